This is an optimization exercise on Yosys and OpenROAD, whose aim is small area, not a production implementation.
Function was checked by simulation only, so behaviour that the tests miss may differ from the original.
The runs stand in the order in which they began. Some may have run side by side, so a run need not build on the results above it, and the first need not be the original design.
Not every run is shown, and edits may drop behaviour that the tests do not exercise.
The clock cells of runs 13 and 14 come from the design's own scripts or RTL, not from TritonCTS.
The clock port is modelled as an ideal driver, which makes a skipped or thinned clock tree look cheaper than it is; a real chip needs a root buffer or a tree.

[design/flow/run.sh]
#!/bin/bash
# synth_recipe.tcl (not shown) runs the flow's synth.tcl, then flattens the netlist and writes it again
# the make line also repeats each setting of config.mk as NAME=value (left out here)
make -C /OpenROAD-flow-scripts/flow DESIGN_CONFIG=/design/flow/config.mk WORK_HOME=/design/flow/orfs CLKGATE_MAP_FILE= SYNTH_SCRIPT=/design/flow/synth_recipe.tcl finish
[design/flow/config.mk]
export PLATFORM = sky130hd
export DESIGN_NAME = spireg_top
export DESIGN_NICKNAME = spireg_top
export VERILOG_FILES = /design/flow/design.v
export SDC_FILE = /design/flow/constraint.sdc
export NUM_CORES = 4
export LEC_CHECK = 0
export CAP_MARGIN = 20
export CORE_MARGIN = 2
export CORE_UTILIZATION = 40
export SLEW_MARGIN = 20
[design/flow/constraint.sdc]
create_clock -name core_clock -period 5.0 [get_ports {clk}]
set_input_delay 1.0000 -clock core_clock [delete_from_list [all_inputs] [get_ports {clk}]]
set_output_delay 1.0000 -clock core_clock [all_outputs]
set_load 0.01 [all_outputs]
[design/flow/design.v]
`timescale 1ns / 1ps
module spireg_top(
    input clk,
    input nrst,
    input mosi,
    output miso,
    input sclk,
    input nss
);
reg mosi1, mosi2;
reg sclk1, sclk2;
reg nss1, nss2;
always @(posedge clk)
if(!nrst) begin
    mosi1 <= 0;
    mosi2 <= 0;
    sclk1 <= 0;
    sclk2 <= 0;
    nss1 <= 0;
    nss2 <= 0;
end else begin
    mosi1 <= mosi;
    mosi2 <= mosi1;
    sclk1 <= sclk;
    sclk2 <= sclk1;
    nss1 <= nss;
    nss2 <= nss1;
end
spireg_example core(
    .clk(clk),
    .nrst(nrst),
    .mosi(mosi2),
    .miso(miso),
    .sclk(sclk2),
    .nss(nss2)
);
endmodule

`timescale 1ns / 1ps
module spireg #(
    parameter ADDR_W = 6,    
    parameter REG_W = 16     
) (
    input clk,
    input nrst,
    input mosi,      
    output miso,
    input sclk,      
    input nss,       
    output [ADDR_W-1:0] reg_addr,
    input [REG_W-1:0] reg_data_i,
    output [REG_W-1:0] reg_data_o,
    output reg reg_data_o_vld,
    input [7:0] status,
    output [5:0] fastcmd,
    output reg fastcmd_vld
);
wire mosi2, sclk2, nss2;
reg sclk3;
reg [REG_W-2:0] mosi_sr;
wire [REG_W-1:0] isr; 
reg [REG_W-1:0] osr;
reg [7:0] cmd;   
reg cmd_vld;
wire [5:0] new_reg_addr;
wire [REG_W-1:0] reg_data_i_be;
reg [REG_W-1:0] reg_data_o_be; 
reg [$clog2(REG_W)-1:0] cnt; 
reg [1:0] state;
wire sclk_samp, sclk_upd, sel, desel, nss_val;
assign isr = {mosi_sr, mosi2};
assign miso = osr[REG_W-1];
assign reg_addr = cmd[ADDR_W-1:0];
assign new_reg_addr = reg_addr + 1;
assign fastcmd = cmd[5:0];
generate 
genvar i;
for(i = 0; i < REG_W / 8; i = i + 1) begin
    localparam integer j = REG_W / 8 - 1 - i;
    assign reg_data_i_be[(i*8)+:8] = reg_data_i[(j*8)+:8];
    assign reg_data_o[(i*8)+:8] = reg_data_o_be[(j*8)+:8];
end
endgenerate
localparam cmd_reg_rd = 2'b00;
localparam cmd_reg_wr = 2'b10;
localparam cmd_fastcmd = 2'b11;
always @(posedge clk)
if(!nrst) begin
    mosi_sr <= 0;
    osr <= 0;
    cmd <= 0;
    cmd_vld <= 0; 
    reg_data_o_be <= 0;
    reg_data_o_vld <= 0;
    fastcmd_vld <= 0;
    cnt <= 0;
    state <= 2'd0;
end else begin
    if(reg_data_o_vld) begin
        reg_data_o_vld <= 0;
        cmd <= {cmd[7:6], new_reg_addr};
    end
    if(fastcmd_vld) fastcmd_vld <= 0;
    case(state)
    2'd0: if(nss_val) begin      
            state <= 2'd1;
        end          
    2'd1: if(!nss_val) begin     
            cmd_vld <= 0;
            cnt <= 0;    
            osr <= {status, {(REG_W-8){1'b0}}};
            state <= 2'd2;
        end
    2'd2: if(nss_val) begin   
            state <= 2'd1;
        end else if(sclk_samp) begin
            if(!cmd_vld && (cnt == 4'd7)) begin
                cmd <= isr;
                if(isr[7:6] == cmd_fastcmd) begin
                    if(!fastcmd_vld) fastcmd_vld <= 1;
                    state <= 2'd0;
                end else begin
                    state <= 2'd3;
                end
            end else if(cmd_vld && (cnt == (REG_W-1))) begin
                if(cmd[7:6] == cmd_reg_wr) begin
                    reg_data_o_be <= isr;
                    if(!reg_data_o_vld) reg_data_o_vld <= 1;
                end
                state <= 2'd3;
            end else begin
                mosi_sr <= isr[REG_W-2:0];
                state <= 2'd3;
            end
        end
    2'd3: if(nss_val) begin   
            state <= 2'd1;
        end else if(sclk_upd) begin
            if((!cmd_vld && (cnt == 4'd7)) ||
               (cmd_vld && (cnt == (REG_W-1)))) begin
                if(!cmd_vld) cmd_vld <= 1;
                if(cmd[7:6] == cmd_reg_rd) begin
                    osr <= reg_data_i_be;
                    cmd <= {cmd[7:6], new_reg_addr};
                end else begin
                    osr <= {REG_W{1'b0}};
                end
                cnt <= 0;
                state <= 2'd2;
            end else begin
                osr <= {osr[REG_W-2:0], 1'b0};
                cnt <= cnt + 1;
                state <= 2'd2; 
            end
        end
    endcase 
end
assign sclk_samp = sclk2 && (!sclk3);    
assign sclk_upd = (!sclk2) && sclk3;     
assign nss_val = nss2;
assign mosi2 = mosi;
assign sclk2 = sclk;
assign nss2 = nss;
always @(posedge clk)
if(!nrst) begin
    sclk3 <= 0;
end else begin
    sclk3 <= sclk2;
end
endmodule
`timescale 1ns / 1ps
module spireg_example(
    input clk,
    input nrst,
    input mosi,
    output miso,
    input sclk,
    input nss
);
localparam integer ADDR_WIDTH = 3;   
localparam integer REG_WIDTH = 16;   
wire [ADDR_WIDTH-1:0] reg_addr;
wire [REG_WIDTH-1:0] reg_data_i, reg_data_o;
wire reg_data_o_vld;
wire [7:0] status;
wire [5:0] fastcmd;
wire fastcmd_vld;
reg [REG_WIDTH-1:0] mem [0:(2**ADDR_WIDTH-1)];
spireg #(
    .ADDR_W(ADDR_WIDTH),
    .REG_W(REG_WIDTH)
) spireg_inst(
    .clk(clk),
    .nrst(nrst),
    .mosi(mosi),
    .miso(miso),
    .sclk(sclk),
    .nss(nss),
    .reg_addr(reg_addr),
    .reg_data_i(reg_data_i),
    .reg_data_o(reg_data_o),
    .reg_data_o_vld(reg_data_o_vld),
    .status(status),
    .fastcmd(fastcmd),
    .fastcmd_vld(fastcmd_vld)
);
assign reg_data_i = mem[reg_addr];
assign status = mem[0][7:0];
integer i;
always @(posedge clk or negedge nrst)
if(!nrst) begin
    for(i = 0; i < 2**ADDR_WIDTH; i = i+1)
        mem[i] <= 0;
end else begin
    if(fastcmd_vld) begin
        case(fastcmd)
            6'd0:  mem[0] <= mem[0] &~ {{(REG_WIDTH - 16){1'b0}}, 16'b00000000_00000001};
            6'd1:  mem[0] <= mem[0] |  {{(REG_WIDTH - 16){1'b0}}, 16'b00000000_00000001};
            6'd2:  mem[0] <= mem[0] &~ {{(REG_WIDTH - 16){1'b0}}, 16'b00000000_00000010};
            6'd3:  mem[0] <= mem[0] |  {{(REG_WIDTH - 16){1'b0}}, 16'b00000000_00000010};
            6'd4:  mem[0] <= mem[0] &~ {{(REG_WIDTH - 16){1'b0}}, 16'b00000000_00000100};
            6'd5:  mem[0] <= mem[0] |  {{(REG_WIDTH - 16){1'b0}}, 16'b00000000_00000100};
            6'd6:  mem[0] <= mem[0] &~ {{(REG_WIDTH - 16){1'b0}}, 16'b00000000_00001000};
            6'd7:  mem[0] <= mem[0] |  {{(REG_WIDTH - 16){1'b0}}, 16'b00000000_00001000};
            6'd8:  mem[0] <= mem[0] &~ {{(REG_WIDTH - 16){1'b0}}, 16'b00000000_00010000};
            6'd9:  mem[0] <= mem[0] |  {{(REG_WIDTH - 16){1'b0}}, 16'b00000000_00010000};
            6'd10: mem[0] <= mem[0] &~ {{(REG_WIDTH - 16){1'b0}}, 16'b00000000_00100000};
            6'd11: mem[0] <= mem[0] |  {{(REG_WIDTH - 16){1'b0}}, 16'b00000000_00100000};
            6'd12: mem[0] <= mem[0] &~ {{(REG_WIDTH - 16){1'b0}}, 16'b00000000_01000000};
            6'd13: mem[0] <= mem[0] |  {{(REG_WIDTH - 16){1'b0}}, 16'b00000000_01000000};
            6'd14: mem[0] <= mem[0] &~ {{(REG_WIDTH - 16){1'b0}}, 16'b00000000_10000000};
            6'd15: mem[0] <= mem[0] |  {{(REG_WIDTH - 16){1'b0}}, 16'b00000000_10000000};
            6'd16: mem[0] <= mem[0] &~ {{(REG_WIDTH - 16){1'b0}}, 16'b00000001_00000000};
            6'd17: mem[0] <= mem[0] |  {{(REG_WIDTH - 16){1'b0}}, 16'b00000001_00000000};
            6'd18: mem[0] <= mem[0] &~ {{(REG_WIDTH - 16){1'b0}}, 16'b00000010_00000000};
            6'd19: mem[0] <= mem[0] |  {{(REG_WIDTH - 16){1'b0}}, 16'b00000010_00000000};
            6'd20: mem[0] <= mem[0] &~ {{(REG_WIDTH - 16){1'b0}}, 16'b00000100_00000000};
            6'd21: mem[0] <= mem[0] |  {{(REG_WIDTH - 16){1'b0}}, 16'b00000100_00000000};
            6'd22: mem[0] <= mem[0] &~ {{(REG_WIDTH - 16){1'b0}}, 16'b00001000_00000000};
            6'd23: mem[0] <= mem[0] |  {{(REG_WIDTH - 16){1'b0}}, 16'b00001000_00000000};
            6'd24: mem[0] <= mem[0] &~ {{(REG_WIDTH - 16){1'b0}}, 16'b00010000_00000000};
            6'd25: mem[0] <= mem[0] |  {{(REG_WIDTH - 16){1'b0}}, 16'b00010000_00000000};
            6'd26: mem[0] <= mem[0] &~ {{(REG_WIDTH - 16){1'b0}}, 16'b00100000_00000000};
            6'd27: mem[0] <= mem[0] |  {{(REG_WIDTH - 16){1'b0}}, 16'b00100000_00000000};
            6'd28: mem[0] <= mem[0] &~ {{(REG_WIDTH - 16){1'b0}}, 16'b01000000_00000000};
            6'd29: mem[0] <= mem[0] |  {{(REG_WIDTH - 16){1'b0}}, 16'b01000000_00000000};
            6'd30: mem[0] <= mem[0] &~ {{(REG_WIDTH - 16){1'b0}}, 16'b10000000_00000000};
            6'd31: mem[0] <= mem[0] |  {{(REG_WIDTH - 16){1'b0}}, 16'b10000000_00000000};
        endcase
    end else if(reg_data_o_vld) begin
        mem[reg_addr] <= reg_data_o;
    end
end
endmodule
==> impl_metrics.env, run 1 <==
export IMPL_synth_largest_area_cell="dfrtp_1"
export IMPL_cp_top_family="adder cells"
export IMPL_topRoutingLayerUsed="met4"
export IMPL_setup_slack_ns=1.81
export IMPL_coreArea_um2=23300
export IMPL_cts_path_max_buffers=2
export IMPL_cts_root_buf="clkbuf_16"
export IMPL_crit_chain="ha_1 > ha_1 > nand2_1 > mux2_2"
export IMPL_yosysUniqueCellTypes=74
export IMPL_die_y_um=157
export IMPL_relSlewSlack_pct=28.2
export IMPL_rows=56
export IMPL_required_ns=5.32
export IMPL_pre_cts_slack_ns=1.84
export IMPL_crit_path_max_fanout=17
export IMPL_port_buffers=5
export IMPL_netlist_instances=874
export IMPL_start_util_pct=40.5
export IMPL_wl_met1_um=11700
export IMPL_antenna_found_initial=0
export IMPL_rsz0062_at_grt="no"
export IMPL_die_x_um=157
export IMPL_num_vias=6837
export IMPL_cts_sinks=199
export IMPL_dp_cells=1140
export IMPL_synthTopCellsByArea="dfrtp_1, mux2_2, dfxtp_1, mux2i_1, nand2_1"
export IMPL_synth_edff_count=0
export IMPL_fin_util_pct=44.1
export IMPL_post_cts_buffers=0
export IMPL_yosys_area_top_type_share_pct=34.0
export IMPL_ys_seq_area_share_pct=49.1
export IMPL_clk_pin_slew_ns=0.07
export IMPL_worstPathArrival_ns=3.51
export IMPL_drv_slew=0
export IMPL_worstMarginPinSlew_ns=1.08
export IMPL_cts_tree="done"
export IMPL_drtIter0Drc=688
export IMPL_skew_ns=0.00790
export IMPL_multi_input_area_um2=4440
export IMPL_grt_pass1_wl_um=39900
export IMPL_clock_latency_ns=0.44
export IMPL_dp_hpwl_um=16600
export IMPL_wl_um=25000
export IMPL_synth_nets=886
export IMPL_drc=0
export IMPL_cts_max_level=4
export IMPL_area_delta_synth_final_pct=8.80
export IMPL_hold_path_class="flip-flop to flip-flop"
export IMPL_crit_path_end_kind="flip-flop"
export IMPL_routed_wl_met2_um=11100
export IMPL_wl_met3_um=1330
export IMPL_synthFlopType="dfrtp_1"
export IMPL_fill_cells=2216
export IMPL_syn_avg_cell_area_um2=10.8
export IMPL_finalSetupTns_ns=0
export IMPL_hold_viol_final=0
export IMPL_grtUsageTotal_pct=21.3
export IMPL_period_needed_ns=3.19
export IMPL_cpPeakStageDelay_ns=0.77
export IMPL_ys_seq_elements=199
export IMPL_synthArstFlopShare_pct=64.3
export IMPL_fmax_mhz=314
export IMPL_path_buf_inv=0
export IMPL_cts_hold_buffers=0
export IMPL_fin_crit_sh_pct=63.8
export IMPL_syn_area_um2=9420
export IMPL_grt_pass1_vias=6759
export IMPL_cts_made_buffers=17
export IMPL_yosys_warnings=4
export IMPL_cpMostUsedCell="ha_1"
export IMPL_grt_ovfl_total=0
export IMPL_ios=6
export IMPL_grt_start_max_net_pins=53
export IMPL_first_pass_iters=6
export IMPL_layout_nets=853
export IMPL_setup_violations=0
export IMPL_register_area_um2=4630
export IMPL_cts_repair_resized=0
export IMPL_place_congestion=0.951
export IMPL_dieArea_um2=24800
export IMPL_outcome="complete, no violations"
export IMPL_antenna_cells=0
export IMPL_wire_per_inst_um=21.4
export IMPL_final_cells=1173
export IMPL_cap_violations=0
export IMPL_routed_via_density=5.83
export IMPL_setup_worst_path_class="flip-flop to flip-flop"
export IMPL_drive_gt1_share_pct=23.1
export IMPL_worstSetupStartpointType="flip-flop"
export IMPL_ant_nets=0
export IMPL_cpMaxStageDelayCell="ha_1"
==> cell type report <==
| type | count | area share, % |
|---|---|---|
| Tap cell | 319 | 3.89 |
| Timing Repair Buffer | 20 | 1.67 |
| Clock buffer | 19 | 4.53 |
| Multi-Input combinational cell | 592 | 43.3 |
| Clock inverter | 13 | 1.04 |
| Inverter | 11 | 0.403 |
| Sequential cell | 199 | 45.1 |
==> worst reg2reg max path: cells and delay by family, from the launching register on <==
family	cells	cell delay, ns
fa+ha+maj	2	1.36
simple gates	1	0.73
mux	1	0.50
flops	1	0.49
==> path summary, 6_finish.rpt <==
kind	from	end	slack [ns]	cells after the start
worst max-delay path	core.spireg_inst.cmd[1]	core.mem[3][14]	1.81	4
min in group asynchronous	nrst	core.mem[1][3]	0.48	1
worst min register to register	sclk1	sclk2	0.43	1
worst min-delay path	sclk1	sclk2	0.43	1
max in group asynchronous	nrst	core.mem[0][8]	3.48	2
worst max register to register	core.spireg_inst.cmd[1]	core.mem[3][14]	1.81	4
==> layer usage <==
metal,GRT usage [%],vias up
li1,-,3155
met1,29.5,3427
met2,32.5,201
met3,4.35,54
met4,9.13,0
met5,0,-
==> cells in the mapped netlist, types with 5 or more instances <==
cell       instances
a211oi_1           9
a21oi_1           38
a221oi_1           5
a222oi_1          15
a22oi_1           10
a31oi_1           16
a32o_1             8
a41oi_1            5
and2_1            14
buf_2             23
clkbuf_1          40
dfrtp_1          128
dfxtp_1           71
ha_1               7
inv_1             10
mux2_2           130
mux2i_1           34
nand2_1           66
nand2b_1           8
nand3_1           16
nand4_1           18
nor2_1            64
nor2b_1            5
nor3_1             8
nor4_1             6
o211a_1            6
o21a_1             7
o21ai_0           19
o2bb2ai_1          6
or2_2              5
==> through the flow <==
step,cell area (µm²),hold WS (ns)
2_1_floorplan,9420,0.412
3_3_place_gp,9670,0.415
3_5_place_dp,9670,0.419
4_1_cts,10200,0.433
5_1_grt,10300,0.443
6_report,10300,0.432
==> logic make-up after synthesis <==
kind of cell / after synthesis / share of synthesized area (%)
and+or+nand+nor: 241 / 12.9
DFF: 199 / 49.1
AOI/OAI and AO/OA: 177 / 13.6
muxes: 165 / 19.3
buffers and inverters: 83 / 3.98
adders and majority gates: 7 / 0.930
xor gates and xnor gates: 2 / 0.186
==> flip-flops by register name, indices dropped and copies added (netlist names) <==
signal and cells:
core.mem 128, core.spireg_inst.cmd 8, core.spireg_inst.cmd_vld 1, core.spireg_inst.cnt 4, core.spireg_inst.fastcmd_vld 1, core.spireg_inst.mosi_sr 15
core.spireg_inst.osr 16, core.spireg_inst.reg_data_o_be 16, core.spireg_inst.reg_data_o_vld 1, core.spireg_inst.sclk3 1, core.spireg_inst.state 2, mosi1 1
mosi2 1, nss1 1, nss2 1, sclk1 1, sclk2 1
==> placed cells by master (no fill, tap or decap), types with 3 or more instances in the layout <==
master	count
mux2_2	130
dfrtp_1	128
dfxtp_1	70
nand2_1	66
nor2_1	64
a21oi_1	38
mux2i_1	34
o21ai_0	19
nand4_1	18
clkbuf_16	18
nand3_1	16
a31oi_1	16
a222oi_1	15
and2_1	14
buf_4	14
a22oi_1	10
inv_1	9
a211oi_1	9
nand2b_1	8
a32o_1	8
nor3_1	8
o21a_1	7
ha_1	7
o211a_1	6
o2bb2ai_1	6
nor2b_1	5
or2_2	5
a221oi_1	5
a41oi_1	5
or3_1	4
nor3b_1	4
nor4_1	4
clkinv_4	4
inv_6	4
clkdlybuf4s50_1	4
or3b_2	3
a22o_1	3
nand4b_1	3
and3_1	3
Power of run 1 is not shown: the default activity estimate is doubtful for this run.
==> run 2, diff against run 1 <==
==> design/flow/design.v (replaced) <==
`timescale 1ns / 1ps
module spireg_top(
    input clk,
    input nrst,
    input mosi,
    output miso,
    input sclk,
    input nss
);
reg mosi1, mosi2;
reg sclk1, sclk2;
reg nss1, nss2;
always @(posedge clk)
if(!nrst) begin
    mosi1 <= 0;
    mosi2 <= 0;
    sclk1 <= 0;
    sclk2 <= 0;
    nss1 <= 0;
    nss2 <= 0;
end else begin
    mosi1 <= mosi;
    mosi2 <= mosi1;
    sclk1 <= sclk;
    sclk2 <= sclk1;
    nss1 <= nss;
    nss2 <= nss1;
end
spireg_example core(
    .clk(clk),
    .nrst(nrst),
    .mosi(mosi2),
    .miso(miso),
    .sclk(sclk2),
    .nss(nss2)
);
endmodule

`timescale 1ns / 1ps
module spireg (
    input clk,
    input mosi,              
    input sclk,              
    input nss,               
    output busy_cmd,         
    output rd_data,          
    output [2:0] reg_addr,   
    output [3:0] bit_idx,    
    output [15:0] wdata,     
    output wr_stb,           
    output fc_stb,           
    output [4:0] fc          
);
localparam ST_CMD = 2'd0, ST_RD = 2'd1, ST_WR = 2'd2, ST_IDLE = 2'd3;
reg sclk_d;
reg [1:0] st;
reg [3:0] cnt;
reg [2:0] addr;
reg [14:0] isr;
wire rise = sclk & ~sclk_d;
wire last = (cnt == 4'd15);
wire [7:0] cmd = {isr[6:0], mosi};
always @(posedge clk) begin
    sclk_d <= sclk;
    if (rise)
        isr <= {isr[13:0], mosi};
    if (nss) begin
        st <= ST_CMD;
        cnt <= 4'd8;
    end else if (rise) begin
        cnt <= cnt + 4'd1;
        if (last) begin
            if (st == ST_CMD) begin
                addr <= cmd[2:0];
                case (cmd[7:6])
                    2'b00: st <= ST_RD;
                    2'b10: st <= ST_WR;
                    default: st <= ST_IDLE;
                endcase
            end else begin
                addr <= addr + 3'd1;
            end
        end
    end
end
assign busy_cmd = (st == ST_CMD);
assign rd_data = (st == ST_RD);
assign reg_addr = addr;
assign bit_idx = {cnt[3] & ~busy_cmd, ~cnt[2:0]};
assign wdata = {isr[6:0], mosi, isr[14:7]};
assign wr_stb = rise & ~nss & last & (st == ST_WR);
assign fc_stb = rise & ~nss & last & busy_cmd & (cmd[7:5] == 3'b110);
assign fc = cmd[4:0];
endmodule
`timescale 1ns / 1ps
module spireg_example(
    input clk,
    input nrst,
    input mosi,
    output miso,
    input sclk,
    input nss
);
wire busy_cmd, rd_data, wr_stb, fc_stb;
wire [2:0] reg_addr;
wire [3:0] bit_idx;
wire [15:0] wdata;
wire [4:0] fc;
reg [15:0] mem [0:7];
spireg spireg_inst(
    .clk(clk),
    .mosi(mosi),
    .sclk(sclk),
    .nss(nss),
    .busy_cmd(busy_cmd),
    .rd_data(rd_data),
    .reg_addr(reg_addr),
    .bit_idx(bit_idx),
    .wdata(wdata),
    .wr_stb(wr_stb),
    .fc_stb(fc_stb),
    .fc(fc)
);
wire [2:0] rd_addr = busy_cmd ? 3'd0 : reg_addr;
wire [15:0] rd_word = mem[rd_addr];
assign miso = (busy_cmd | rd_data) & rd_word[bit_idx];
integer i;
always @(posedge clk) begin
    if (!nrst) begin
        for (i = 0; i < 8; i = i + 1)
            mem[i] <= 16'h0000;
    end else begin
        if (wr_stb)
            mem[reg_addr] <= wdata;
        if (fc_stb)
            mem[0][fc[4:1]] <= fc[0];
    end
end
endmodule
==> run 2 against run 1 <==
Still clean on timing, DRC and antenna; global-route usage shrank 1.3 points; cell count shrank 27%; critical path depth grew 5; register-to-register slack lost 0.31 ns; hold slack lost 0.052 ns; count of clock-buffer cells in the layout shrank 1; die area shrank 18%; flip-flop and latch count shrank 40; final area shrank 18%; maximum frequency shrank 30%; critical path type is now flip-flop to primary output; critical endpoint is now miso; highest routed layer unchanged.
==> impl_metrics.env, run 2 <==
export IMPL_drv_slew=0
export IMPL_layout_common_cells="edfxtp_1, and2_1, o21ai_0"
export IMPL_cpPeakStageDelay_ns=0.69
export IMPL_cap_violations=0
export IMPL_fin_crit_sh_pct=91.1
export IMPL_r2r_cells=8
export IMPL_yosys_warnings=3
export IMPL_finalSetupTns_ns=0
export IMPL_place_area_um2=7840
export IMPL_netlist_instances=623
export IMPL_cts_path_max_buffers=2
export IMPL_top_usage_layer="met2"
export IMPL_drtIter0Drc=635
export IMPL_synth_largest_area_cell="edfxtp_1"
export IMPL_worstSetupStartpointType="flip-flop"
export IMPL_period_needed_ns=4.55
export IMPL_area_delta_synth_final_pct=10.4
export IMPL_critical_path_endpoint="miso"
export IMPL_worstMarginPinSlew_ns=0.981
export IMPL_reg_top3="core.mem: 128 flops, core.spireg_inst.isr: 15 flops, core.spireg_inst.cnt: 4 flops"
export IMPL_die_x_um=142
export IMPL_coreArea_um2=18700
export IMPL_crit_chain="buf_12 > inv_2 > or3_1 > o21ai_0 > a21oi_1 > o31ai_1 > o21bai_1 > o31a_1 > clkdlybuf4s50_1"
export IMPL_antenna_found_initial=0
export IMPL_yosysUniqueCellTypes=72
export IMPL_setup_worst_path_class="flip-flop to primary output"
export IMPL_grt_pass1_wl_um=29700
export IMPL_crit_path_end_kind="primary output"
export IMPL_place_congestion=0.956
export IMPL_clock_latency_ns=0.43
export IMPL_timing_rr_start="core.spireg_inst.cnt[0]"
export IMPL_worstSetupStartpoint="core.spireg_inst.addr[0]"
export IMPL_port_buffers=5
export IMPL_antenna_cells=0
export IMPL_grtUsageTotal_pct=20.0
export IMPL_synthArstFlopShare_pct=0
export IMPL_ys_seq_elements=159
export IMPL_yosys_area_top_type_share_pct=57.3
export IMPL_crit_path_max_fanout=50
export IMPL_r2r_setup_slack_ns=1.50
export IMPL_rows=50
export IMPL_drc=0
export IMPL_grt_pass1_vias=5059
export IMPL_layout_commonest_cell="edfxtp_1"
export IMPL_synthFlopType="edfxtp_1"
export IMPL_cts_sinks=159
export IMPL_layout_nets=622
export IMPL_grt_start_max_net_pins=51
export IMPL_cp_top_family="compound AO/OA/AOI/OAI gates"
export IMPL_cts_root_buf="clkbuf_16"
export IMPL_routed_via_density=5.88
export IMPL_drive_gt1_share_pct=13.2
export IMPL_largest_reg_flops=128
export IMPL_worstPathArrival_ns=3.55
export IMPL_first_pass_iters=5
export IMPL_ios=6
export IMPL_path_buf_inv=3
export IMPL_gr_usage_met1_pct=26.5
export IMPL_cts_tree="done"
export IMPL_wire_per_inst_um=22.2
export IMPL_start_util_pct=40.9
export IMPL_post_cts_buffers=0
export IMPL_relSlewSlack_pct=34.4
export IMPL_synth_most_common_cell="edfxtp_1"
export IMPL_rr_endpoint="core.mem[1][0]"
export IMPL_synthTopCellsByArea="edfxtp_1, and2_1, dfxtp_1, o21ai_0, mux2i_1"
export IMPL_ys_seq_area_share_pct=60.7
export IMPL_die_y_um=142
export IMPL_fin_area_um2=8440
export IMPL_fmax_mhz=220
export IMPL_wl_um=19100
export IMPL_syn_avg_cell_area_um2=12.3
export IMPL_cts_repair_resized=0
export IMPL_synth_edff_count=146
export IMPL_dieArea_um2=20200
export IMPL_rsz0062_at_grt="no"
export IMPL_skew_ns=0.00604
export IMPL_ant_nets=0
export IMPL_setup_violations=0
export IMPL_synth_nets=630
export IMPL_required_ns=4.00
export IMPL_synthTopCellsByCount="edfxtp_1, and2_1, o21ai_0"
export IMPL_cts_max_level=4
export IMPL_num_vias=5069
export IMPL_cpMaxStageDelayCell="edfxtp_1"
export IMPL_grt_met2_usage_pct=31.3
export IMPL_syn_area_um2=7650
export IMPL_clk_pin_slew_ns=0.06
export IMPL_cts_hold_buffers=0
export IMPL_hold_path_class="flip-flop to flip-flop"
export IMPL_cts_made_buffers=17
export IMPL_use_met3_pct=4.21
export IMPL_top_register="core.mem"
export IMPL_hold_viol_final=0
export IMPL_path_depth=9
export IMPL_dp_hpwl_um=12400
export IMPL_outcome="complete, no violations"
export IMPL_grt_ovfl_total=0
run 2: kinds of logic (layout without fill, tap and decap cells):
kind of cell    after synthesis  in the layout  share of synthesized area (%)
flops                       159            159                           60.7
fa+ha+maj                     2              2                          0.327
mux                          28             28                           4.06
xor+xnor                      4              4                          0.458
simple gates                231            231                           17.5
buf+inv                      55             60                           4.07
compound gates              144            144                           12.8
run 2: how the worst min path moves through the flow:
stage / startpoint / endpoint / slack (ns) / depth (start not counted)
3_5_place_dp: sclk2 / core.spireg_inst.sclk_d / 0.37 / 0
2_1_floorplan: sclk2 / core.spireg_inst.sclk_d / 0.34 / 0
3_3_place_gp: sclk2 / core.spireg_inst.sclk_d / 0.36 / 0
4_1_cts: sclk2 / core.spireg_inst.sclk_d / 0.38 / 0
5_1_grt: sclk2 / core.spireg_inst.sclk_d / 0.40 / 0
6_report: sclk2 / core.spireg_inst.sclk_d / 0.38 / 0
run 2: routing by layer:
layer / up-vias / part of all wire [%]
met5: - / 0
met4: 0 / 3.8
met3: 51 / 6.7
met2: 220 / 47
met1: 2492 / 43
li1: 2306 / -
run 2: cell type report:
class | instances | area, µm²
Clock inverter | 14 | 168
Timing Repair Buffer | 20 | 175
Fill cell | 1680 | 10300
Multi-Input combinational cell | 409 | 2700
Inverter | 8 | 30.0
Clock buffer | 18 | 429
Tap cell | 234 | 293
Sequential cell | 159 | 4640
run 2: through the flow:
stage / cells / hold slack [ns] / worst slack (ns) / utilization, %
floorplan: 623 / 0.344 / 1.92 / -
global placement: 830 / 0.358 / 1.03 / 41.9
detailed placement: 830 / 0.369 / 0.969 / 41.9
CTS: 862 / 0.378 / 0.504 / 45.1
global route: 862 / 0.397 / 0.213 / 45.1
finish: 862 / 0.380 / 0.447 / 45.1
Power of run 2 is not shown: the default activity estimate is doubtful for this run.
==> run 3, diff against run 2 <==
==> design/flow/design.v (replaced) <==
`timescale 1ns / 1ps
module spireg_top(
    input clk,
    input nrst,
    input mosi,
    output miso,
    input sclk,
    input nss
);
reg mosi1, mosi2;
reg sclk1, sclk2;
reg nss1, nss2;
always @(posedge clk)
if(!nrst) begin
    mosi1 <= 0;
    mosi2 <= 0;
    sclk1 <= 0;
    sclk2 <= 0;
    nss1 <= 0;
    nss2 <= 0;
end else begin
    mosi1 <= mosi;
    mosi2 <= mosi1;
    sclk1 <= sclk;
    sclk2 <= sclk1;
    nss1 <= nss;
    nss2 <= nss1;
end
spireg_example core(
    .clk(clk),
    .nrst(nrst),
    .mosi(mosi2),
    .miso(miso),
    .sclk(sclk2),
    .nss(nss2)
);
endmodule

`timescale 1ns / 1ps
module spireg (
    input clk,
    input nrst,
    input mosi,              
    input sclk,              
    input nss,               
    output rd_en,            
    output [2:0] rd_reg,     
    output [3:0] rd_idx,     
    output [2:0] wr_reg,     
    output wr_en,            
    output [15:0] wr_word,   
    output fc_en,            
    output [3:0] fc_idx,     
    output fc_val            
);
localparam ST_CMD = 3'd0, ST_RD = 3'd1, ST_WR = 3'd2, ST_NOP = 3'd3, ST_FC = 3'd4;
reg sclk_d;
reg [2:0] st;
reg [3:0] cnt;
reg [2:0] addr;
reg [15:0] isr;
reg wdone;               
wire rise = sclk & ~sclk_d;
wire last = (cnt == 4'd15);
wire [7:0] cmd = {isr[6:0], mosi};
always @(posedge clk) begin
    sclk_d <= sclk;
    if (rise)
        isr <= {isr[14:0], mosi};
    if (!nrst || nss) begin
        st <= ST_CMD;
        cnt <= 4'd8;
    end else if (rise) begin
        cnt <= cnt + 4'd1;
        wdone <= last && (st == ST_WR);
        if (last && st == ST_CMD) begin
            addr <= cmd[2:0];
            case (cmd[7:6])
                2'b00: st <= ST_RD;
                2'b10: st <= ST_WR;
                2'b11: st <= cmd[5] ? ST_NOP : ST_FC;
                default: st <= ST_NOP;
            endcase
        end else begin
            if (st == ST_FC)
                st <= ST_NOP;
            if ((last && st == ST_RD) || (wdone && st == ST_WR))
                addr <= addr + 3'd1;
        end
    end
end
assign rd_en = (st == ST_CMD) || (st == ST_RD);
assign rd_reg = (st == ST_CMD) ? 3'd0 : addr;
assign rd_idx = {cnt[3] & (st != ST_CMD), cnt[2:0]};
assign wr_reg = addr;
assign wr_en = wdone && (st == ST_WR);
assign wr_word = isr;
assign fc_en = (st == ST_FC);
assign fc_idx = {isr[4], ~isr[3:1]};
assign fc_val = isr[0];
endmodule
`timescale 1ns / 1ps
module spireg_example(
    input clk,
    input nrst,
    input mosi,
    output miso,
    input sclk,
    input nss
);
wire rd_en, wr_en, fc_en, fc_val;
wire [2:0] rd_reg, wr_reg;
wire [3:0] rd_idx, fc_idx;
wire [15:0] wr_word;
spireg spireg_inst(
    .clk(clk),
    .nrst(nrst),
    .mosi(mosi),
    .sclk(sclk),
    .nss(nss),
    .rd_en(rd_en),
    .rd_reg(rd_reg),
    .rd_idx(rd_idx),
    .wr_reg(wr_reg),
    .wr_en(wr_en),
    .wr_word(wr_word),
    .fc_en(fc_en),
    .fc_idx(fc_idx),
    .fc_val(fc_val)
);
reg [1:0] ph;
reg rst1, rst2;
reg miso_q;
wire clear = ~nrst | rst1 | rst2;
always @(posedge clk) begin
    ph <= ph + 2'd1;
    rst1 <= ~nrst;
    rst2 <= rst1;
end
reg [3:0] ring [0:31];    
wire [31:0] tap;
wire [3:0] col;
genvar r, k;
generate
for (k = 0; k < 4; k = k + 1) begin : g_col
    wire [3:0] wb = {wr_word[12-4*k], wr_word[13-4*k], wr_word[14-4*k], wr_word[15-4*k]};
    assign col[k] = ~clear & (fc_en ? fc_val : wb[ph]);
end
for (r = 0; r < 8; r = r + 1) begin : g_reg
    for (k = 0; k < 4; k = k + 1) begin : g_ring
        wire ins;
        if (r == 0)
            assign ins = clear | (wr_en && wr_reg == r) |
                         (fc_en && fc_idx == {k[1:0], ph});
        else
            assign ins = clear | (wr_en && wr_reg == r);
        assign tap[4*r+k] = ring[4*r+k][3];
        always @(posedge clk)
            ring[4*r+k] <= {ring[4*r+k][2:0], ins ? col[k] : ring[4*r+k][3]};
    end
end
endgenerate
always @(posedge clk)
    if (ph == rd_idx[1:0])
        miso_q <= rd_en & tap[{rd_reg, rd_idx[3:2]}];
assign miso = miso_q;
endmodule
==> run 3 against run 2 <==
Still clean on timing, DRC and antenna; hold slack worse by 0.059 ns; via count down 47%; core utilization up 2.7 points; final area down 32%; global-route usage down 6.3 points; flip-flop and latch count up 8; maximum frequency up 87%; sequential share of layout area up 6.6 points; die area down 34%; first-iteration DRC count down 78%; non-clock buffer count down 14; worst setup slack better by 2.1 ns; critical endpoint is now core.ring[29][0]; highest routed layer unchanged.
==> impl_metrics.env, run 3 <==
export IMPL_rows=40
export IMPL_grt_start_max_net_pins=32
export IMPL_ys_seq_elements=167
export IMPL_top_register="core.ring"
export IMPL_clk_pin_slew_ns=0.06
export IMPL_path_depth=6
export IMPL_synth_nets=392
export IMPL_worstMarginPinSlew_ns=0.771
export IMPL_multi_input_area_um2=1300
export IMPL_dp_hpwl_um=5240
export IMPL_cts_repair_resized=0
export IMPL_layout_nets=407
export IMPL_setup_worst_path_class="input pin to flip-flop"
export IMPL_area_delta_synth_final_pct=16.2
export IMPL_place_congestion=0.782
export IMPL_syn_avg_cell_area_um2=13.0
export IMPL_required_ns=5.34
export IMPL_setup_slack_ns=2.57
export IMPL_fin_area_um2=5760
export IMPL_rsz0062_at_grt="no"
export IMPL_cpPeakStageDelay_ns=0.58
export IMPL_cts_made_buffers=17
export IMPL_wire_per_inst_um=14.2
export IMPL_antenna_found_initial=0
export IMPL_synth_most_common_cell="dfxtp_1"
export IMPL_drv_slew=0
export IMPL_cts_path_max_buffers=2
export IMPL_ys_seq_area_share_pct=71.7
export IMPL_register_area_um2=3550
export IMPL_relSlewSlack_pct=48.5
export IMPL_r2r_cells=5
export IMPL_coreArea_um2=12100
export IMPL_clock_latency_ns=0.42
export IMPL_path_buf_inv=3
export IMPL_die_y_um=115
export IMPL_synthTopCellsByArea="dfxtp_1, edfxtp_1, mux4_2, nand3_1, o21ai_0"
export IMPL_layout_commonest_cell="dfxtp_1"
export IMPL_crit_path_max_fanout=31
export IMPL_drc=0
export IMPL_routed_via_density=4.66
export IMPL_synthArstFlopShare_pct=0
export IMPL_place_area_um2=5160
export IMPL_layout_common_cells="dfxtp_1, o21ai_0, nand3_1"
export IMPL_synth_largest_area_cell="dfxtp_1"
export IMPL_drive_gt1_share_pct=12.3
export IMPL_synth_edff_count=21
export IMPL_worstSetupStartpointType="input pin"
export IMPL_cpMaxStageDelayCell="clkdlybuf4s50_1"
export IMPL_ant_nets=0
export IMPL_grt_ovfl_total=0
export IMPL_yosys_area_top_type_share_pct=58.9
export IMPL_outcome="complete, no violations"
export IMPL_finalSetupTns_ns=0
export IMPL_cts_root_buf="clkbuf_16"
export IMPL_netlist_instances=380
export IMPL_crit_path_end_kind="flip-flop"
export IMPL_largest_reg_flops=128
export IMPL_cts_sinks=167
export IMPL_yosys_warnings=4
export IMPL_port_buffers=5
export IMPL_cts_max_level=4
export IMPL_setup_violations=0
export IMPL_cts_tree="done"
export IMPL_fill_cells=1088
export IMPL_grt_pass1_vias=2583
export IMPL_crit_chain="clkdlybuf4s50_1 > inv_1 > nor3_2 > buf_4 > nand2_1 > o21ai_0"
export IMPL_worstPathArrival_ns=2.76
export IMPL_die_x_um=115
export IMPL_yosysUniqueCellTypes=44
export IMPL_fin_crit_sh_pct=48.6
export IMPL_cts_hold_buffers=0
export IMPL_fmax_mhz=412
export IMPL_num_vias=2677
export IMPL_grtUsageTotal_pct=13.7
export IMPL_pre_cts_slack_ns=2.16
export IMPL_start_util_pct=41.1
export IMPL_cap_violations=0
export IMPL_synthTopCellsByCount="dfxtp_1, nand3_1, o21ai_0"
export IMPL_reg_top3="core.ring: 128 flops, core.spireg_inst.isr: 16 flops, core.spireg_inst.cnt: 4 flops"
export IMPL_period_needed_ns=2.43
export IMPL_skew_ns=0.00904
export IMPL_ios=6
export IMPL_hold_depth=0
export IMPL_hold_path_class="flip-flop to flip-flop"
export IMPL_grt_pass1_wl_um=13100
export IMPL_syn_area_um2=4960
export IMPL_wl_um=8170
export IMPL_synthFlopType="dfxtp_1"
export IMPL_hold_viol_final=0
export IMPL_cp_top_family="buffers and inverters"
export IMPL_dieArea_um2=13300
export IMPL_drtIter0Drc=141
export IMPL_antenna_cells=0
export IMPL_first_pass_iters=4
export IMPL_post_cts_buffers=0
## run 3: worst paths after layout
kind                                         startpoint          endpoint  slack, ns
worst min register to register          core.ring[6][1]   core.ring[6][2]       0.32
worst max register to register  core.spireg_inst.cnt[2]       core.miso_q       2.72
worst max-delay path                               nrst  core.ring[29][0]       2.57
worst min-delay path                    core.ring[6][1]   core.ring[6][2]       0.32
## run 3: cells by family after synthesis
kind of cell | share of synthesized area [%]
buf+inv | 2.30
xor+xnor | 1.41
compound gates | 6.84
fa+ha+maj | 1.77
mux | 6.11
simple gates | 9.92
flops | 71.7
## run 3: cell type report
class	count	share of cell area, %
Inverter	12	0.782
Clock buffer	18	7.45
Tap cell	168	3.65
Sequential cell	167	61.7
Multi-Input combinational cell	191	22.5
Clock inverter	13	2.95
Timing Repair Buffer	6	0.999
## run 3: metal layers
layer  track usage [%]  part of all wire, %
met1              18.4                   53
met2              18.7                   42
met3              4.96                  2.9
met4              8.27                  2.8
met5                 0                    0
## run 3: through the flow
stage	utilization [%]	instances	hold WS, ns
6_report	47.8	575	0.321
5_1_grt	47.8	575	0.328
4_1_cts	47.8	575	0.320
3_5_place_dp	42.8	544	0.312
3_3_place_gp	42.8	544	0.310
2_1_floorplan	-	380	0.310
## run 3: worst reg2reg max path: cells and delay by family, from the launching register on
| family | cells | cell delay (ns) |
|---|---|---|
| multiplexers | 1 | 0.62 |
| AO/OA/AOI/OAI | 3 | 0.46 |
| AND/OR/NAND/NOR | 1 | 0.11 |
| flip-flops | 1 | 0.82 |
Power of run 3 is not shown: the default activity estimate is doubtful for this run.
==> run 4, diff against run 3 <==
--- a/design/flow/config.mk
+++ b/design/flow/config.mk
@@ -7,5 +7,8 @@
 export LEC_CHECK = 0
 export CAP_MARGIN = 20
 export CORE_MARGIN = 2
-export CORE_UTILIZATION = 40
+export CORE_UTILIZATION = 60
+export CTS_BUF_LIST = sky130_fd_sc_hd__clkbuf_8
+export CTS_CLUSTER_DIAMETER = 100
+export CTS_CLUSTER_SIZE = 50
 export SLEW_MARGIN = 20
==> run 4 against run 3 <==
Worst setup slack got worse by 0.011 ns; register-to-register slack gained 0.05 ns; count of clock-buffer cells in the layout did not move; via count is 2.2% higher; first-iteration DRC count is 28% lower; synthesized cell count unchanged; core utilization is 20 points higher; sequential share of layout area increased by 3.2 points; global-route usage increased by 7.0 points; clock skew up 0.0070 ns; die area is 32% lower; critical endpoint is now core.ring[16][0].
==> impl_metrics.env, run 4 <==
export IMPL_outcome="complete, no violations"
export IMPL_pre_cts_slack_ns=2.13
export IMPL_cpMaxStageDelayCell="clkdlybuf4s50_1"
export IMPL_hold_slack_ns=0.325
export IMPL_required_ns=5.35
export IMPL_ant_nets=0
export IMPL_ys_seq_elements=167
export IMPL_cts_path_max_buffers=2
export IMPL_syn_area_um2=4960
export IMPL_yosys_warnings=4
export IMPL_wire_per_inst_um=16.1
export IMPL_hold_viol_final=0
export IMPL_layout_common_cells="dfxtp_1, o21ai_0, nand3_1"
export IMPL_cap_violations=0
export IMPL_hold_path_class="flip-flop to flip-flop"
export IMPL_grt_start_max_net_pins=32
export IMPL_setup_slack_ns=2.56
export IMPL_fmax_mhz=410
export IMPL_rsz0062_at_grt="no"
export IMPL_setup_violations=0
export IMPL_hp_start="core.ring[23][0]"
export IMPL_grt_ovfl_total=0
export IMPL_cts_hold_buffers=0
export IMPL_reg_top3="core.ring: 128 flops, core.spireg_inst.isr: 16 flops, core.spireg_inst.cnt: 4 flops"
export IMPL_rows=33
export IMPL_num_vias=2736
export IMPL_grtUsageTotal_pct=20.7
export IMPL_antenna_found_initial=0
export IMPL_cts_max_level=4
export IMPL_syn_avg_cell_area_um2=13.0
export IMPL_grt_pass1_wl_um=13600
export IMPL_dp_hpwl_um=5450
export IMPL_cts_repair_resized=0
export IMPL_synth_nets=392
export IMPL_worstPathArrival_ns=2.79
export IMPL_cts_root_buf="clkbuf_8"
export IMPL_drive_gt1_share_pct=12.7
export IMPL_crit_path_max_fanout=31
export IMPL_drc=0
export IMPL_place_congestion=0.746
export IMPL_port_buffers=5
export IMPL_synthTopCellsByArea="dfxtp_1, edfxtp_1, mux4_2, nand3_1, o21ai_0"
export IMPL_crit_path_end_kind="flip-flop"
export IMPL_die_x_um=94.9
export IMPL_drtIter0Drc=101
export IMPL_worstMarginPinSlew_ns=0.747
export IMPL_timing_rr_start="core.spireg_inst.cnt[2]"
export IMPL_coreArea_um2=8090
export IMPL_first_pass_iters=4
export IMPL_antenna_cells=0
export IMPL_synth_most_common_cell="dfxtp_1"
export IMPL_cp_top_family="buffers and inverters"
export IMPL_path_buf_inv=3
export IMPL_dieArea_um2=9010
export IMPL_clk_pin_slew_ns=0.09
export IMPL_crit_chain="clkdlybuf4s50_1 > inv_1 > nor3_2 > buf_4 > nand2_1 > o21ai_0"
export IMPL_drv_slew=0
export IMPL_synth_edff_count=21
export IMPL_clock_latency_ns=0.44
export IMPL_cts_tree="done"
export IMPL_routed_via_density=5.33
export IMPL_ys_seq_area_share_pct=71.7
export IMPL_top_register="core.ring"
export IMPL_grt_pass1_vias=2653
export IMPL_cts_made_buffers=17
export IMPL_cpPeakStageDelay_ns=0.57
export IMPL_ios=6
export IMPL_period_needed_ns=2.44
export IMPL_netlist_instances=380
export IMPL_worstSetupStartpoint="nrst"
export IMPL_synthArstFlopShare_pct=0
export IMPL_worstSetupStartpointType="input pin"
export IMPL_setup_worst_path_class="input pin to flip-flop"
export IMPL_yosys_area_top_type_share_pct=58.9
export IMPL_start_util_pct=61.3
export IMPL_die_y_um=94.9
export IMPL_fin_crit_sh_pct=48.8
export IMPL_layout_commonest_cell="dfxtp_1"
export IMPL_relSlewSlack_pct=50.1
export IMPL_largest_reg_flops=128
export IMPL_synthTopCellsByCount="dfxtp_1, nand3_1, o21ai_0"
export IMPL_cts_sinks=167
export IMPL_synth_largest_area_cell="dfxtp_1"
export IMPL_wl_um=8270
export IMPL_skew_ns=0.0160
export IMPL_place_area_um2=5080
export IMPL_yosysUniqueCellTypes=44
export IMPL_layout_nets=407
export IMPL_finalSetupTns_ns=0
export IMPL_area_delta_synth_final_pct=10.5
export IMPL_synthFlopType="dfxtp_1"
export IMPL_fin_area_um2=5480
export IMPL_post_cts_buffers=0
-- run 4: changes by cell type in the layout (fill, tap and decap cells not counted), moves of 2 or more --
cell        delta
bufinv_16      -3
clkbuf_16     -17
clkinv_8       +2
inv_8          +5
clkinvlp_4     -3
clkbuf_8      +18
-- run 4: final timing paths --
kind	endpoint	slack [ns]	cells after the start
setup / recovery	core.ring[16][0]	2.56	6
hold / removal	core.ring[23][1]	0.32	0
setup reg to reg	core.miso_q	2.77	5
hold reg to reg	core.ring[23][1]	0.32	0
-- run 4: cells by family after synthesis --
logic type / Yosys count / synth area share, %
AO/OA/AOI/OAI: 57 / 6.84
XOR/XNOR: 8 / 1.41
multiplexers: 20 / 6.11
adder cells (fa/ha/maj): 7 / 1.77
flip-flops: 167 / 71.7
AND/OR/NAND/NOR: 99 / 9.92
buffers and inverters: 22 / 2.30
-- run 4: through the flow --
stage	utilization, %	std cells
after detailed placement	62.8	481
after CTS	67.7	513
after global routing	67.7	513
final	67.7	513
after floorplan	-	380
after global placement	62.8	481
-- run 4: cell type report --
type,count,area (µm²)
Sequential cell,167,3550
Fill cell,617,2610
Multi-Input combinational cell,191,1300
Clock buffer,18,248
Clock inverter,14,150
Tap cell,105,131
Timing Repair Buffer,6,57.6
Inverter,12,45.0
-- run 4: routing by layer --
| metal | global-route usage [%] | share of wire (%) | vias to the layer above |
|---|---|---|---|
| met5 | 0 | 0 | - |
| met2 | 30.7 | 46 | 31 |
| met3 | 5.27 | 2.9 | 13 |
| met1 | 28.3 | 49 | 1338 |
| li1 | - | - | 1354 |
| met4 | 10.7 | 1.7 | 0 |
Power of run 4 is not shown: the default activity estimate is doubtful for this run.
==> run 5, diff against run 4 <==
--- a/design/flow/config.mk
+++ b/design/flow/config.mk
@@ -8,7 +8,7 @@
 export CAP_MARGIN = 20
 export CORE_MARGIN = 2
 export CORE_UTILIZATION = 60
-export CTS_BUF_LIST = sky130_fd_sc_hd__clkbuf_8
-export CTS_CLUSTER_DIAMETER = 100
-export CTS_CLUSTER_SIZE = 50
+export CTS_BUF_LIST = sky130_fd_sc_hd__clkbuf_16
+export CTS_CLUSTER_DIAMETER = 500
+export CTS_CLUSTER_SIZE = 100
 export SLEW_MARGIN = 20
==> run 5 against run 4 <==
Cell count unchanged; sequential share of layout area shrank 2.1 points; register-to-register slack barely moved; flip-flop and latch count stayed put; highest routed layer unchanged; maximum frequency is 2.2% lower; critical endpoint is now core.ring[0][0]; final area rose by 3.3%; area after synthesis stayed put; clock skew fell by 0.0048 ns; non-clock buffer count unchanged.
==> impl_metrics.env, run 5 <==
export IMPL_outcome="complete, no violations"
export IMPL_ys_seq_area_share_pct=71.7
export IMPL_clk_pin_slew_ns=0.07
export IMPL_syn_area_um2=4960
export IMPL_reg_top3="core.ring: 128 flops, core.spireg_inst.isr: 16 flops, core.spireg_inst.cnt: 4 flops"
export IMPL_grt_pass1_wl_um=14100
export IMPL_synthFlopType="dfxtp_1"
export IMPL_cts_max_level=4
export IMPL_period_needed_ns=2.49
export IMPL_worstPathArrival_ns=2.81
export IMPL_hold_path_class="flip-flop to flip-flop"
export IMPL_die_x_um=94.9
export IMPL_synthTopCellsByCount="dfxtp_1, nand3_1, o21ai_0"
export IMPL_port_buffers=5
export IMPL_setup_violations=0
export IMPL_synth_edff_count=21
export IMPL_syn_avg_cell_area_um2=13.0
export IMPL_coreArea_um2=8090
export IMPL_dp_hpwl_um=5450
export IMPL_antenna_cells=0
export IMPL_layout_commonest_cell="dfxtp_1"
export IMPL_drc=0
export IMPL_finalSetupTns_ns=0
export IMPL_pre_cts_slack_ns=2.13
export IMPL_fmax_mhz=401
export IMPL_largest_reg_flops=128
export IMPL_cts_made_buffers=17
export IMPL_setup_slack_ns=2.51
export IMPL_drtIter0Drc=152
export IMPL_synth_largest_area_cell="dfxtp_1"
export IMPL_cts_hold_buffers=0
export IMPL_num_vias=2791
export IMPL_cts_path_max_buffers=2
export IMPL_rsz0062_at_grt="no"
export IMPL_netlist_instances=380
export IMPL_dieArea_um2=9010
export IMPL_synth_nets=392
export IMPL_area_delta_synth_final_pct=14.2
export IMPL_first_pass_iters=5
export IMPL_gr_usage_met1_pct=29.0
export IMPL_yosysUniqueCellTypes=44
export IMPL_yosys_area_top_type_share_pct=58.9
export IMPL_clock_latency_ns=0.41
export IMPL_layout_nets=407
export IMPL_yosys_warnings=4
export IMPL_antenna_found_initial=0
export IMPL_cts_repair_resized=0
export IMPL_wl_um=8570
export IMPL_ys_seq_elements=167
export IMPL_grt_start_max_net_pins=32
export IMPL_grt_ovfl_total=0
export IMPL_ant_nets=0
export IMPL_synthArstFlopShare_pct=0
export IMPL_synth_most_common_cell="dfxtp_1"
export IMPL_drv_slew=0
export IMPL_cap_violations=0
export IMPL_cts_tree="done"
export IMPL_grt_met2_usage_pct=32.4
export IMPL_skew_ns=0.0112
export IMPL_wire_per_inst_um=16.7
export IMPL_fin_crit_sh_pct=49.9
export IMPL_top_register="core.ring"
export IMPL_required_ns=5.31
export IMPL_crit_path_max_fanout=31
export IMPL_layout_common_cells="dfxtp_1, o21ai_0, nand3_1"
export IMPL_routed_via_density=5.44
export IMPL_cts_sinks=167
export IMPL_die_y_um=94.9
export IMPL_final_cells=513
export IMPL_worstMarginPinSlew_ns=0.757
export IMPL_fin_util_pct=70.0
export IMPL_use_met3_pct=5.35
export IMPL_setup_worst_path_class="input pin to flip-flop"
export IMPL_dp_cells=481
export IMPL_ios=6
export IMPL_worstSetupStartpointType="input pin"
export IMPL_start_util_pct=61.3
export IMPL_grt_pass1_vias=2744
export IMPL_top_usage_layer="met2"
export IMPL_grtUsageTotal_pct=21.4
export IMPL_hold_viol_final=0
export IMPL_relSlewSlack_pct=49.5
export IMPL_post_cts_buffers=0
export IMPL_cts_root_buf="clkbuf_16"
export IMPL_rows=33
export IMPL_place_congestion=0.746
export IMPL_synthTopCellsByArea="dfxtp_1, edfxtp_1, mux4_2, nand3_1, o21ai_0"
export IMPL_drive_gt1_share_pct=12.5
export IMPL_crit_path_end_kind="flip-flop"
run 5: cell counts after synthesis:
No cell type changed its count.
run 5: worst max-delay path, cell delays in order:
cell             delay [ns]
clkdlybuf4s50_1        0.57
inv_1                  0.11
nor3_2                 0.17
buf_4                  0.33
nand2_1                0.30
mux2i_1                0.30
run 5: path summary, 6_finish.rpt:
kind | from | end | slack (ns) | cells after the start
min reg2reg | core.ring[23][0] | core.ring[23][1] | 0.32 | 0
min | core.ring[23][0] | core.ring[23][1] | 0.32 | 0
max reg2reg | core.spireg_inst.cnt[2] | core.miso_q | 2.76 | 5
max | nrst | core.ring[0][0] | 2.51 | 6
run 5: layout make-up:
type                       count  area (µm²)
clock buffer                  17         425
clock inverter                15         154
fill                         585        2430
inverter                      12        45.0
multi-input combinational    191        1300
sequential                   167        3550
tap                          105         131
timing repair buffer           6        57.6
run 5: cells by family (layout without fill, tap and decap cells):
group	Yosys count	in the layout	share of synthesized area, %
flip-flops	167	167	71.7
adder cells (fa/ha/maj)	7	7	1.77
buffers and inverters	22	50	2.30
AND/OR/NAND/NOR	99	99	9.92
multiplexers	20	20	6.11
XOR/XNOR	8	8	1.41
AO/OA/AOI/OAI	57	57	6.84
run 5: routing by layer:
layer	share of wire (%)	routed length, µm
met5	0	0
met4	1.6	138
met3	4.2	364
met2	46	3950
met1	48	4120
run 5: per-stage QoR:
| stage | hold slack (ns) | cell area (µm²) |
|---|---|---|
| 3_3_place_gp | 0.310 | 5080 |
| 4_1_cts | 0.322 | 5660 |
| 5_1_grt | 0.326 | 5660 |
| 2_1_floorplan | 0.310 | 4960 |
| 3_5_place_dp | 0.312 | 5080 |
| 6_report | 0.321 | 5660 |
Power of run 5 is not shown: the default activity estimate is doubtful for this run.
==> run 6, diff against run 5 <==
==> design/flow/flow/run.sh (new file) <==
#!/bin/bash
# Standard layout, with a clock tree built without dummy loads.
set -e
cp standard.sh standard_copy.sh.txt
export CTS_ARGS="-sink_clustering_enable -repair_clock_nets -dont_use_dummy_load -sink_clustering_size 60 -sink_clustering_max_diameter 400 -buf_list sky130_fd_sc_hd__clkbuf_16"
bash standard.sh > standard.log 2>&1
==> design/flow/standard.sh (new file) <==
#!/bin/bash
# synth_recipe.tcl (not shown) runs the flow's synth.tcl, then flattens the netlist and writes it again
# the make line also repeats each setting of config.mk as NAME=value (left out here)
make -C /OpenROAD-flow-scripts/flow DESIGN_CONFIG=/design/flow/config.mk WORK_HOME=/design/flow/orfs CLKGATE_MAP_FILE= SYNTH_SCRIPT=/design/flow/synth_recipe.tcl "${@:-finish}"
==> design/flow/config.mk (replaced) <==
export PLATFORM = sky130hd
export DESIGN_NAME = spireg_top
export DESIGN_NICKNAME = spireg_top
export VERILOG_FILES = /design/flow/design.v
export SDC_FILE = /design/flow/constraint.sdc
export NUM_CORES = 4
export LEC_CHECK = 0
export CAP_MARGIN = 20
export CORE_MARGIN = 2
export CORE_UTILIZATION = 40
export SLEW_MARGIN = 20
removed: design/flow/run.sh
==> run 6 against run 5 <==
Still clean on timing, DRC and antenna; via count is 5.8% lower; sequential share of layout area is 0.84 points higher; hold slack worse by 0.013 ns; area after synthesis stayed put; flip-flop and latch count stayed put; worst setup slack better by 0.050 ns; global-route usage is 7.9 points lower; maximum frequency is 2.0% higher; first-iteration DRC count is 15% lower.
==> impl_metrics.env, run 6 <==
export IMPL_outcome="complete, no violations"
export IMPL_timing_rr_start="core.spireg_inst.cnt[2]"
export IMPL_worstPathArrival_ns=2.77
export IMPL_cap_violations=0
export IMPL_yosysUniqueCellTypes=44
export IMPL_cts_sinks=167
export IMPL_antenna_cells=0
export IMPL_path_depth=6
export IMPL_layout_commonest_cell="dfxtp_1"
export IMPL_cpMaxStageDelayCell="clkdlybuf4s50_1"
export IMPL_reg_top3="core.ring: 128 flops, core.spireg_inst.isr: 16 flops, core.spireg_inst.cnt: 4 flops"
export IMPL_rows=40
export IMPL_syn_area_um2=4960
export IMPL_register_area_um2=3550
export IMPL_cts_made_buffers=17
export IMPL_ys_seq_elements=167
export IMPL_cts_root_buf="clkbuf_16"
export IMPL_drtIter0Drc=129
export IMPL_cp_top_family="buffers and inverters"
export IMPL_r2r_cells=5
export IMPL_clock_latency_ns=0.41
export IMPL_critical_path_endpoint="core.ring[29][0]"
export IMPL_topRoutingLayerUsed="met4"
export IMPL_netlist_instances=380
export IMPL_r2r_setup_slack_ns=2.70
export IMPL_synthFlopType="dfxtp_1"
export IMPL_fill_cells=1106
export IMPL_cts_repair_resized=0
export IMPL_finalSetupTns_ns=0
export IMPL_die_y_um=115
export IMPL_relSlewSlack_pct=47.5
export IMPL_cts_hold_buffers=0
export IMPL_synth_edff_count=21
export IMPL_wl_met1_um=4240
export IMPL_multi_input_area_um2=1300
export IMPL_ant_nets=0
export IMPL_coreArea_um2=12100
export IMPL_largest_reg_flops=128
export IMPL_worstSetupStartpoint="nrst"
export IMPL_routed_via_density=4.69
export IMPL_drc=0
export IMPL_setup_violations=0
export IMPL_fmax_mhz=409
export IMPL_post_cts_buffers=0
export IMPL_path_buf_inv=3
export IMPL_first_pass_iters=4
export IMPL_synthTopCellsByCount="dfxtp_1, nand3_1, o21ai_0"
export IMPL_routed_wl_met2_um=3450
export IMPL_drive_gt1_share_pct=9.41
export IMPL_grtUsageTotal_pct=13.6
export IMPL_top_register="core.ring"
export IMPL_start_util_pct=41.1
export IMPL_wire_per_inst_um=14.4
export IMPL_crit_path_end_kind="flip-flop"
export IMPL_worstSetupStartpointType="input pin"
export IMPL_rsz0062_at_grt="no"
export IMPL_required_ns=5.32
export IMPL_period_needed_ns=2.44
export IMPL_synthArstFlopShare_pct=0
export IMPL_cts_tree="done"
export IMPL_place_congestion=0.782
export IMPL_clk_pin_slew_ns=0.06
export IMPL_rr_endpoint="core.miso_q"
export IMPL_ios=6
export IMPL_die_x_um=115
export IMPL_grt_ovfl_total=0
export IMPL_layout_nets=407
export IMPL_synth_nets=392
export IMPL_dieArea_um2=13300
export IMPL_wl_um=8060
export IMPL_pre_cts_slack_ns=2.16
export IMPL_antenna_found_initial=0
export IMPL_place_area_um2=5160
export IMPL_fin_crit_sh_pct=48.9
export IMPL_area_delta_synth_final_pct=12.7
export IMPL_cts_path_max_buffers=2
export IMPL_cpPeakStageDelay_ns=0.58
export IMPL_wl_met3_um=235
export IMPL_ys_seq_area_share_pct=71.7
export IMPL_hold_path_class="flip-flop to flip-flop"
export IMPL_grt_pass1_wl_um=13000
export IMPL_layout_common_cells="dfxtp_1, o21ai_0, nand3_1"
export IMPL_grt_pass1_vias=2573
export IMPL_crit_path_max_fanout=31
export IMPL_hold_viol_final=0
export IMPL_synthTopCellsByArea="dfxtp_1, edfxtp_1, mux4_2, nand3_1, o21ai_0"
export IMPL_num_vias=2629
export IMPL_yosys_area_top_type_share_pct=58.9
export IMPL_skew_ns=0.0176
export IMPL_fin_area_um2=5590
export IMPL_worstMarginPinSlew_ns=0.787
export IMPL_synth_most_common_cell="dfxtp_1"
export IMPL_yosys_warnings=4
export IMPL_dp_hpwl_um=5240
export IMPL_drv_slew=0
export IMPL_crit_chain="clkdlybuf4s50_1 > inv_1 > nor3_2 > buf_4 > nand2_1 > o21ai_0"
export IMPL_setup_slack_ns=2.56
export IMPL_cts_max_level=4
export IMPL_syn_avg_cell_area_um2=13.0
export IMPL_setup_worst_path_class="input pin to flip-flop"
export IMPL_port_buffers=5
export IMPL_synth_largest_area_cell="dfxtp_1"
export IMPL_grt_start_max_net_pins=32
-- run 6: cell types whose count changed in the layout (fill, tap and decap cells not counted) --
cell / previous run / this run
inv_8: 5 / 0
clkinv_4: 4 / 0
clkinv_1: 1 / 0
inv_6: 3 / 0
clkinv_8: 2 / 0
-- run 6: logic make-up after synthesis --
logic type      share of synthesized area (%)
simple gates                             9.92
compound gates                           6.84
mux                                      6.11
fa+ha+maj                                1.77
xor+xnor                                 1.41
flops                                    71.7
buf+inv                                  2.30
-- run 6: worst register-to-register path: stages, from the launching register on --
cell and delay (ns):
dfxtp_1 0.82, mux4_2 0.62, nor2_1 0.11, a311oi_1 0.05
o21ai_0 0.25, a32oi_1 0.16
-- run 6: layout make-up --
type | instances | share of cell area, %
inverters | 12 | 0.806
multi-input cells | 191 | 23.2
well taps | 168 | 3.76
clock buffers | 17 | 7.61
repair buffers | 6 | 1.03
flip-flops and latches | 167 | 63.6
-- run 6: metrics by stage --
step	std cells	hold WS [ns]	utilization, %
after floorplan	380	0.310	-
after global placement	544	0.310	42.8
after detailed placement	544	0.312	42.8
after CTS	561	0.307	46.3
after global routing	561	0.316	46.3
final	561	0.308	46.3
-- run 6: how the worst min path moves through the flow --
stage	depth (start not counted)	start	to
after global routing	0	core.ring[6][1]	core.ring[6][2]
after detailed placement	0	core.ring[10][2]	core.ring[10][3]
after floorplan	0	core.ring[0][0]	core.ring[0][1]
after global placement	0	core.ring[15][1]	core.ring[15][2]
after CTS	0	core.ring[6][1]	core.ring[6][2]
final	0	core.ring[6][1]	core.ring[6][2]
-- run 6: layer usage --
layer / GRT usage [%] / up-vias
met5: 0 / -
met4: 7.55 / 0
met3: 5.43 / 12
met2: 18.5 / 29
met1: 18.3 / 1255
li1: - / 1333
Power of run 6 is not shown: the default activity estimate is doubtful for this run.
==> run 7, diff against run 6 <==
==> design/flow/flow/run.sh (replaced) <==
#!/bin/bash
# The standard layout, except the clock tree: flow/pre_cts.tcl splits the
# clock pins into CLK_NGX x CLK_NGY groups by position and gives each group
# one clock buffer; a root buffer fed by the clock port drives those. TritonCTS
# then finds no unbuffered clock net and leaves the tree as it is; the rest of
# the CTS step (timing repair, legalisation) runs as usual.
set -e
export PRE_CTS_TCL=$PWD/flow/pre_cts.tcl
export CLK_NGX=3 CLK_NGY=2 CLK_BUF=sky130_fd_sc_hd__clkbuf_16 CLK_ROOT=sky130_fd_sc_hd__clkbuf_4
export CTS_ARGS="-sink_clustering_enable -repair_clock_nets -dont_use_dummy_load"
bash standard.sh > standard.log 2>&1
==> design/flow/flow/pre_cts.tcl (new file) <==
# Clock tree by hand: the clock pins are split into NGROUP groups by
# position, and each group gets one clock buffer driven straight from the
# clock port.
set ngx $::env(CLK_NGX)
set ngy $::env(CLK_NGY)
set bufcell $::env(CLK_BUF)
set block [ord::get_db_block]
set clknet [$block findNet clk]
set sinks {}
foreach pin [get_pins -of_objects [get_nets clk]] {
  set it [sta::sta_to_db_pin $pin]
  if {$it == "NULL" || $it == ""} { continue }
  set inst [$it getInst]
  set bb [$inst getBBox]
  set x [expr {([$bb xMin] + [$bb xMax]) / 2}]
  set y [expr {([$bb yMin] + [$bb yMax]) / 2}]
  lappend sinks [list $pin $x $y]
}
set n [llength $sinks]
puts "hand CTS: $n clock sinks"
set byx [lsort -integer -index 1 $sinks]
set cols {}
for {set i 0} {$i < $ngx} {incr i} {
  set a [expr {$i * $n / $ngx}]
  set b [expr {($i + 1) * $n / $ngx - 1}]
  lappend cols [lrange $byx $a $b]
}
set g 0
foreach col $cols {
  set m [llength $col]
  set byy [lsort -integer -index 2 $col]
  for {set j 0} {$j < $ngy} {incr j} {
    set a [expr {$j * $m / $ngy}]
    set b [expr {($j + 1) * $m / $ngy - 1}]
    set grp [lrange $byy $a $b]
    set sx 0; set sy 0; set pins {}
    foreach s $grp {
      lappend pins [lindex $s 0]
      set sx [expr {$sx + [lindex $s 1]}]
      set sy [expr {$sy + [lindex $s 2]}]
    }
    set k [llength $grp]
    set dbu [$block getDbUnitsPerMicron]
    set cx [expr {double($sx) / $k / $dbu}]
    set cy [expr {double($sy) / $k / $dbu}]
    puts "hand CTS: group $g has $k sinks, buffer at $cx $cy"
    insert_buffer -buffer_cell $bufcell -net clk -load_pins $pins \
      -location [list $cx $cy] -buffer_name clkbuf_hand_$g -net_name clknet_hand_$g
    incr g
  }
}
if {[info exists ::env(CLK_ROOT)] && $::env(CLK_ROOT) != ""} {
  set leafpins {}
  foreach pin [get_pins -of_objects [get_nets clk]] {
    set it [sta::sta_to_db_pin $pin]
    if {$it == "NULL" || $it == ""} { continue }
    lappend leafpins $pin
  }
  set dbu [$block getDbUnitsPerMicron]
  set die [$block getDieArea]
  insert_buffer -buffer_cell $::env(CLK_ROOT) -net clk -load_pins $leafpins \
    -location [list [expr {([$die xMax] + [$die xMin]) / 2.0 / $dbu}] [expr {([$die yMax] + [$die yMin]) / 2.0 / $dbu}]] \
    -buffer_name clkbuf_hand_root -net_name clknet_hand_root
  puts "hand CTS: root buffer $::env(CLK_ROOT) drives [llength $leafpins] buffers"
}
--- a/design/flow/config.mk
+++ b/design/flow/config.mk
@@ -7,5 +7,5 @@
 export LEC_CHECK = 0
 export CAP_MARGIN = 20
 export CORE_MARGIN = 2
-export CORE_UTILIZATION = 40
+export CORE_UTILIZATION = 65
 export SLEW_MARGIN = 20
==> run 7 against run 6 <==
Hold slack better by 0.026 ns; area after synthesis stayed put; routed wire length is 0.77% lower; maximum frequency is 14% lower; global-route usage is 6.2 points higher; die area is 37% lower; critical endpoint is now core.ring[11][0].
==> impl_metrics.env, run 7 <==
export IMPL_outcome="complete, no violations"
export IMPL_fmax_mhz=351
export IMPL_wl_um=8000
export IMPL_setup_worst_path_class="input pin to flip-flop"
export IMPL_grt_pass1_wl_um=13100
export IMPL_antenna_cells=0
export IMPL_dp_hpwl_um=5330
export IMPL_worstMarginPinSlew_ns=1.04
export IMPL_crit_chain="clkdlybuf4s50_1 > inv_1 > nor3_2 > nand2_1 > o21ai_0"
export IMPL_cts_repair_resized=0
export IMPL_drive_gt1_share_pct=7.05
export IMPL_antenna_found_initial=0
export IMPL_reg_top3="core.ring: 128 flops, core.spireg_inst.isr: 16 flops, core.spireg_inst.cnt: 4 flops"
export IMPL_hold_path_class="flip-flop to flip-flop"
export IMPL_coreArea_um2=7330
export IMPL_dieArea_um2=8340
export IMPL_place_congestion=0.780
export IMPL_setup_violations=0
export IMPL_synthArstFlopShare_pct=0
export IMPL_port_buffers=5
export IMPL_crit_path_end_kind="flip-flop"
export IMPL_drv_slew=0
export IMPL_path_buf_inv=2
export IMPL_cap_violations=0
export IMPL_start_util_pct=67.6
export IMPL_grt_pass1_vias=2509
export IMPL_post_cts_buffers=0
export IMPL_die_x_um=91.3
export IMPL_syn_area_um2=4960
export IMPL_synthFlopType="dfxtp_1"
export IMPL_cpMaxStageDelayCell="nor3_2"
export IMPL_ios=6
export IMPL_fill_cells=530
export IMPL_multi_input_area_um2=1300
export IMPL_cts_hold_buffers=0
export IMPL_ys_seq_elements=167
export IMPL_worstPathArrival_ns=3.27
export IMPL_rows=31
export IMPL_num_vias=2613
export IMPL_yosys_area_top_type_share_pct=58.9
export IMPL_yosys_warnings=4
export IMPL_drtIter0Drc=204
export IMPL_yosysUniqueCellTypes=44
export IMPL_worstSetupStartpointType="input pin"
export IMPL_synth_nets=392
export IMPL_grt_ovfl_total=0
export IMPL_layout_commonest_cell="dfxtp_1"
export IMPL_clk_pin_slew_ns=0.09
export IMPL_rsz0062_at_grt="no"
export IMPL_layout_common_cells="dfxtp_1, o21ai_0, nand3_1"
export IMPL_area_delta_synth_final_pct=5.55
export IMPL_netlist_instances=380
export IMPL_first_pass_iters=4
export IMPL_period_needed_ns=2.85
export IMPL_relSlewSlack_pct=30.0
export IMPL_routed_via_density=5.42
export IMPL_hold_viol_final=0
export IMPL_top_register="core.ring"
export IMPL_drc=0
export IMPL_ant_nets=0
export IMPL_layout_nets=397
export IMPL_cpPeakStageDelay_ns=0.86
export IMPL_largest_reg_flops=128
export IMPL_crit_path_max_fanout=16
export IMPL_die_y_um=91.3
export IMPL_synth_most_common_cell="dfxtp_1"
export IMPL_synthTopCellsByCount="dfxtp_1, nand3_1, o21ai_0"
export IMPL_register_area_um2=3550
export IMPL_clock_latency_ns=0.51
export IMPL_synth_edff_count=21
export IMPL_synth_largest_area_cell="dfxtp_1"
export IMPL_cp_top_family="simple AND/OR/NAND/NOR gates"
export IMPL_ys_seq_area_share_pct=71.7
export IMPL_syn_avg_cell_area_um2=13.0
export IMPL_grtUsageTotal_pct=19.7
export IMPL_synthTopCellsByArea="dfxtp_1, edfxtp_1, mux4_2, nand3_1, o21ai_0"
export IMPL_wire_per_inst_um=16.6
export IMPL_skew_ns=0.0140
export IMPL_required_ns=5.42
export IMPL_finalSetupTns_ns=0
export IMPL_fin_crit_sh_pct=56.9
export IMPL_grt_start_max_net_pins=29
export IMPL_fin_util_pct=71.4
## run 7: cell counts after synthesis
Identical to the previous run, type by type.
## run 7: area by class of cell, clock buffers not listed
| type | count | share of cell area, % |
|---|---|---|
| Inverter | 12 | 0.861 |
| Multi-Input combinational cell | 191 | 24.8 |
| Sequential cell | 167 | 67.9 |
| Tap cell | 99 | 2.37 |
| Timing Repair Buffer | 6 | 1.10 |
## run 7: metal layers
metal | GRT usage [%] | routed length, µm | vias up
met1 | 30.6 | 4030 | 1240
met5 | 0 | 0 | -
met3 | 2.07 | 287 | 12
met4 | 2.90 | 134 | 0
met2 | 31.0 | 3550 | 48
li1 | - | - | 1313
## run 7: worst paths after layout
kind / startpoint / end / slack, ns / cells after the start
worst max-delay path: nrst / core.ring[11][0] / 2.15 / 5
worst min-delay path: core.ring[26][1] / core.ring[26][2] / 0.33 / 0
worst max register to register: core.spireg_inst.cnt[2] / core.miso_q / 2.79 / 5
worst min register to register: core.ring[26][1] / core.ring[26][2] / 0.33 / 0
## run 7: per-stage QoR
step                cells  hold slack, ns  worst slack (ns)  instance area (µm²)
floorplan             380           0.310              2.99                 4960
global placement      475           0.310              1.83                 5080
detailed placement    475           0.312              1.71                 5080
CTS                   482           0.312              1.67                 5230
global route          482           0.338              1.99                 5230
finish                482           0.334              2.15                 5230
## run 7: kinds of logic (layout without fill, tap and decap cells)
| group | Yosys count | count (layout) | share of synthesized area, % |
|---|---|---|---|
| DFF | 167 | 167 | 71.7 |
| xor gates and xnor gates | 8 | 8 | 1.41 |
| muxes | 20 | 20 | 6.11 |
| buffers and inverters | 22 | 25 | 2.30 |
| AOI/OAI and AO/OA | 57 | 57 | 6.84 |
| adders and majority gates | 7 | 7 | 1.77 |
| and+or+nand+nor | 99 | 99 | 9.92 |
Power of run 7 is not shown: the default activity estimate is doubtful for this run.
==> run 8, diff against run 7 <==
==> design/flow/flow/run.sh (replaced) <==
#!/bin/bash
# The standard layout with two changes:
#  1. After the standard synthesis, flow/remap.tcl hands the gates between
#     the flip-flops to ABC again with an area-oriented script
#     (flow/abc_area.scr). The flip-flops keep their cells and names.
#  2. The clock tree is built by flow/pre_cts.tcl (hooked in before CTS):
#     the clock pins are split by position into CLK_NGX x CLK_NGY groups, each
#     with one clock buffer, driven by one root buffer on the clock port.
#     TritonCTS then finds no unbuffered clock net and leaves the tree as it
#     is; the rest of the CTS step (timing repair, legalisation) runs as usual.
# Each tool's output goes to a log file of its own in this folder.
set -e
YOSYS=$FLOW_HOME/../tools/install/yosys/bin/yosys
[ -x "$YOSYS" ] || YOSYS=yosys
RES=orfs/results/$FLOW_PLATFORM/spireg_top/base

bash standard.sh synth > standard_synth.log 2>&1

cp $RES/1_2_yosys.v $RES/1_2_yosys_standard.v
export REMAP_IN=$RES/1_2_yosys_standard.v REMAP_OUT=$RES/1_2_yosys_remap.v
export REMAP_LIB=$FLOW_HOME/platforms/$FLOW_PLATFORM/lib/sky130_fd_sc_hd__tt_025C_1v80.lib
export REMAP_SCRIPT=$PWD/flow/abc_area.scr REMAP_TOP=$FLOW_TOP
export REMAP_DONT_USE="$(cat flow/dont_use.txt)"
$YOSYS -c flow/remap.tcl > remap.log 2>&1
cp $RES/1_2_yosys_remap.v $RES/1_2_yosys.v

export PRE_CTS_TCL=$PWD/flow/pre_cts.tcl
export CLK_NGX=3 CLK_NGY=2 CLK_BUF=sky130_fd_sc_hd__clkbuf_16 CLK_ROOT=sky130_fd_sc_hd__clkbuf_4
export CTS_ARGS="-sink_clustering_enable -repair_clock_nets -dont_use_dummy_load"
bash standard.sh > standard.log 2>&1
==> design/flow/flow/abc_area.scr (new file) <==
strash
&get -n
&dch -f
&nf -a -p
&put
topo
==> design/flow/flow/dont_use.txt (new file) <==
sky130_fd_sc_hd__probe_p_8
sky130_fd_sc_hd__probec_p_8
sky130_fd_sc_hd__lpflow_bleeder_1
sky130_fd_sc_hd__lpflow_clkbufkapwr_1
sky130_fd_sc_hd__lpflow_clkbufkapwr_16
sky130_fd_sc_hd__lpflow_clkbufkapwr_2
sky130_fd_sc_hd__lpflow_clkbufkapwr_4
sky130_fd_sc_hd__lpflow_clkbufkapwr_8
sky130_fd_sc_hd__lpflow_clkinvkapwr_1
sky130_fd_sc_hd__lpflow_clkinvkapwr_16
sky130_fd_sc_hd__lpflow_clkinvkapwr_2
sky130_fd_sc_hd__lpflow_clkinvkapwr_4
sky130_fd_sc_hd__lpflow_clkinvkapwr_8
sky130_fd_sc_hd__lpflow_decapkapwr_12
sky130_fd_sc_hd__lpflow_decapkapwr_3
sky130_fd_sc_hd__lpflow_decapkapwr_4
sky130_fd_sc_hd__lpflow_decapkapwr_6
sky130_fd_sc_hd__lpflow_decapkapwr_8
sky130_fd_sc_hd__lpflow_inputiso0n_1
sky130_fd_sc_hd__lpflow_inputiso0p_1
sky130_fd_sc_hd__lpflow_inputiso1n_1
sky130_fd_sc_hd__lpflow_inputiso1p_1
sky130_fd_sc_hd__lpflow_inputisolatch_1
sky130_fd_sc_hd__lpflow_isobufsrc_1
sky130_fd_sc_hd__lpflow_isobufsrc_16
sky130_fd_sc_hd__lpflow_isobufsrc_2
sky130_fd_sc_hd__lpflow_isobufsrc_4
sky130_fd_sc_hd__lpflow_isobufsrc_8
sky130_fd_sc_hd__lpflow_isobufsrckapwr_16
sky130_fd_sc_hd__lpflow_lsbuf_lh_hl_isowell_tap_1
sky130_fd_sc_hd__lpflow_lsbuf_lh_hl_isowell_tap_2
sky130_fd_sc_hd__lpflow_lsbuf_lh_hl_isowell_tap_4
sky130_fd_sc_hd__lpflow_lsbuf_lh_isowell_4
sky130_fd_sc_hd__lpflow_lsbuf_lh_isowell_tap_1
sky130_fd_sc_hd__lpflow_lsbuf_lh_isowell_tap_2
sky130_fd_sc_hd__lpflow_lsbuf_lh_isowell_tap_4
sky130_fd_sc_hd__fill_1
sky130_fd_sc_hd__fill_2
sky130_fd_sc_hd__fill_4
sky130_fd_sc_hd__fill_8
--- a/design/flow/flow/pre_cts.tcl
+++ b/design/flow/flow/pre_cts.tcl
@@ -1,6 +1,6 @@
-# Clock tree by hand: the clock pins are split into NGROUP groups by
-# position, and each group gets one clock buffer driven straight from the
-# clock port.
+# Clock tree by hand: the clock pins are split into CLK_NGX x CLK_NGY groups
+# by position, and each group gets one clock buffer. With CLK_ROOT set, one
+# root buffer fed by the clock port drives the group buffers.
 set ngx $::env(CLK_NGX)
 set ngy $::env(CLK_NGY)
 set bufcell $::env(CLK_BUF)
==> design/flow/flow/remap.tcl (new file) <==
# Re-map the combinational logic of the standard synthesis for area.
# The flip-flops (and tie cells) stay as they are, with their names; only the
# gates between them are handed to ABC again, with an area-oriented script.
# Usage: yosys -c remap.tcl   with env REMAP_IN, REMAP_OUT, REMAP_LIB,
# REMAP_SCRIPT, REMAP_DONT_USE (cell names).
yosys -import
set lib $::env(REMAP_LIB)
read_liberty -ignore_miss_func $lib
read_verilog $::env(REMAP_IN)
hierarchy -top $::env(REMAP_TOP)
set seq [list]
foreach c {df* edf* sdf* sedf* dl* conb*} { lappend seq "sky130_fd_sc_hd__$c" }
setattr -mod -set keep_hierarchy 1 {*}$seq
flatten
opt_clean
set du [list]
foreach c $::env(REMAP_DONT_USE) { lappend du -dont_use $c }
abc -liberty $lib {*}$du -script $::env(REMAP_SCRIPT)
opt_clean -purge
hilomap -singleton -hicell sky130_fd_sc_hd__conb_1 HI -locell sky130_fd_sc_hd__conb_1 LO
insbuf -buf sky130_fd_sc_hd__buf_4 A X
opt_clean -purge
select $::env(REMAP_TOP)
tee -o $::env(REMAP_OUT).stat stat -liberty $lib
write_verilog -noattr -nohex -nodec -selected $::env(REMAP_OUT)
==> run 8 against run 7 <==
Via count rose by 1.3%; area after synthesis decreased by 3.8%; sequential share of layout area increased by 1.6 points; global-route usage is 0.24 points higher.
==> impl_metrics.env, run 8 <==
export IMPL_outcome="complete, no violations"
export IMPL_synth_nets=376
export IMPL_post_cts_buffers=0
export IMPL_hold_viol_final=0
export IMPL_dieArea_um2=8040
export IMPL_cts_hold_buffers=0
export IMPL_relSlewSlack_pct=40.4
export IMPL_worstMarginPinSlew_ns=0.893
export IMPL_area_delta_synth_final_pct=7.21
export IMPL_period_needed_ns=2.89
export IMPL_grt_pass1_vias=2544
export IMPL_worstSetupStartpointType="input pin"
export IMPL_cap_violations=0
export IMPL_setup_worst_path_class="input pin to flip-flop"
export IMPL_routed_via_density=5.48
export IMPL_num_vias=2646
export IMPL_fill_cells=517
export IMPL_antenna_cells=0
export IMPL_ant_nets=0
export IMPL_layout_commonest_cell="dfxtp_1"
export IMPL_drc=0
export IMPL_largest_reg_flops=128
export IMPL_ios=6
export IMPL_skew_ns=0.0183
export IMPL_syn_avg_cell_area_um2=12.9
export IMPL_worstPathArrival_ns=3.26
export IMPL_place_congestion=0.865
export IMPL_fin_crit_sh_pct=57.8
export IMPL_wl_um=7820
export IMPL_drv_slew=0
export IMPL_die_x_um=89.7
export IMPL_drive_gt1_share_pct=3.91
export IMPL_top_register="core.ring"
export IMPL_reg_top3="core.ring: 128 flops, core.spireg_inst.isr: 16 flops, core.spireg_inst.cnt: 4 flops"
export IMPL_grt_pass1_wl_um=12600
export IMPL_cts_repair_resized=0
export IMPL_layout_nets=391
export IMPL_rsz0062_at_grt="no"
export IMPL_wire_per_inst_um=16.2
export IMPL_fmax_mhz=346
export IMPL_finalSetupTns_ns=0
export IMPL_layout_common_cells="dfxtp_1, o21ai_0, nand3_1"
export IMPL_grt_start_max_net_pins=34
export IMPL_clk_pin_slew_ns=0.11
export IMPL_die_y_um=89.7
export IMPL_start_util_pct=66.5
export IMPL_required_ns=5.37
export IMPL_syn_area_um2=4770
export IMPL_antenna_found_initial=0
export IMPL_grtUsageTotal_pct=20.0
export IMPL_setup_violations=0
export IMPL_dp_hpwl_um=5090
export IMPL_netlist_instances=371
export IMPL_grt_ovfl_total=0
export IMPL_crit_path_max_fanout=33
export IMPL_yosys_warnings=4
export IMPL_port_buffers=5
export IMPL_drtIter0Drc=200
export IMPL_hold_path_class="flip-flop to flip-flop"
export IMPL_crit_path_end_kind="flip-flop"
export IMPL_clock_latency_ns=0.51
export IMPL_rows=31
export IMPL_first_pass_iters=4
export IMPL_coreArea_um2=7180
==> run 8: cell count changes in the layout (fill, tap and decap cells not counted), sizes merged, moves of 5 or more <==
cell | before | now
inv | 12 | 0
o21ai | 35 | 44
ha | 7 | 0
nor2b | 0 | 5
clkinv | 0 | 10
nand2 | 26 | 21
==> run 8: per-stage QoR <==
stage          area, µm²  hold WS [ns]  instances  util (%)  worst slack, ns
2_1_floorplan       4770         0.310        371         -             1.33
3_3_place_gp        4960         0.310        476      69.1             1.85
3_5_place_dp        4960         0.312        476      69.1             1.65
4_1_cts             5120         0.312        483      71.3             1.63
5_1_grt             5120         0.335        483      71.3             1.93
6_report            5120         0.324        483      71.3             2.11
==> run 8: final cells by class, clock buffers not listed <==
type	count	area, µm²	share of cell area [%]
Sequential cell	167	3550	69.5
Multi-Input combinational cell	194	1190	23.2
Tap cell	99	124	2.42
Timing Repair Buffer	6	57.6	1.12
Inverter	10	37.5	0.734
==> run 8: path summary, 6_finish.rpt <==
kind | to | start | cells past startpoint | slack (ns)
setup / recovery | core.ring[0][0] | nrst | 7 | 2.11
hold reg to reg | core.ring[19][3] | core.ring[19][2] | 0 | 0.32
setup reg to reg | core.miso_q | core.spireg_inst.cnt[2] | 6 | 2.71
hold / removal | core.ring[19][3] | core.ring[19][2] | 0 | 0.32
==> run 8: layer usage <==
metal / GRT usage [%] / wire length [µm]
met1: 29.6 / 3900
met2: 32.1 / 3470
met5: 0 / 0
met3: 1.83 / 258
met4: 4.88 / 182
==> run 8: worst max-delay path: stages <==
cell and delay [ns]:
clkdlybuf4s50_1 0.58, clkinv_1 0.16, nor3_2 0.12, buf_4 0.34, a21boi_0 0.61, o21ai_0 0.26, mux2i_1 0.17
Power of run 8 is not shown: the default activity estimate is doubtful for this run.
==> run 9, diff against run 8 <==
==> design/flow/design.v (replaced) <==
`timescale 1ns / 1ps
module spireg_top(
    input clk,
    input nrst,
    input mosi,
    output miso,
    input sclk,
    input nss
);
reg mosi1, mosi2;
reg sclk1, sclk2;
reg nss1, nss2;
always @(posedge clk)
if(!nrst) begin
    mosi1 <= 0;
    mosi2 <= 0;
    sclk1 <= 0;
    sclk2 <= 0;
    nss1 <= 0;
    nss2 <= 0;
end else begin
    mosi1 <= mosi;
    mosi2 <= mosi1;
    sclk1 <= sclk;
    sclk2 <= sclk1;
    nss1 <= nss;
    nss2 <= nss1;
end
spireg_example core(
    .clk(clk),
    .nrst(nrst),
    .mosi(mosi2),
    .miso(miso),
    .sclk(sclk2),
    .nss(nss2)
);
endmodule

`timescale 1ns / 1ps
module spireg (
    input clk,
    input nrst,
    input mosi,              
    input sclk,              
    input nss,               
    output rise,             
    output rx_en,            
    output [3:0] rx_idx,
    output rd_en,            
    output [2:0] rd_reg,     
    output [3:0] rd_idx,     
    output [2:0] wr_reg,     
    output wr_en,            
    output fc_en,            
    output [3:0] fc_idx,     
    output fc_val            
);
reg sclk_d;
reg cmdp;                
reg [7:0] c;             
reg [3:0] cnt;           
reg wdone;               
assign rise = sclk & ~sclk_d;
wire last = (cnt == 4'd15);
wire is_rd = (c[7:6] == 2'b00);
wire is_wr = (c[7:6] == 2'b10);
always @(posedge clk) begin
    sclk_d <= sclk;
    if (!nrst || nss) begin
        cmdp <= 1'b1;
        cnt <= 4'd8;
    end else if (rise) begin
        cnt <= cnt + 4'd1;
        wdone <= last && !cmdp && is_wr;
        if (cmdp) begin
            c <= {c[6:0], mosi};
            if (last)
                cmdp <= 1'b0;
        end else if ((last && is_rd) || (wdone && is_wr)) begin
            c[2:0] <= c[2:0] + 3'd1;
        end
    end
end
wire first = ~cmdp & (rise ? (cnt == 4'd0) : (cnt == 4'd1));
assign rx_en = sclk ? first : (cnt != 4'd0);
assign rx_idx = sclk ? 4'd0 : cnt;
assign rd_en = cmdp | is_rd;
assign rd_reg = cmdp ? 3'd0 : c[2:0];
assign rd_idx = {cnt[3] & ~cmdp, cnt[2:0]};
assign wr_reg = c[2:0];
assign wr_en = ~cmdp & is_wr & ((rise & last) | (wdone & ~rise));
assign fc_en = ~cmdp & (c[7:5] == 3'b110);
assign fc_idx = {c[4], ~c[3:1]};
assign fc_val = c[0];
endmodule
`timescale 1ns / 1ps
module spireg_example(
    input clk,
    input nrst,
    input mosi,
    output miso,
    input sclk,
    input nss
);
wire rise, rx_en, rd_en, wr_en, fc_en, fc_val;
wire [2:0] rd_reg, wr_reg;
wire [3:0] rx_idx, rd_idx, fc_idx;
spireg spireg_inst(
    .clk(clk),
    .nrst(nrst),
    .mosi(mosi),
    .sclk(sclk),
    .nss(nss),
    .rise(rise),
    .rx_en(rx_en),
    .rx_idx(rx_idx),
    .rd_en(rd_en),
    .rd_reg(rd_reg),
    .rd_idx(rd_idx),
    .wr_reg(wr_reg),
    .wr_en(wr_en),
    .fc_en(fc_en),
    .fc_idx(fc_idx),
    .fc_val(fc_val)
);
reg [2:0] ph;
reg rst_q;
reg miso_q;
wire clear = ~nrst | rst_q;
always @(posedge clk) begin
    ph <= ph + 3'd1;
    rst_q <= ~nrst | (rst_q & ~rise);
end
reg [3:0] rx [0:3];
wire [3:0] rx_tap;
genvar r, k;
generate
for (k = 0; k < 4; k = k + 1) begin : g_rx
    wire ins = rx_en && rx_idx == {k[1:0], ph[1:0]};
    assign rx_tap[k] = rx[k][3];
    always @(posedge clk)
        rx[k] <= {rx[k][2:0], ins ? mosi : rx[k][3]};
end
endgenerate
reg [7:0] ring [0:15];    
wire [15:0] tap7, tap3;
wire [1:0] col;
generate
for (k = 0; k < 2; k = k + 1) begin : g_col
    assign col[k] = ~clear & (fc_en ? fc_val : rx_tap[2*k + ph[2]]);
end
for (r = 0; r < 8; r = r + 1) begin : g_reg
    for (k = 0; k < 2; k = k + 1) begin : g_ring
        wire ins;
        if (r == 0)
            assign ins = clear | (wr_en && wr_reg == r) |
                         (fc_en && fc_idx == {k[0], ph});
        else
            assign ins = clear | (wr_en && wr_reg == r);
        assign tap7[2*r+k] = ring[2*r+k][7];
        assign tap3[2*r+k] = ring[2*r+k][3];
        always @(posedge clk)
            ring[2*r+k] <= {ring[2*r+k][6:0], ins ? col[k] : ring[2*r+k][7]};
    end
end
endgenerate
wire [3:0] rsel = {rd_reg, rd_idx[3]};
wire rbit = (ph[2] == rd_idx[2]) ? tap7[rsel] : tap3[rsel];
always @(posedge clk)
    if (clear)
        miso_q <= 1'b0;
    else if (ph[1:0] == rd_idx[1:0])
        miso_q <= rd_en & rbit;
assign miso = miso_q;
endmodule
--- a/design/flow/flow/run.sh
+++ b/design/flow/flow/run.sh
@@ -8,6 +8,7 @@
 #     with one clock buffer, driven by one root buffer on the clock port.
 #     TritonCTS then finds no unbuffered clock net and leaves the tree as it
 #     is; the rest of the CTS step (timing repair, legalisation) runs as usual.
+#  3. Ports are buffered with buf_1 cells.
 # Each tool's output goes to a log file of its own in this folder.
 set -e
 YOSYS=$FLOW_HOME/../tools/install/yosys/bin/yosys
@@ -27,4 +28,5 @@
 export PRE_CTS_TCL=$PWD/flow/pre_cts.tcl
 export CLK_NGX=3 CLK_NGY=2 CLK_BUF=sky130_fd_sc_hd__clkbuf_16 CLK_ROOT=sky130_fd_sc_hd__clkbuf_4
 export CTS_ARGS="-sink_clustering_enable -repair_clock_nets -dont_use_dummy_load"
+export BUFFER_PORTS_ARGS="-buffer_cell sky130_fd_sc_hd__buf_1"
 bash standard.sh > standard.log 2>&1
==> run 9 against run 8 <==
Still clean; largest cell class unchanged; worst setup slack better by 0.39 ns; die area down 4.3%; critical path depth down 1; sequential share of layout area up 2.2 points; via count down 6.4%; area after synthesis down 4.5%; hold slack better by 0.0035 ns; critical path type is now flip-flop to flip-flop; flip-flop and latch count up 3; maximum frequency up 16%; register-to-register slack worse by 0.21 ns; core utilization up 0.43 points.
==> impl_metrics.env, run 9 <==
export IMPL_worstMarginPinSlew_ns=0.750
export IMPL_cpMaxStageDelayCell="dfxtp_1"
export IMPL_hold_path_class="flip-flop to flip-flop"
export IMPL_largest_reg_flops=128
export IMPL_top_usage_layer="met2"
export IMPL_coreArea_um2=6790
export IMPL_port_buffers=5
export IMPL_die_x_um=87.8
export IMPL_grtUsageTotal_pct=19.9
export IMPL_clk_pin_slew_ns=0.10
export IMPL_path_buf_inv=0
export IMPL_drc=0
export IMPL_num_vias=2477
export IMPL_wire_per_inst_um=16.2
export IMPL_ant_nets=0
export IMPL_first_pass_iters=4
export IMPL_setup_worst_path_class="flip-flop to flip-flop"
export IMPL_cp_top_family="compound AO/OA/AOI/OAI gates"
export IMPL_dieArea_um2=7700
export IMPL_yosys_warnings=5
export IMPL_syn_avg_cell_area_um2=13.0
export IMPL_place_congestion=0.800
export IMPL_antenna_cells=0
export IMPL_rr_endpoint="core.ring[0][0]"
export IMPL_grt_ovfl_total=0
export IMPL_synth_nets=357
export IMPL_drv_slew=0
export IMPL_grt_pass1_wl_um=11900
export IMPL_grt_start_max_net_pins=30
export IMPL_wl_um=7500
export IMPL_use_met3_pct=2.17
export IMPL_path_depth=6
export IMPL_r2r_cells=6
export IMPL_reg_top3="core.ring: 128 flops, core.rx: 16 flops, core.spireg_inst.c: 8 flops"
export IMPL_worstPathArrival_ns=2.88
export IMPL_required_ns=5.39
export IMPL_fmax_mhz=400
export IMPL_routed_via_density=5.36
export IMPL_layout_commonest_cell="dfxtp_1"
export IMPL_layout_nets=373
export IMPL_critical_path_endpoint="core.ring[0][0]"
export IMPL_period_needed_ns=2.50
export IMPL_setup_violations=0
export IMPL_hold_viol_final=0
export IMPL_gr_usage_met1_pct=30.1
export IMPL_timing_rr_start="core.spireg_inst.cnt[3]"
export IMPL_cpPeakStageDelay_ns=0.68
export IMPL_relSlewSlack_pct=49.8
export IMPL_die_y_um=87.8
export IMPL_rows=30
export IMPL_layout_common_cells="dfxtp_1, a21oi_1, nor2_1"
export IMPL_drive_gt1_share_pct=2.73
export IMPL_fin_crit_sh_pct=50.0
export IMPL_crit_chain="nand4_1 > nor2_1 > o211ai_1 > o41ai_1 > o21ai_0 > o31a_1"
export IMPL_hold_depth=0
export IMPL_ios=6
export IMPL_worstSetupStartpointType="flip-flop"
export IMPL_skew_ns=0.00770
export IMPL_clock_latency_ns=0.48
export IMPL_grt_pass1_vias=2354
export IMPL_grt_met2_usage_pct=32.9
export IMPL_dp_hpwl_um=5070
export IMPL_cts_hold_buffers=0
export IMPL_worstSetupStartpoint="core.spireg_inst.cnt[3]"
export IMPL_crit_path_max_fanout=12
export IMPL_syn_area_um2=4560
export IMPL_rsz0062_at_grt="no"
export IMPL_r2r_setup_slack_ns=2.50
export IMPL_finalSetupTns_ns=0
export IMPL_antenna_found_initial=0
export IMPL_cts_repair_resized=0
export IMPL_post_cts_buffers=0
export IMPL_area_delta_synth_final_pct=6.89
export IMPL_crit_path_end_kind="flip-flop"
export IMPL_netlist_instances=352
export IMPL_top_register="core.ring"
export IMPL_drtIter0Drc=127
export IMPL_start_util_pct=67.1
export IMPL_outcome="complete, no violations"
export IMPL_cap_violations=0
run 9: worst min-delay path by stage:
stage,from,end,slack (ns)
2_1_floorplan,core.ring[0][0],core.ring[0][1],0.31
3_3_place_gp,core.ring[6][1],core.ring[6][2],0.31
3_5_place_dp,core.ring[7][6],core.ring[7][7],0.31
4_1_cts,core.ring[15][0],core.ring[15][1],0.31
5_1_grt,core.ring[8][2],core.ring[8][3],0.34
6_report,core.ring[7][5],core.ring[7][6],0.33
run 9: per-layer routing:
layer | up-vias | wire, µm
li1 | 1236 | -
met4 | 0 | 57
met1 | 1186 | 3620
met3 | 6 | 339
met2 | 49 | 3480
met5 | - | 0
run 9: worst reg2reg max path: stages, from the launching register on:
cell and delay (ns):
dfxtp_1 0.68, nand4_1 0.31, nor2_1 0.23, o211ai_1 0.33, o41ai_1 0.55, o21ai_0 0.18, o31a_1 0.13
run 9: layout make-up, clock buffers not listed:
type                            count  area, µm²
Inverter                            4       15.0
Tap cell                           96        120
Fill cell                         490       1920
Sequential cell                   170       3490
Multi-Input combinational cell    178       1050
Timing Repair Buffer                7       33.8
run 9: through the flow:
| stage | utilization [%] | std cells | instance area, µm² | worst slack, ns | hold WS (ns) |
|---|---|---|---|---|---|
| floorplan | - | 352 | 4560 | 2.57 | 0.310 |
| global placement | 69.4 | 455 | 4710 | 1.93 | 0.310 |
| detailed placement | 69.4 | 455 | 4710 | 1.81 | 0.312 |
| CTS | 71.7 | 462 | 4870 | 1.79 | 0.312 |
| global route | 71.7 | 462 | 4870 | 2.33 | 0.338 |
| finish | 71.7 | 462 | 4870 | 2.50 | 0.328 |
Power of run 9 is not shown: the default activity estimate is doubtful for this run.
==> run 10, diff against run 9 <==
--- a/design/flow/flow/run.sh
+++ b/design/flow/flow/run.sh
@@ -1,5 +1,5 @@
 #!/bin/bash
-# The standard layout with two changes:
+# The standard layout with these changes:
 #  1. After the standard synthesis, flow/remap.tcl hands the gates between
 #     the flip-flops to ABC again with an area-oriented script
 #     (flow/abc_area.scr). The flip-flops keep their cells and names.
==> run 10 against run 9 <==
Via count stayed put; sequential share of layout area stayed put; register-to-register slack hardly changed; highest routed layer unchanged; final area stayed put; largest cell class unchanged.
==> impl_metrics.env, run 10 <==
export IMPL_outcome="complete, no violations"
export IMPL_grt_pass1_wl_um=11900
export IMPL_finalSetupTns_ns=0
export IMPL_final_cells=462
export IMPL_grt_met2_usage_pct=32.9
export IMPL_netlist_instances=352
export IMPL_port_buffers=5
export IMPL_grtUsageTotal_pct=19.9
export IMPL_antenna_cells=0
export IMPL_gr_usage_met1_pct=30.1
export IMPL_top_usage_layer="met2"
export IMPL_setup_violations=0
export IMPL_fill_cells=490
export IMPL_hold_path_class="flip-flop to flip-flop"
export IMPL_clock_latency_ns=0.48
export IMPL_timing_rr_start="core.spireg_inst.cnt[3]"
export IMPL_drtIter0Drc=127
export IMPL_hp_start="core.ring[7][5]"
export IMPL_place_congestion=0.800
export IMPL_post_cts_buffers=0
export IMPL_period_needed_ns=2.50
export IMPL_syn_area_um2=4560
export IMPL_holdPathEnd="core.ring[7][6]"
export IMPL_required_ns=5.39
export IMPL_layout_common_cells="dfxtp_1, a21oi_1, nor2_1"
export IMPL_clk_pin_slew_ns=0.10
export IMPL_setup_worst_path_class="flip-flop to flip-flop"
export IMPL_num_vias=2477
export IMPL_start_util_pct=67.1
export IMPL_area_delta_synth_final_pct=6.89
export IMPL_synth_nets=357
export IMPL_die_y_um=87.8
export IMPL_yosys_warnings=5
export IMPL_reg_top3="core.ring: 128 flops, core.rx: 16 flops, core.spireg_inst.c: 8 flops"
export IMPL_drc=0
export IMPL_cap_violations=0
export IMPL_grt_ovfl_total=0
export IMPL_worstSetupStartpointType="flip-flop"
export IMPL_rr_endpoint="core.ring[0][0]"
export IMPL_drive_gt1_share_pct=2.73
export IMPL_grt_start_max_net_pins=30
export IMPL_first_pass_iters=4
export IMPL_skew_ns=0.00770
export IMPL_r2r_setup_slack_ns=2.50
export IMPL_layout_commonest_cell="dfxtp_1"
export IMPL_cts_repair_resized=0
export IMPL_cp_top_family="compound AO/OA/AOI/OAI gates"
export IMPL_fmax_mhz=400
export IMPL_hold_depth=0
export IMPL_use_met3_pct=2.17
export IMPL_rows=30
export IMPL_syn_avg_cell_area_um2=13.0
export IMPL_cpMaxStageDelayCell="dfxtp_1"
export IMPL_rsz0062_at_grt="no"
export IMPL_worstPathArrival_ns=2.88
export IMPL_top_register="core.ring"
export IMPL_dieArea_um2=7700
export IMPL_crit_chain="nand4_1 > nor2_1 > o211ai_1 > o41ai_1 > o21ai_0 > o31a_1"
export IMPL_dp_hpwl_um=5070
export IMPL_dp_cells=455
export IMPL_relSlewSlack_pct=49.8
export IMPL_ant_nets=0
export IMPL_worstSetupStartpoint="core.spireg_inst.cnt[3]"
export IMPL_hold_viol_final=0
export IMPL_path_buf_inv=0
export IMPL_ios=6
export IMPL_coreArea_um2=6790
export IMPL_worstMarginPinSlew_ns=0.750
export IMPL_cpPeakStageDelay_ns=0.68
export IMPL_wire_per_inst_um=16.2
export IMPL_largest_reg_flops=128
export IMPL_die_x_um=87.8
export IMPL_crit_path_max_fanout=12
export IMPL_cts_hold_buffers=0
export IMPL_fin_crit_sh_pct=50.0
export IMPL_layout_nets=373
export IMPL_antenna_found_initial=0
export IMPL_r2r_cells=6
export IMPL_crit_path_end_kind="flip-flop"
export IMPL_routed_via_density=5.36
export IMPL_grt_pass1_vias=2354
export IMPL_wl_um=7500
export IMPL_drv_slew=0
[run 10: how the worst max path moves through the flow]
stage	to	cells past startpoint	slack [ns]
floorplan	core.ring[0][0]	5	2.57
global placement	core.ring[0][0]	6	1.93
detailed placement	core.ring[0][0]	6	1.81
CTS	core.ring[0][0]	6	1.79
global route	core.ring[0][0]	6	2.33
finish	core.ring[0][0]	6	2.50
[run 10: layout make-up, clock buffers not listed]
cell class | count | area [µm²] | share of cell area [%]
flip-flops and latches | 170 | 3490 | 71.7
multi-input cells | 178 | 1050 | 21.6
well taps | 96 | 120 | 2.46
repair buffers | 7 | 33.8 | 0.693
inverters | 4 | 15.0 | 0.308
[run 10: metrics by stage]
step | instance area (µm²) | worst slack, ns | util [%] | hold WS, ns
final | 4870 | 2.50 | 71.7 | 0.328
after global routing | 4870 | 2.33 | 71.7 | 0.338
after CTS | 4870 | 1.79 | 71.7 | 0.312
after detailed placement | 4710 | 1.81 | 69.4 | 0.312
after global placement | 4710 | 1.93 | 69.4 | 0.310
after floorplan | 4560 | 2.57 | - | 0.310
[run 10: worst register-to-register path, cell delays in order (launching register included)]
cell and delay, ns:
dfxtp_1 0.68, nand4_1 0.31, nor2_1 0.23, o211ai_1 0.33, o41ai_1 0.55, o21ai_0 0.18, o31a_1 0.13
[run 10: routing by layer]
layer / up-vias / share of wire, %
met3: 6 / 4.5
met5: - / 0
li1: 1236 / -
met4: 0 / 0.76
met2: 49 / 46
met1: 1186 / 48
Power of run 10 is not shown: the default activity estimate is doubtful for this run.
==> run 11, diff against run 10 <==
==> design/flow/flow/run.sh (replaced) <==
#!/bin/bash
# The standard layout with these changes:
#  1. After the standard synthesis, flow/remap.tcl hands the gates between
#     the flip-flops to ABC again with area-oriented scripts (flow/abc_*.scr)
#     and keeps the smallest result. The flip-flops keep their cells and
#     names.
#  2. The clock tree is built by flow/pre_cts.tcl (hooked in before CTS):
#     the clock pins are split by position into CLK_NGROUP groups, each with
#     one clock buffer, driven by one root buffer on the clock port.
#     TritonCTS then finds no unbuffered clock net and leaves the tree as it
#     is; the rest of the CTS step (timing repair, legalisation) runs as usual.
#  3. Ports are buffered with buf_1 cells.
# Each tool's output goes to a log file of its own in this folder.
set -e
YOSYS=$FLOW_HOME/../tools/install/yosys/bin/yosys
[ -x "$YOSYS" ] || YOSYS=yosys
RES=orfs/results/$FLOW_PLATFORM/spireg_top/base

bash standard.sh synth > standard_synth.log 2>&1

cp $RES/1_2_yosys.v $RES/1_2_yosys_standard.v
export REMAP_IN=$RES/1_2_yosys_standard.v
export REMAP_LIB=$FLOW_HOME/platforms/$FLOW_PLATFORM/lib/sky130_fd_sc_hd__tt_025C_1v80.lib
export REMAP_TOP=$FLOW_TOP
export REMAP_DONT_USE="$(cat flow/dont_use.txt)"
best=""; best_area=""
for scr in flow/abc_*.scr; do
  n=$(basename $scr .scr)
  export REMAP_SCRIPT=$PWD/$scr REMAP_OUT=$RES/1_2_yosys_$n.v
  if $YOSYS -c flow/remap.tcl > remap_$n.log 2>&1; then
    a=$(awk '/Chip area/ {print $NF}' $REMAP_OUT.stat)
    echo "$n $a" >> remap_areas.txt
    if [ -z "$best" ] || awk -v a=$a -v b=$best_area 'BEGIN {exit !(a < b)}'; then
      best=$REMAP_OUT; best_area=$a
    fi
  fi
done
echo "kept $best ($best_area)" >> remap_areas.txt
cp $best $RES/1_2_yosys.v

export PRE_CTS_TCL=$PWD/flow/pre_cts.tcl
export CLK_NGROUP=5 CLK_BUF=sky130_fd_sc_hd__clkbuf_16 CLK_ROOT=sky130_fd_sc_hd__clkbuf_2
export CTS_ARGS="-sink_clustering_enable -repair_clock_nets -dont_use_dummy_load"
export BUFFER_PORTS_ARGS="-buffer_cell sky130_fd_sc_hd__buf_1"
bash standard.sh > standard.log 2>&1
==> design/flow/flow/abc_1.scr (new file) <==
strash
&get -n
&dch -f
&nf -a -p
&put
topo
==> design/flow/flow/abc_2.scr (new file) <==
strash
dc2
dch -f
map -a
topo
==> design/flow/flow/abc_3.scr (new file) <==
strash
dc2
dch -f
map -a
strash
dc2
dch -f
map -a
topo
==> design/flow/flow/abc_4.scr (new file) <==
strash
dc2
&get -n
&dch -f
&nf -a -p
&put
topo
==> design/flow/flow/pre_cts.tcl (replaced) <==
set ngroup $::env(CLK_NGROUP)
set bufcell $::env(CLK_BUF)
set block [ord::get_db_block]
set dbu [$block getDbUnitsPerMicron]
set sinks {}
foreach pin [get_pins -of_objects [get_nets clk]] {
  set it [sta::sta_to_db_pin $pin]
  if {$it == "NULL" || $it == ""} { continue }
  set bb [[$it getInst] getBBox]
  set x [expr {([$bb xMin] + [$bb xMax]) / 2}]
  set y [expr {([$bb yMin] + [$bb yMax]) / 2}]
  lappend sinks [list $pin $x $y]
}
puts "hand CTS: [llength $sinks] clock sinks"

# split sinks into k groups: cut along the longer side of their bounding box
proc split_groups {sinks k} {
  if {$k <= 1} { return [list $sinks] }
  set xs [lmap s $sinks {lindex $s 1}]
  set ys [lmap s $sinks {lindex $s 2}]
  set w [expr {[tcl::mathfunc::max {*}$xs] - [tcl::mathfunc::min {*}$xs]}]
  set h [expr {[tcl::mathfunc::max {*}$ys] - [tcl::mathfunc::min {*}$ys]}]
  set idx [expr {$w >= $h ? 1 : 2}]
  set sorted [lsort -integer -index $idx $sinks]
  set k1 [expr {($k + 1) / 2}]
  set n [llength $sorted]
  set cut [expr {($n * $k1 + $k / 2) / $k}]
  return [concat [split_groups [lrange $sorted 0 [expr {$cut - 1}]] $k1] \
                 [split_groups [lrange $sorted $cut end] [expr {$k - $k1}]]]
}

set g 0
foreach grp [split_groups $sinks $ngroup] {
  set sx 0; set sy 0; set pins {}
  foreach s $grp {
    lappend pins [lindex $s 0]
    set sx [expr {$sx + [lindex $s 1]}]
    set sy [expr {$sy + [lindex $s 2]}]
  }
  set k [llength $grp]
  set cx [expr {double($sx) / $k / $dbu}]
  set cy [expr {double($sy) / $k / $dbu}]
  puts "hand CTS: group $g has $k sinks, buffer at $cx $cy"
  insert_buffer -buffer_cell $bufcell -net clk -load_pins $pins \
    -location [list $cx $cy] -buffer_name clkbuf_hand_$g -net_name clknet_hand_$g
  incr g
}

if {[info exists ::env(CLK_ROOT)] && $::env(CLK_ROOT) != ""} {
  set leafpins {}
  set sx 0; set sy 0
  foreach pin [get_pins -of_objects [get_nets clk]] {
    set it [sta::sta_to_db_pin $pin]
    if {$it == "NULL" || $it == ""} { continue }
    lappend leafpins $pin
    set bb [[$it getInst] getBBox]
    set sx [expr {$sx + ([$bb xMin] + [$bb xMax]) / 2}]
    set sy [expr {$sy + ([$bb yMin] + [$bb yMax]) / 2}]
  }
  set k [llength $leafpins]
  insert_buffer -buffer_cell $::env(CLK_ROOT) -net clk -load_pins $leafpins \
    -location [list [expr {double($sx) / $k / $dbu}] [expr {double($sy) / $k / $dbu}]] \
    -buffer_name clkbuf_hand_root -net_name clknet_hand_root
  puts "hand CTS: root buffer $::env(CLK_ROOT) drives $k buffers"
}
removed: design/flow/flow/abc_area.scr
==> run 11 against run 10 <==
Still clean on timing, DRC and antenna; routed wire length down 6.0%; worst setup slack better by 0.10 ns; via count down 0.57%; clock skew up 0.0030 ns; register-to-register slack better by 0.10 ns; sequential share of layout area up 2.1 points; maximum frequency up 4.2%; flip-flop and latch count unchanged; critical endpoint is now core.miso_q.
==> impl_metrics.env, run 11 <==
export IMPL_layout_common_cells="dfxtp_1, nor2_1, clkinv_1"
export IMPL_grt_ovfl_total=0
export IMPL_dieArea_um2=7570
export IMPL_period_needed_ns=2.40
export IMPL_timing_rr_start="core.spireg_inst.c[0]"
export IMPL_skew_ns=0.0107
export IMPL_first_pass_iters=4
export IMPL_netlist_instances=369
export IMPL_yosys_warnings=5
export IMPL_reg_top3="core.ring: 128 flops, core.rx: 16 flops, core.spireg_inst.c: 8 flops"
export IMPL_cts_repair_resized=0
export IMPL_ios=6
export IMPL_syn_area_um2=4480
export IMPL_hold_path_class="flip-flop to flip-flop"
export IMPL_pre_cts_slack_ns=2.15
export IMPL_grt_pass1_wl_um=11300
export IMPL_dp_hpwl_um=4960
export IMPL_syn_avg_cell_area_um2=12.1
export IMPL_r2r_setup_slack_ns=2.60
export IMPL_setup_violations=0
export IMPL_cap_violations=0
export IMPL_die_y_um=87
export IMPL_start_util_pct=66.6
export IMPL_hold_depth=0
export IMPL_layout_commonest_cell="dfxtp_1"
export IMPL_coreArea_um2=6720
export IMPL_fmax_mhz=417
export IMPL_antenna_found_initial=0
export IMPL_clock_latency_ns=0.58
export IMPL_drtIter0Drc=136
export IMPL_crit_path_end_kind="flip-flop"
export IMPL_post_cts_buffers=0
export IMPL_path_buf_inv=1
export IMPL_area_delta_synth_final_pct=5.78
export IMPL_fin_crit_sh_pct=47.9
export IMPL_worstMarginPinSlew_ns=0.721
export IMPL_cp_top_family="compound AO/OA/AOI/OAI gates"
export IMPL_crit_chain="clkinv_1 > a21oi_1 > nor2_1 > or4_2 > o211ai_1 > nand3_1 > a221oi_1"
export IMPL_setup_slack_ns=2.60
export IMPL_die_x_um=87
export IMPL_place_area_um2=4600
export IMPL_drc=0
export IMPL_place_congestion=0.949
export IMPL_largest_reg_flops=128
export IMPL_grt_pass1_vias=2268
export IMPL_holdPathEnd="core.ring[0][7]"
export IMPL_num_vias=2463
export IMPL_ant_nets=0
export IMPL_top_register="core.ring"
export IMPL_grt_start_max_net_pins=35
export IMPL_relSlewSlack_pct=51.5
export IMPL_rsz0062_at_grt="no"
export IMPL_rows=30
export IMPL_cpPeakStageDelay_ns=0.61
export IMPL_hp_start="core.ring[0][6]"
export IMPL_worstSetupStartpointType="flip-flop"
export IMPL_fin_area_um2=4740
export IMPL_grtUsageTotal_pct=19.0
export IMPL_port_buffers=5
export IMPL_hold_viol_final=0
export IMPL_wire_per_inst_um=15.3
export IMPL_worstPathArrival_ns=2.90
export IMPL_outcome="complete, no violations"
export IMPL_rr_endpoint="core.miso_q"
export IMPL_finalSetupTns_ns=0
export IMPL_routed_via_density=5.33
export IMPL_hold_slack_ns=0.336
export IMPL_layout_nets=388
export IMPL_cpMaxStageDelayCell="or4_2"
export IMPL_drive_gt1_share_pct=3.41
export IMPL_cts_hold_buffers=0
export IMPL_wl_um=7050
export IMPL_synth_nets=374
export IMPL_required_ns=5.50
export IMPL_drv_slew=0
export IMPL_r2r_cells=7
export IMPL_crit_path_max_fanout=8
export IMPL_clk_pin_slew_ns=0.12
export IMPL_setup_worst_path_class="flip-flop to flip-flop"
run 11: worst reg2reg max path, stage by stage (launching register included):
cell	delay [ns]
edfxtp_1	0.45
clkinv_1	0.23
a21oi_1	0.49
nor2_1	0.07
or4_2	0.61
o211ai_1	0.11
nand3_1	0.10
a221oi_1	0.26
run 11: cell type report, clock buffers not listed:
cell class | count | area, µm²
diodes | 1 | 2.50
repair buffers | 6 | 26.3
fillers | 513 | 1980
well taps | 80 | 100
inverters | 35 | 131
flip-flops and latches | 170 | 3490
multi-input cells | 164 | 853
run 11: routing by layer:
layer	track usage, %	wire length (µm)	vias up
met5	0	0	-
met4	2.70	108	0
met3	2.18	258	7
met2	31.6	3150	39
met1	27.6	3540	1152
li1	-	-	1265
run 11: worst max path at each step:
stage / start / endpoint / slack, ns / depth (start not counted)
finish: core.spireg_inst.c[0] / core.miso_q / 2.60 / 7
CTS: nrst / core.spireg_inst.c[0] / 2.13 / 6
floorplan: nrst / core.ring[12][0] / 2.54 / 5
global route: core.spireg_inst.cnt[3] / core.ring[14][0] / 2.36 / 11
detailed placement: nrst / core.spireg_inst.c[0] / 2.15 / 6
global placement: nrst / core.spireg_inst.c[2] / 2.25 / 6
run 11: stage by stage:
step                      util, %  instances
after floorplan                 -        369
after global placement       68.5        455
after detailed placement     68.5        455
after CTS                    70.5        461
after global routing         70.5        461
final                        70.5        462
Power of run 11 is not shown: the default activity estimate is doubtful for this run.
==> run 12, diff against run 11 <==
==> design/flow/flow/abc_5.scr (new file) <==
strash
dc2
&get -n
&deepsyn -T 20
&put
dch -f
map -a
topo
==> design/flow/flow/abc_6.scr (new file) <==
strash
dc2
&get -n
&deepsyn -T 10
&put
dch -f
map -a
strash
dc2
dch -f
map -a
topo
==> run 12 against run 11 <==
Area after synthesis decreased by 0.75%; highest routed layer unchanged; routed wire length increased by 2.5%; sequential share of layout area increased by 0.69 points; still clean on timing, DRC and antenna; critical path depth unchanged; global-route usage increased by 0.85 points; hold slack got worse by 0.012 ns; flip-flop and latch count unchanged.
==> impl_metrics.env, run 12 <==
export IMPL_antenna_cells=0
export IMPL_wl_um=7220
export IMPL_coreArea_um2=6720
export IMPL_hold_path_class="flip-flop to flip-flop"
export IMPL_synth_nets=374
export IMPL_setup_worst_path_class="input pin to flip-flop"
export IMPL_grt_start_max_net_pins=35
export IMPL_ios=6
export IMPL_place_congestion=1.03
export IMPL_gr_usage_met1_pct=29.0
export IMPL_cpMaxStageDelayCell="nor2_1"
export IMPL_outcome="complete, no violations"
export IMPL_skew_ns=0.0137
export IMPL_crit_chain="buf_1 > clkinv_1 > nor2_1 > clkinv_1 > nor4_1 > a21oi_1 > o21ai_0"
export IMPL_reg_top3="core.ring: 128 flops, core.rx: 16 flops, core.spireg_inst.c: 8 flops"
export IMPL_cpPeakStageDelay_ns=0.56
export IMPL_top_usage_layer="met2"
export IMPL_worstSetupStartpointType="input pin"
export IMPL_rows=30
export IMPL_cts_hold_buffers=0
export IMPL_grt_ovfl_total=0
export IMPL_yosys_warnings=5
export IMPL_hold_viol_final=0
export IMPL_drc=0
export IMPL_syn_avg_cell_area_um2=12.0
export IMPL_ant_nets=0
export IMPL_post_cts_buffers=0
export IMPL_routed_via_density=5.39
export IMPL_drv_slew=0
export IMPL_cpMostUsedCell="clkinv_1"
export IMPL_clk_pin_slew_ns=0.12
export IMPL_layout_nets=387
export IMPL_wire_per_inst_um=15.7
export IMPL_grt_pass1_wl_um=11600
export IMPL_fin_util_pct=69.9
export IMPL_drive_gt1_share_pct=1.58
export IMPL_crit_path_max_fanout=9
export IMPL_netlist_instances=369
export IMPL_die_y_um=86.7
export IMPL_multi_input_area_um2=816
export IMPL_worstPathArrival_ns=3.07
export IMPL_use_met3_pct=2.29
export IMPL_grtUsageTotal_pct=19.9
export IMPL_finalSetupTns_ns=0
export IMPL_grt_met2_usage_pct=33.0
export IMPL_worstMarginPinSlew_ns=0.649
export IMPL_layout_common_cells="dfxtp_1, nor2_1, clkinv_1"
export IMPL_cts_repair_resized=0
export IMPL_layout_commonest_cell="dfxtp_1"
export IMPL_crit_path_end_kind="flip-flop"
export IMPL_r2r_setup_slack_ns=2.69
export IMPL_cp_top_family="simple AND/OR/NAND/NOR gates"
export IMPL_hold_slack_ns=0.324
export IMPL_fin_crit_sh_pct=50.9
export IMPL_cap_violations=0
export IMPL_rsz0062_at_grt="no"
export IMPL_drtIter0Drc=212
export IMPL_register_area_um2=3490
export IMPL_clock_latency_ns=0.60
export IMPL_relSlewSlack_pct=56.6
export IMPL_top_register="core.ring"
export IMPL_area_delta_synth_final_pct=5.60
export IMPL_antenna_found_initial=0
export IMPL_grt_pass1_vias=2339
export IMPL_port_buffers=5
export IMPL_period_needed_ns=2.54
export IMPL_setup_violations=0
export IMPL_fill_cells=497
export IMPL_largest_reg_flops=128
export IMPL_fmax_mhz=393
export IMPL_first_pass_iters=4
export IMPL_path_buf_inv=3
export IMPL_num_vias=2480
export IMPL_required_ns=5.52
export IMPL_syn_area_um2=4440
export IMPL_dp_hpwl_um=5020
export IMPL_die_x_um=86.7
export IMPL_start_util_pct=66.1
export IMPL_dieArea_um2=7520
run 12: layer usage:
metal	routed length, µm	vias up
met1	3390	1169
met4	108	0
met5	0	-
met3	369	9
met2	3350	55
li1	-	1247
run 12: layout make-up, clock buffers not listed:
cell class,instances,area share [%]
Sequential cell,170,74.4
Tap cell,80,2.13
Multi-Input combinational cell,163,17.4
Timing Repair Buffer,5,0.400
Inverter,36,2.88
run 12: final timing paths:
| path | start | end | depth (start not counted) |
|---|---|---|---|
| max | nrst | core.ring[11][0] | 7 |
| min | core.ring[12][0] | core.ring[12][1] | 0 |
| max reg2reg | core.spireg_inst.cnt[3] | core.ring[11][0] | 9 |
| min reg2reg | core.ring[12][0] | core.ring[12][1] | 0 |
run 12: metrics by stage:
stage | setup WS (ns) | cell area, µm² | std cells
6_report | 2.46 | 4690 | 460
5_1_grt | 2.19 | 4690 | 460
4_1_cts | 1.89 | 4690 | 460
3_5_place_dp | 1.95 | 4560 | 454
3_3_place_gp | 2.12 | 4560 | 454
2_1_floorplan | 2.63 | 4440 | 369
Power of run 12 is not shown: the default activity estimate is doubtful for this run.
==> run 13, diff against run 12 <==
==> design/flow/flow/run.sh (replaced) <==
#!/bin/bash
# The standard layout with these changes:
#  1. After the standard synthesis, flow/remap.tcl hands the gates between
#     the flip-flops to ABC again with area-oriented scripts (flow/abc_*.scr)
#     and keeps the smallest result. The flip-flops keep their cells and
#     names.
#  2. Ports are buffered with buf_1 cells.
#  3. The CTS step is flow/cts_inv.tcl instead of ORFS's cts.tcl: the clock
#     pins are split by position into CLK_NGROUP groups, each driven by one
#     CLK_LEAF inverter, and one CLK_ROOT inverter on the clock port drives
#     those (two inversions to every clock pin). It then legalises the
#     placement and writes 4_1_cts.odb and 4_cts.sdc, and the standard flow
#     goes on from there.
# Each tool's output goes to a log file of its own in this folder.
set -e
YOSYS=$FLOW_HOME/../tools/install/yosys/bin/yosys
[ -x "$YOSYS" ] || YOSYS=yosys
RES=orfs/results/$FLOW_PLATFORM/spireg_top/base
LIB=$FLOW_HOME/platforms/$FLOW_PLATFORM/lib/sky130_fd_sc_hd__tt_025C_1v80.lib

bash standard.sh synth > standard_synth.log 2>&1

cp $RES/1_2_yosys.v $RES/1_2_yosys_standard.v
export REMAP_IN=$RES/1_2_yosys_standard.v REMAP_LIB=$LIB REMAP_TOP=$FLOW_TOP
export REMAP_DONT_USE="$(cat flow/dont_use.txt)"
best=""; best_area=""
for scr in flow/abc_*.scr; do
  n=$(basename $scr .scr)
  export REMAP_SCRIPT=$PWD/$scr REMAP_OUT=$RES/1_2_yosys_$n.v
  if $YOSYS -c flow/remap.tcl > remap_$n.log 2>&1; then
    a=$(awk '/Chip area/ {print $NF}' $REMAP_OUT.stat)
    echo "$n $a" >> remap_areas.txt
    if [ -z "$best" ] || awk -v a=$a -v b=$best_area 'BEGIN {exit !(a < b)}'; then
      best=$REMAP_OUT; best_area=$a
    fi
  fi
done
echo "kept $best ($best_area)" >> remap_areas.txt
cp $best $RES/1_2_yosys.v

export BUFFER_PORTS_ARGS="-buffer_cell sky130_fd_sc_hd__buf_1"
bash standard.sh place > standard_place.log 2>&1

export CTS_RESULTS=$RES CTS_LIB=$LIB CTS_SETRC=$FLOW_HOME/platforms/$FLOW_PLATFORM/setRC.tcl
export CLK_NGROUP=5 CLK_LEAF=sky130_fd_sc_hd__inv_12 CLK_ROOT=sky130_fd_sc_hd__inv_6
openroad -no_init -exit flow/cts_inv.tcl > cts_inv.log 2>&1

bash standard.sh > standard.log 2>&1
==> design/flow/flow/cts_inv.tcl (new file) <==
# The CTS step, done by hand with inverters instead of TritonCTS.
# The clock pins are split by recursive bisection of their positions into
# CLK_NGROUP groups of nearly equal size. Each group gets one CLK_LEAF
# inverter at its centre; one CLK_ROOT inverter on the clock port drives the
# group inverters, so every clock pin sees the clock through two inversions.
# Then the step does what ORFS's CTS step does after the tree is built:
# legalise, check, and write 4_1_cts.odb and 4_cts.sdc.
set res $::env(CTS_RESULTS)
read_db $res/3_place.odb
read_liberty $::env(CTS_LIB)
read_sdc $res/3_place.sdc
source $::env(CTS_SETRC)

set ngroup $::env(CLK_NGROUP)
set db [ord::get_db]
set block [ord::get_db_block]
set leafm [$db findMaster $::env(CLK_LEAF)]
set rootm [$db findMaster $::env(CLK_ROOT)]
set clknet [$block findNet clk]
set sinks {}
foreach it [$clknet getITerms] {
  set bb [[$it getInst] getBBox]
  set x [expr {([$bb xMin] + [$bb xMax]) / 2}]
  set y [expr {([$bb yMin] + [$bb yMax]) / 2}]
  lappend sinks [list $it $x $y]
}
puts "hand CTS: [llength $sinks] clock sinks"

proc split_groups {sinks k} {
  if {$k <= 1} { return [list $sinks] }
  set xs [lmap s $sinks {lindex $s 1}]
  set ys [lmap s $sinks {lindex $s 2}]
  set w [expr {[tcl::mathfunc::max {*}$xs] - [tcl::mathfunc::min {*}$xs]}]
  set h [expr {[tcl::mathfunc::max {*}$ys] - [tcl::mathfunc::min {*}$ys]}]
  set idx [expr {$w >= $h ? 1 : 2}]
  set sorted [lsort -integer -index $idx $sinks]
  set k1 [expr {($k + 1) / 2}]
  set n [llength $sorted]
  set cut [expr {($n * $k1 + $k / 2) / $k}]
  return [concat [split_groups [lrange $sorted 0 [expr {$cut - 1}]] $k1] \
                 [split_groups [lrange $sorted $cut end] [expr {$k - $k1}]]]
}

proc place_at {inst x y} {
  $inst setLocation [expr {int($x)}] [expr {int($y)}]
  $inst setPlacementStatus PLACED
}

set rootnet [odb::dbNet_create $block clknet_hand_root]
$rootnet setSigType CLOCK
set root [odb::dbInst_create $block $rootm clkinv_hand_root]
[$root findITerm A] connect $clknet
[$root findITerm Y] connect $rootnet
set g 0
set tx 0; set ty 0
foreach grp [split_groups $sinks $ngroup] {
  set net [odb::dbNet_create $block clknet_hand_$g]
  $net setSigType CLOCK
  set leaf [odb::dbInst_create $block $leafm clkinv_hand_$g]
  [$leaf findITerm A] connect $rootnet
  [$leaf findITerm Y] connect $net
  set sx 0; set sy 0
  foreach s $grp {
    set it [lindex $s 0]
    $it disconnect
    $it connect $net
    set sx [expr {$sx + [lindex $s 1]}]
    set sy [expr {$sy + [lindex $s 2]}]
  }
  set k [llength $grp]
  place_at $leaf [expr {$sx / $k}] [expr {$sy / $k}]
  set tx [expr {$tx + $sx / $k}]
  set ty [expr {$ty + $sy / $k}]
  puts "hand CTS: group $g has $k sinks"
  incr g
}
place_at $root [expr {$tx / $g}] [expr {$ty / $g}]
global_connect

set_propagated_clock [all_clocks]
estimate_parasitics -placement
detailed_placement
check_placement -verbose
estimate_parasitics -placement
report_clock_skew
report_worst_slack -min
report_worst_slack -max
report_design_area
write_db $res/4_1_cts.odb
write_sdc -no_timestamp $res/4_cts.sdc
removed: design/flow/flow/pre_cts.tcl
==> run 13 against run 12 <==
Still clean on timing, DRC and antenna; synthesized cell count did not move; critical path depth did not move; hold slack got worse by 0.0016 ns; worst setup slack got worse by 0.39 ns; via count fell by 1.3%; maximum frequency fell by 13%; final area fell by 0.85%; die area did not move; first-iteration DRC count rose by 0.94%; area after synthesis did not move; core utilization fell by 0.60 points; critical path type unchanged; highest routed layer unchanged.
==> impl_metrics.env, run 13 <==
export IMPL_outcome="complete, no violations"
export IMPL_fill_cells=491
export IMPL_fmax_mhz=340
export IMPL_worstSetupStartpointType="input pin"
export IMPL_dieArea_um2=7520
export IMPL_required_ns=5.18
export IMPL_layout_nets=387
export IMPL_grtUsageTotal_pct=19.6
export IMPL_yosys_warnings=5
export IMPL_cap_violations=0
export IMPL_crit_path_end_kind="flip-flop"
export IMPL_die_y_um=86.7
export IMPL_grt_pass1_vias=2316
export IMPL_setup_violations=0
export IMPL_layout_commonest_cell="dfxtp_1"
export IMPL_skew_ns=0.0149
export IMPL_finalSetupTns_ns=0
export IMPL_drv_slew=0
export IMPL_dp_cells=454
export IMPL_syn_avg_cell_area_um2=12.0
export IMPL_hp_start="core.ring[2][4]"
export IMPL_place_congestion=1.03
export IMPL_hold_depth=0
export IMPL_ios=6
export IMPL_antenna_found_initial=0
export IMPL_rows=30
export IMPL_die_x_um=86.7
export IMPL_wire_per_inst_um=15.5
export IMPL_first_pass_iters=4
export IMPL_drc=0
export IMPL_start_util_pct=66.1
export IMPL_ant_nets=0
export IMPL_num_vias=2449
export IMPL_relSlewSlack_pct=58.1
export IMPL_setup_slack_ns=2.06
export IMPL_hold_viol_final=0
export IMPL_crit_path_max_fanout=9
export IMPL_drtIter0Drc=214
export IMPL_timing_rr_start="core.spireg_inst.cnt[3]"
export IMPL_reg_top3="core.ring: 128 flops, core.rx: 16 flops, core.spireg_inst.c: 8 flops"
export IMPL_grt_pass1_wl_um=11500
export IMPL_worstSetupStartpoint="nrst"
export IMPL_rsz0062_at_grt="no"
export IMPL_worstPathArrival_ns=3.12
export IMPL_period_needed_ns=2.94
export IMPL_setup_worst_path_class="input pin to flip-flop"
export IMPL_grt_ovfl_total=0
export IMPL_grt_start_max_net_pins=35
export IMPL_area_delta_synth_final_pct=4.70
export IMPL_dp_hpwl_um=5020
export IMPL_port_buffers=5
export IMPL_antenna_cells=0
export IMPL_wl_met3_um=319
export IMPL_r2r_cells=9
export IMPL_layout_common_cells="dfxtp_1, nor2_1, clkinv_1"
export IMPL_worstMarginPinSlew_ns=0.626
export IMPL_netlist_instances=369
export IMPL_drive_gt1_share_pct=1.58
export IMPL_topRoutingLayerUsed="met4"
export IMPL_routed_via_density=5.32
export IMPL_fin_crit_sh_pct=58.7
export IMPL_coreArea_um2=6720
export IMPL_clock_latency_ns=0.25
export IMPL_r2r_setup_slack_ns=2.71
export IMPL_top_register="core.ring"
export IMPL_largest_reg_flops=128
export IMPL_synth_nets=374
export IMPL_syn_area_um2=4440
export IMPL_routed_wl_met2_um=3270
export IMPL_pre_cts_slack_ns=1.95
export IMPL_wl_met1_um=3430
export IMPL_hold_path_class="flip-flop to flip-flop"
export IMPL_final_cells=460
export IMPL_clk_pin_slew_ns=0.12
export IMPL_wl_um=7120
## run 13: layout make-up
type | count | area, µm² | share of cell area, %
Tap cell | 80 | 100 | 2.15
Timing Repair Buffer | 5 | 18.8 | 0.403
Multi-Input combinational cell | 163 | 816 | 17.5
Inverter | 42 | 225 | 4.84
Sequential cell | 170 | 3490 | 75.1
## run 13: worst max-delay path: stages
cell and delay [ns]:
buf_1 0.13, clkinv_1 0.22, nor2_1 0.54, clkinv_1 0.35
nor4_1 0.41, a21oi_1 0.24, o21ai_0 0.23
## run 13: worst paths after layout
kind / endpoint
max: core.ring[6][0]
min: core.ring[2][5]
max reg2reg: core.ring[11][0]
min reg2reg: core.ring[2][5]
## run 13: stage by stage
stage / area (µm²) / utilization [%] / hold WS, ns
2_1_floorplan: 4440 / - / 0.310
3_3_place_gp: 4560 / 67.9 / 0.310
3_5_place_dp: 4560 / 67.9 / 0.312
5_1_grt: 4650 / 69.3 / 0.338
6_report: 4650 / 69.3 / 0.323
## run 13: per-layer routing
layer	up-vias	global-route usage, %
met4	0	2.27
li1	1248	-
met5	-	0
met1	1151	28.8
met3	7	1.90
met2	43	32.7
Power of run 13 is not shown: the default activity estimate is doubtful for this run.
==> run 14, diff against run 13 <==
--- a/design/flow/design.v
+++ b/design/flow/design.v
@@ -128,7 +128,7 @@
 reg miso_q;
 wire clear = ~nrst | rst_q;
 always @(posedge clk) begin
-    ph <= ph + 3'd1;
+    ph <= clear ? 3'd0 : ph + 3'd1;
     rst_q <= ~nrst | (rst_q & ~rise);
 end
 reg [3:0] rx [0:3];
--- a/design/flow/config.mk
+++ b/design/flow/config.mk
@@ -7,5 +7,5 @@
 export LEC_CHECK = 0
 export CAP_MARGIN = 20
 export CORE_MARGIN = 2
-export CORE_UTILIZATION = 65
+export CORE_UTILIZATION = 80
 export SLEW_MARGIN = 20
==> run 14 against run 13 <==
Still clean on timing, DRC and antenna; global-route usage is 9.7 points higher; via count is 12% higher; synthesized cell count is 1.4% higher; register-to-register slack worse by 0.47 ns; critical endpoint is now core.ring[9][0]; largest cell class unchanged.
==> impl_metrics.env, run 14 <==
export IMPL_outcome="complete, no violations"
export IMPL_antenna_cells=0
export IMPL_required_ns=5.16
export IMPL_rsz0062_at_grt="no"
export IMPL_synth_nets=379
export IMPL_cap_violations=0
export IMPL_fill_cells=225
export IMPL_coreArea_um2=5440
export IMPL_fin_util_pct=85.8
export IMPL_dp_hpwl_um=6160
export IMPL_drv_slew=0
export IMPL_layout_common_cells="dfxtp_1, nor2_1, clkinv_1, o21ai_0, nand2_1"
export IMPL_ios=6
export IMPL_syn_area_um2=4470
export IMPL_place_congestion=0.840
export IMPL_skew_ns=0.0103
export IMPL_fin_crit_sh_pct=66.0
export IMPL_grt_start_max_net_pins=35
export IMPL_crit_path_max_fanout=14
export IMPL_layout_commonest_cell="dfxtp_1"
export IMPL_crit_chain="buf_1 > clkinv_1 > nor2_1 > clkinv_1 > nor3_1 > a31oi_1 > o21ai_0"
export IMPL_antenna_found_initial=0
export IMPL_routed_via_density=6.00
export IMPL_cpPeakStageDelay_ns=0.80
export IMPL_clock_latency_ns=0.25
export IMPL_area_delta_synth_final_pct=4.45
export IMPL_finalSetupTns_ns=0
export IMPL_die_y_um=78.7
export IMPL_syn_avg_cell_area_um2=11.9
export IMPL_worstPathArrival_ns=3.46
export IMPL_reg_top3="core.ring: 128 flops, core.rx: 16 flops, core.spireg_inst.c: 8 flops"
export IMPL_drc=0
export IMPL_grtUsageTotal_pct=29.2
export IMPL_yosys_warnings=5
export IMPL_grt_pass1_vias=2658
export IMPL_grt_ovfl_total=0
export IMPL_worstMarginPinSlew_ns=0.978
export IMPL_dieArea_um2=6200
export IMPL_hold_path_class="flip-flop to flip-flop"
export IMPL_first_pass_iters=5
export IMPL_grt_pass1_wl_um=13700
export IMPL_cpMaxStageDelayCell="nor2_1"
export IMPL_hold_slack_ns=0.335
export IMPL_top_register="core.ring"
export IMPL_drtIter0Drc=214
export IMPL_pre_cts_slack_ns=1.51
export IMPL_start_util_pct=82.1
export IMPL_setup_violations=0
export IMPL_drive_gt1_share_pct=1.82
export IMPL_fmax_mhz=303
export IMPL_worstSetupStartpointType="input pin"
export IMPL_crit_path_end_kind="flip-flop"
export IMPL_layout_nets=392
export IMPL_netlist_instances=374
export IMPL_setup_worst_path_class="input pin to flip-flop"
export IMPL_relSlewSlack_pct=34.5
export IMPL_wire_per_inst_um=18.8
export IMPL_port_buffers=5
export IMPL_num_vias=2740
export IMPL_largest_reg_flops=128
export IMPL_die_x_um=78.7
export IMPL_wl_um=8590
export IMPL_rows=27
export IMPL_period_needed_ns=3.30
export IMPL_hold_viol_final=0
export IMPL_ant_nets=0
export IMPL_cpMostUsedCell="clkinv_1"
export IMPL_setup_slack_ns=1.70
export IMPL_clk_pin_slew_ns=0.11
-- run 14: cell count changes in the layout (fill, tap and decap cells not counted), moves of 4 or more --
| cell | change |
|---|---|
| a22oi_1 | +7 |
| clkinv_1 | -5 |
| nand2_1 | +5 |
| nand3_1 | +10 |
| nor3_1 | +5 |
| o22ai_1 | -10 |
| xor2_1 | -4 |
-- run 14: worst max-delay path: cells and delay by family --
family	cells	cell delay [ns]
AOI/OAI and AO/OA	2	0.55
buffers and inverters	3	0.78
and+or+nand+nor	2	1.13
-- run 14: layer usage --
metal  GRT usage, %  vias up  routed length (µm)  part of all wire [%]
met5              0        -                   0                     0
met2           51.5      122                4380                    51
met4           10.4        0                 257                   3.0
met3           3.07       29                 492                   5.7
met1           37.8     1325                3470                    40
li1               -     1264                   -                     -
-- run 14: area by class of cell --
type | instances | area (µm²) | area share (%)
Timing Repair Buffer | 5 | 18.8 | 0.402
Sequential cell | 170 | 3490 | 74.9
Inverter | 37 | 206 | 4.43
Multi-Input combinational cell | 173 | 856 | 18.3
Tap cell | 72 | 90.1 | 1.93
-- run 14: stage by stage --
| stage | cell area (µm²) | cells |
|---|---|---|
| 3_5_place_dp | 4570 | 451 |
| 2_1_floorplan | 4470 | 374 |
| 5_1_grt | 4660 | 457 |
| 6_report | 4660 | 457 |
| 3_3_place_gp | 4570 | 451 |
-- run 14: path summary, 6_finish.rpt --
| check | from | to | slack (ns) | depth (start not counted) |
|---|---|---|---|---|
| max | nrst | core.ring[9][0] | 1.70 | 7 |
| min | core.ring[5][6] | core.ring[5][7] | 0.33 | 0 |
| max reg2reg | core.spireg_inst.c[0] | core.miso_q | 2.24 | 9 |
| min reg2reg | core.ring[5][6] | core.ring[5][7] | 0.33 | 0 |
Power of run 14 is not shown: the default activity estimate is doubtful for this run.

-- afterwards: timing with drivers on the ports --
In the flow no input, the clock included, has a driving cell. The finished layouts below were timed again as built, in two steps. Step 1: set_driving_cell puts a clkbuf_16 on clk and a buf_2 on each other input, an assumption about the parent block. Step 2 also shifts input and output timing later by t, the mid clock arrival at the registers, as if the neighbouring blocks saw the same clock. Three values: ideal ports, drivers, drivers and shift; two values: the first two.
| run | t (ns) | setup WS [ns] | worst setup path at the end | clock arrival spread, ns |
|---|---|---|---|---|
| run 1 | 0.487 | 1.812 / 1.812 / 1.812 | register to register | 0.011 / 0.011 |
| run 2 | 0.475 | 0.447 / 0.401 / 0.876 | register to output | 0.008 / 0.008 |
| run 3 | 0.454 | 2.572 / 2.586 / 2.132 | input to register | 0.010 / 0.010 |
| run 4 | 0.470 | 2.561 / 2.573 / 2.103 | input to register | 0.017 / 0.018 |
| run 5 | 0.446 | 2.506 / 2.521 / 2.076 | input to register | 0.013 / 0.013 |
| run 6 | 0.444 | 2.556 / 2.570 / 2.126 | input to register | 0.018 / 0.019 |
| run 7 | 0.532 | 2.154 / 2.161 / 1.629 | input to register | 0.014 / 0.014 |
| run 8 | 0.527 | 2.110 / 2.115 / 1.588 | input to register | 0.018 / 0.018 |
| run 9 | 0.508 | 2.502 / 2.502 / 2.167 | input to register | 0.009 / 0.009 |
| run 10 | 0.508 | 2.502 / 2.502 / 2.167 | input to register | 0.009 / 0.009 |
| run 11 | 0.609 | 2.604 / 2.604 / 2.159 | input to register | 0.011 / 0.011 |
| run 12 | 0.623 | 2.457 / 2.463 / 1.840 | input to register | 0.015 / 0.015 |
| run 13 | 0.284 | 2.063 / 2.081 / 1.797 | input to register | 0.016 / 0.016 |
| run 14 | 0.292 | 1.701 / 1.718 / 1.426 | input to register | 0.010 / 0.011 |
After both steps setup and hold are still met in every run listed. For run 12, which loses most, drivers alone change the setup slack by +0.006 ns; drivers and shift together by -0.617 ns.
